This is an optimization exercise on Yosys and OpenROAD, whose aim is small area, not a production implementation. The RTL was checked by simulation tests, not by an equivalence proof against the original design. The runs stand in the order in which they began. Some may have run side by side, so a run need not build on the results above it, and the first need not be the original design. The series may have gaps, and a smaller design here may also do less where the tests do not look. Power is estimated from default activity; no workload was simulated.

### design.v
`timescale 1ns / 1ps
module debouncer(input clk,input rst,input button1,output reg button2);
 reg [3:0] cnt1;
 reg [1:0]  cnt2;
always @(posedge clk) begin
  if(rst) begin
  button2<=1'b0;cnt1<=4'b0;cnt2<=2'b0;end
  else
  if(cnt1==0&&button1==1'b1) begin
  button2<=1'b1;cnt2<=2'b11;cnt1<=4'b1011;end
  else if(button2==1'b1&&cnt2!=0) begin
  cnt2<=cnt2-1'b1;cnt1<=cnt1-1'b1;end
  else if (cnt2==0&&cnt1!=0) begin button2<=1'b0;cnt1<=cnt1-1;end
  else button2<=1'b0;
end
endmodule
`timescale 1ns / 1ps
module flappy_game(input clk,input rst,
				input pushin,paus,quit,
				input STATUS_IN,
				input [7:0] temp,    
				input [7:0] temp2,   
				output reg [2:0] state,
				output reg mode,
				output reg [1:0] level,
				output reg [7:0] score1,score2,
				output reg [8:0] birdrow1,birdrow2,
				output reg [7:0] birdcolumn1,birdcolumn2,
				output reg [1:0] birdangle1,birdangle2,
				output [8:0] row0,row1,row2,
				output [9:0] column0,column1,column2,
				output reg [7:0] height2,
				output test);
parameter set0=3'b000,set=3'b001,set2=3'b010,play=3'b011,pause=3'b100,fail=3'b101;
parameter set2time=6'b111111;
reg [8:0] row[2:0]; 
reg [9:0] column[2:0]; 
reg [7:0] height; 
reg heightdir,heightch; 
reg [5:0] counter1; 
reg [7:0] counter2; 
reg collide1,collide2;
reg [3:0] risetimec1,risetimec2; 
reg [6:0] falltimec1,falltimec2; 
wire push,push1,push2;  
wire [8:0] randomR;
reg [7:0] temp1,temp21; 
wire Pause,Quit;
integer i;  
assign row0=row[0]; assign row1=row[1]; assign row2=row[2];
assign column0=column[0]; assign column1=column[1]; assign column2=column[2];
debouncer D1(clk,rst,pushin,push1); 
Random R(clk,rst,randomR);
assign test=temp1[0];
assign push=STATUS_IN? temp1[0]:push1||temp21[0];  
assign push2=temp21[7];  
assign Pause=paus||temp1[2]||temp21[2]; 
assign Quit=STATUS_IN? quit||temp1[1]:quit||temp21[1]; 
always@(posedge clk) begin   
if(rst) temp1<=8'b0; else
case(temp)
   0:temp1<=8'b0;
	8'b00100000:temp1<=8'b00000100;
   8'b01100001:temp1<=8'b00000010;
   8'b01100110:temp1<=8'b00000001;
	8'b01101100:temp1<=8'b10000000;
   8'b01110011:temp1<=8'b00001000;
	8'b00110001:temp1<=8'b01000000;
	8'b00110010:temp1<=8'b00100000;
	8'b00110011:temp1<=8'b00010000;
   default:temp1<=8'b0;  
endcase
end
always@(posedge clk) begin   
if(rst) temp21<=8'b0; else
case(temp2)
   8'b00100000:temp21<=8'b00000100;  
	8'b01100001:temp21<=8'b00000010;  
	8'b01100110:temp21<=8'b00000001;  
	8'b01101100:temp21<=8'b10000000;  
	8'b01110011:temp21<=8'b00001000;  
	8'b00110001:temp21<=8'b01000000;  
	8'b00110010:temp21<=8'b00100000;  
	8'b00110011:temp21<=8'b00010000;  
default:temp21<=8'b0; 
endcase	
end
always@(posedge clk) begin  
 if(rst) begin
   state=set0; mode=1'b0; level=2'b0; score1=8'b0; score2=8'b0;
   birdrow1=9'b0; birdrow2=9'b0; birdcolumn1=8'b0; birdcolumn2=8'b0;
   birdangle1=2'b0; birdangle2=2'b0; height=8'b0; height2=8'b0;
   heightdir=1'b0; heightch=1'b0; counter1=6'b0; counter2=8'b0;
   collide1=1'b0; collide2=1'b0; risetimec1=4'b0; risetimec2=4'b0;
   falltimec1=7'b0; falltimec2=7'b0;
   for(i=0;i<3;i=i+1) begin row[i]=9'b0; column[i]=10'b0; end
 end else begin
 if(state==set0) begin 
                if(STATUS_IN==1) begin 
					                      if(temp1[0]) begin mode=1'b0;state=set;end  
												 else if(temp1[7]||temp21[7]) begin mode=1'b1;state=set;end  
												 else state=set0;
											end
					 else begin
					         if(temp21[0]) begin mode=1'b0;state=set;end 
							   else if(temp21[7]) begin mode=1'b1;state=set;end
								else state=set0;
					      end
					 end 
 if(state==set) begin 
                if(Quit==1'b1)     begin state=set0;end else
                if(temp1[6:4]==3'b100||temp21[6:4]==3'b100) begin state=set2;height=210;level=2'b0;heightch=0;counter1=set2time;end else
                if(temp1[6:4]==3'b010||temp21[6:4]==3'b010) begin state=set2;height=150;level=2'b01;heightch=0;counter1=set2time;end else
					 if(temp1[6:4]==3'b001||temp21[6:4]==3'b001) begin state=set2;height=130;level=2'b10;heightch=1;counter1=set2time;end else
						                 begin state=set;height=0;end 
					 end 
 else
 if(state==set2) begin 
                    if(counter1==0) begin state=play;
					                           score1=8'b0;score2=8'b0;collide1=1'b0; birdangle1=2'b00;birdangle2=2'b00;
													   row[0]=1'b0;row[1]=1'b0;row[2]=1'b0;column[0]=1'b0;column[1]=1'b0;column[2]=1'b0;
                                          birdrow1=240;falltimec1=0;falltimec2=0;risetimec1=0;risetimec2=0;counter2=140;
														birdcolumn1=250;birdcolumn2=150;heightdir=1'b1;height2=height;
														collide2=mode?1'b0:1'b1;
														birdrow2=mode?240:511;
                                    end  
                    else counter1=counter1-1;  
					  end 
 else
 if(state==play) begin 
                    if(Pause==1'b1) state=pause; else 
						  if(birdrow1>470&&birdrow2>470)  state=fail; else 
						   state=play;
					  end 
 else
 if(state==pause) begin 
                     if(Quit==1'b1) state=play; else 
						                  state=pause;
						end 
 else
 if(state==fail) begin 
                     if(Quit==1'b1) state=set; else 
							               state=fail;
					  end 
 else
 state=set0;
 if(state==play) begin  
                    if(push==1) begin risetimec1=4'b1011;falltimec1=7'b0;end 
						  else
                    if(push==0&&risetimec1>0) risetimec1=risetimec1-1; 
						  else
                    if(push==0&&risetimec1==0&&falltimec1<7'b1111111) falltimec1=falltimec1+1;
	                 else falltimec1=7'b1111111;
						  if(mode==1'b1) begin 
						                       if(push2==1) begin risetimec2=4'b1011;falltimec2=7'b0;end 
						                       else
                                         if(push2==0&&risetimec2>0) risetimec2=risetimec2-1; 
						                       else
                                         if(push2==0&&risetimec2==0&&falltimec2<7'b1111111) falltimec2=falltimec2+1;
	                                      else falltimec2=7'b1111111; 
												 end
                 end
 if(state==play&&collide1==1'b0) begin   
                    if(risetimec1>4'b1000 && birdrow1>19)  begin birdrow1=birdrow1-5;birdangle1=2'b01;end 
						  else 
						  if(risetimec1>4'b0011 && birdrow1>19)  begin birdrow1=birdrow1-4;birdangle1=2'b01;end 
						  else 
						  if(risetimec1>4'b0000 && birdrow1>19)  begin birdrow1=birdrow1-2;birdangle1=2'b01;end 
						  else 
						  if(risetimec1>4'b0000 && birdrow1<=19) begin birdrow1=19;birdangle1=2'b00;end
	                 else 
						  if(risetimec1==0&&falltimec1<20&& birdrow1<500)       begin birdrow1=birdrow1+falltimec1[6:4];birdangle1=2'b00;end 
						  else 
						  if(risetimec1==0&&falltimec1>19&& birdrow1<500)       begin birdrow1=birdrow1+falltimec1[6:4];birdangle1=2'b10;end
						  else  begin birdrow1=511;birdangle1=2'b00;end
                 end
 if(state==play&&collide2==1'b0) begin   
                    if(risetimec2>4'b1000 && birdrow2>19)  begin birdrow2=birdrow2-5;birdangle2=2'b01;end 
						  else 
						  if(risetimec2>4'b0011 && birdrow2>19)  begin birdrow2=birdrow2-4;birdangle2=2'b01;end 
						  else 
						  if(risetimec2>4'b0000 && birdrow2>19)  begin birdrow2=birdrow2-2;birdangle2=2'b01;end 
						  else 
						  if(risetimec2>4'b0000 && birdrow2<=19) begin birdrow2=19;birdangle2=2'b00;end
	                 else 
						  if(risetimec2==0&&falltimec2<20&& birdrow2<500)       begin birdrow2=birdrow2+falltimec2[6:4];birdangle2=2'b00;end
                    else 
						  if(risetimec2==0&&falltimec2>19&& birdrow2<500)       begin birdrow2=birdrow2+falltimec2[6:4];birdangle2=2'b10;end						  
						  else  begin birdrow2=511;birdangle2=2'b00;end
                 end
 if(state==play&&(collide1==0||collide2==0)) begin  
                   if(counter2==119) begin 
                                        row[2]=row[1];column[2]=column[1];row[1]=row[0];column[1]=column[0];
													 column[0]=610;row[0]=randomR; counter2=counter2-1; 
	                                  end
						 else
                   if(counter2==0) begin counter2=120; end  
						 else begin 
						         counter2=counter2-1'b1;
									for(i=0;i<3;i=i+1) begin  
                                              if(column[i]>=25) column[i]=column[i]-2;else column[i]=0;
                                             end
									if(heightch==1) begin  
									                   if(height2>160) begin heightdir=0;height2=height2-2;end else
															 if(height2<130) begin heightdir=1;height2=height2+2;end else
															 height2=heightdir? height2+1:height2-1;
									                end
							   end
                 end
 if(state==play) begin 
                    for(i=1;i<3;i=i+1) begin 
						                       if(column[i]>birdcolumn2-25-16&&column[i]<birdcolumn2-25-13&&collide2==1'b0) score2=score2+1;else 
						                       if(column[i]==birdcolumn1-25-15&&collide1==1'b0) score1=score1+1;else
													  begin score2=score2;score1=score1; end
													end
                 end
 if(state==play) begin  
	                 if((column[0]>birdcolumn1-25-15)&&(column[0]<birdcolumn1+25+15)) 
						        begin 
								      if((birdrow1<row[0]+height/2-12)&&(birdrow1>row[0]-height/2+12)) collide1=collide1;
										else collide1=1'b1;
								  end 
						  else
                    if((column[1]>birdcolumn1-25-15)&&(column[1]<birdcolumn1+25+15)) 
						        begin 
								      if((birdrow1<row[1]+height/2-12)&&(birdrow1>row[1]-height/2+12)) collide1=collide1;
										else collide1=1'b1;
								  end 
						  else collide1=collide1;
                 end
 if(state==play&&mode==1'b1) begin  
                     if((column[0]>birdcolumn2-25-15)&&(column[0]<birdcolumn2+25+15)) 
						        begin 
								      if((birdrow2<row[0]+height/2-12)&&(birdrow2>row[0]-height/2+12)) collide2=collide2;
										else collide2=1'b1;
								  end 
						  else
                    if((column[1]>birdcolumn2-25-15)&&(column[1]<birdcolumn2+25+15)) 
						        begin 
								      if((birdrow2<row[1]+height/2-12)&&(birdrow2>row[1]-height/2+12)) collide2=collide2;
										else collide2=1'b1;
								  end 
						  else collide2=collide2;
                 end
 if(state==play&&collide1==1'b1&&birdrow1<505&&collide2==1'b0) begin 
                                                                  if(column[1]>birdcolumn1+25+15-2&&column[1]<birdcolumn1+25+15+2)
																						   begin birdrow1=birdrow1+4;birdcolumn1=birdcolumn1-2;end else
																						if(column[1]<birdcolumn1-25-15||column[1]>birdcolumn1+25+15) birdrow1=birdrow1+4;
																					end 
 if(state==play&&collide2==1'b1&&birdrow2<505&&collide1==1'b0) begin 
                                                                if(column[2]>birdcolumn2+25+15-2&&column[2]<birdcolumn2+25+15+2)
																					     begin birdrow2=birdrow2+4;birdcolumn2=birdcolumn2-2; end else
																				    if(column[2]<birdcolumn2-25-15||column[2]>birdcolumn2+25+15) birdrow2=birdrow2+4;
																					 end
 if(state==play&&collide1==1'b1&&collide2==1'b1) begin 
                                                 if(birdrow1<505) birdrow1=birdrow1+4;
																 if(birdrow2<505) birdrow2=birdrow2+4;
																end
 end
end
endmodule
module Random(input clk,input rst,output reg [8:0] random); 
reg [6:0] counter;
reg [4:0] random1;
always@(posedge clk) begin
  if(rst) begin counter=7'b0; random1=5'b0; random<=9'b0; end else begin
  counter=counter+1;
  case(counter[4:1])
    3'b000: random1=4'b1101^counter[5:2];
	 3'b001: random1=4'b1010^counter[5:2];
  	 3'b010: random1=4'b1111^counter[6:3];
	 3'b011: random1=4'b0111^counter[5:2];
	 3'b100: random1=4'b0110^counter[6:3];
	 3'b101: random1=4'b1101^counter[5:2];
	 3'b110: random1=4'b1110^counter[6:3];
	 default: random1=4'b1011^counter[5:2];
 endcase
  random<=365-17*random1;  
  end
end
endmodule
### run.sh
#!/bin/bash
# synth_recipe.tcl (not shown) runs the flow's synth.tcl, then flattens the netlist and writes it again
# the make line also repeats each setting of config.mk as NAME=value (left out here)
make -C /OpenROAD-flow-scripts/flow DESIGN_CONFIG=/design/flow/config.mk WORK_HOME=/design/flow/orfs CLKGATE_MAP_FILE= SYNTH_SCRIPT=/design/flow/synth_recipe.tcl finish
### config.mk
export PLATFORM = sky130hd
export DESIGN_NAME = flappy_game
export DESIGN_NICKNAME = flappy_game
export VERILOG_FILES = /design/flow/design.v
export SDC_FILE = /design/flow/constraint.sdc
export NUM_CORES = 4
export LEC_CHECK = 0
export CAP_MARGIN = 20
export CORE_MARGIN = 2
export CORE_UTILIZATION = 40
export SLEW_MARGIN = 20
### constraint.sdc
create_clock -name core_clock -period 20.0 [get_ports {clk}]
set_input_delay 4.0000 -clock core_clock [delete_from_list [all_inputs] [get_ports {clk}]]
set_output_delay 4.0000 -clock core_clock [all_outputs]
set_load 0.01 [all_outputs]
==> results of run 1 <==
-- power breakdown --
part,switching (mW),total (mW),internal [mW]
Combinational,0.136,0.221,0.0851
Clock,0.214,0.548,0.333
Sequential,0.0145,0.449,0.434
-- cell families (layout without fill, tap and decap cells) --
| kind of cell | count (synthesis) | after routing | synth area share, % |
|---|---|---|---|
| other cells | 1 | 2 | 0.0152 |
| mux | 42 | 42 | 1.78 |
| simple gates | 1273 | 1273 | 25.7 |
| flops | 209 | 209 | 16.9 |
| fa+ha+maj | 386 | 386 | 19.8 |
| compound gates | 874 | 874 | 24.6 |
| xor+xnor | 186 | 186 | 6.60 |
| buf+inv | 289 | 410 | 4.63 |
-- area by class of cell --
cell class	instances	area, um^2
fillers	6210	33400
multi-input cells	2763	19400
flip-flops and latches	209	4180
repair buffers	188	1780
well taps	790	988
clock buffers	40	817
inverters	172	646
clock inverters	10	159
-- Yosys cell counts, drive strengths merged, types with 13 or more instances --
cell | count | area, um^2
o31ai | 26 | 219
nor2b | 48 | 300
nor3 | 101 | 549
and2 | 52 | 325
nand2b | 45 | 282
or4 | 20 | 150
nand3 | 99 | 505
a211oi | 39 | 323
clkbuf | 77 | 289
a31oi | 43 | 284
a21o | 36 | 270
xor2 | 59 | 517
o22ai | 15 | 93.8
ha | 379 | 4740
and3 | 30 | 188
a22oi | 13 | 108
or3 | 34 | 213
mux2i | 30 | 300
xnor2 | 127 | 1110
o21ai | 170 | 870
inv | 171 | 642
o21bai | 14 | 105
nor2 | 345 | 1310
buf | 40 | 209
a21oi | 220 | 1120
dfxtp | 209 | 4180
o21a | 88 | 662
o211ai | 31 | 246
o2111ai | 15 | 144
nand2 | 320 | 1200
nand4 | 58 | 369
or2 | 21 | 131
nor4 | 38 | 250
nand3b | 13 | 110
-- layer usage --
layer	vias up	wire [um]	track usage, %
li1	12100	-	-
met2	917	39400	43.6
met1	11800	39700	36.8
met3	141	5930	3.45
met4	0	2310	6.61
met5	-	0	0
-- state kept, by name, indices dropped and copies added (netlist names), 6 cells and up --
name,cells
R.counter,7
R.random,9
birdcolumn1,8
birdcolumn2,8
birdrow1,9
birdrow2,9
column,30
counter1,6
counter2,8
falltimec1,7
falltimec2,7
height,7
height2,8
row,27
score1,8
score2,8
temp1,7
temp21,7
-- layout by cell type, fill, tap and decap left out, types with 14 or more instances in the layout --
| master | synthesis | layout |
|---|---|---|
| a211oi_1 | 36 | 36 |
| a21o_1 | 36 | 36 |
| a21oi_1 | 216 | 216 |
| a31oi_1 | 42 | 42 |
| and2_1 | 49 | 49 |
| and3_1 | 30 | 30 |
| buf_4 | 2 | 41 |
| clkbuf_16 | 0 | 29 |
| clkdlybuf4s50_1 | 0 | 146 |
| dfxtp_1 | 209 | 209 |
| ha_1 | 379 | 379 |
| inv_1 | 170 | 170 |
| mux2i_1 | 30 | 30 |
| nand2_1 | 319 | 319 |
| nand2b_1 | 45 | 45 |
| nand3_1 | 97 | 97 |
| nand4_1 | 57 | 57 |
| nor2_1 | 341 | 341 |
| nor2b_1 | 48 | 48 |
| nor3_1 | 96 | 96 |
| nor4_1 | 36 | 35 |
| o211ai_1 | 30 | 30 |
| o21a_1 | 87 | 87 |
| o21ai_0 | 160 | 159 |
| o21bai_1 | 14 | 14 |
| o22ai_1 | 15 | 15 |
| o31ai_1 | 23 | 23 |
| or2_2 | 18 | 18 |
| or3_1 | 34 | 34 |
| or4_1 | 20 | 20 |
| xnor2_1 | 127 | 127 |
| xor2_1 | 59 | 59 |
-- path summary, 6_finish.rpt --
path | start | endpoint | slack [ps] | cells past startpoint
setup / recovery | paus | birdrow1[8]$_SDFF_PP0_ | 6930 | 42
hold / removal | row[2][5]$_SDFF_PP0_ | row[2][5]$_SDFF_PP0_ | 460 | 2
setup reg to reg | state[1]$_SDFF_PP0_ | birdrow1[8]$_SDFF_PP0_ | 9050 | 39
hold reg to reg | row[2][5]$_SDFF_PP0_ | row[2][5]$_SDFF_PP0_ | 460 | 2
-- worst register-to-register path, delay by kind of cell (launching register included) --
kind	cells	cell delay [ps]
flops	1	480
compound gates	15	3620
simple gates	14	4230
buf+inv	5	1230
fa+ha+maj	4	1160
xor+xnor	1	150
==> flow_metrics.py, run 1 <==
metrics = {
    "run_status": {
        "status": "no timing/DRC/antenna violations",
    },
    "place": {
        "dp.cells": 4122,
        "placed_area_um2": 27000,
        "pre_cts_ws_ps": 6460,
        "hpwl_um": 67000,
        "io_buffer_count": 147,
        "gp_congestion": 0.931,
    },
    "yosys": {
        "syn_area_per_cell_um2": 7.58,
        "ys_seq_area_share_pct": 16.9,
        "synth_edf_count": 0,
        "ys_ff_latch": 209,
        "synth-main-ff-cell": "dfxtp_1",
        "ys_async_sr_fraction_pct": 0,
        "syn_area_um2": 24700,
        "netlist_instances": 3260,
        "synth-warning-count": 5,
        "ys_types": 126,
    },
    "worst_setup_path": {
        "crit_fanout": 21,
        "crit_type": "input pin to register",
        "path_common_cell": "o21ai_0",
        "endpoint_kind": "register",
        "cpPeakStageDelay_ps": 500,
        "cpLargestDelayFamily": "simple AND/OR/NAND/NOR gates",
        "critPathSlowestCell": "or2_2",
        "cp.required_ps": 20520,
        "arrival_ps": 13590,
        "worst-path-buf-inv": 6,
        "cp-start-kind": "input pin",
    },
    "global_routing": {
        "grt_max_degree": 77,
        "antenna_found_initial": 1,
        "grt.total_usage_pct": 26.6,
        "grt_remaining_overflow": 0,
        "grt_pass1_wl_um": 135000,
        "grt_pass1_vias": 22900,
    },
    "timing": {
        "worst_pin_slew_ps": 1170,
        "drv_slew": 0,
        "post-route-min-period_ps": 13070,
        "setup_tns_ps": 0,
        "slew_headroom_pct": 21.4,
        "fmax_mhz": 76.5,
        "setup_viol": 0,
        "whs_ps": 458,
        "skew_ps": 23.3,
        "final_hold_viol_count": 0,
        "grt_setup_unrepaired": "false",
        "period_share_pct": 65.4,
        "setup_slack_ps": 6930,
    },
    "clock_tree": {
        "cts_resized": 0,
        "cts.sinks": 209,
        "root_buffer": "clkbuf_16",
        "htreeDepth": 1,
        "cts-buffers-inserted": 29,
        "clk_pin_slew_ps": 60,
        "post-cts-setup-buffers": 0,
        "cts_buffer_depth": 3,
        "cts_tree": "built",
        "cts_hold_buf": 0,
        "clock_latency_ps": 600,
    },
    "detailed_routing": {
        "vias_per_cell": 5.99,
        "drt_iter0_drc": 2148,
        "firstDrtPassIters": 6,
        "wl_per_cell_um": 20.9,
        "routed_wl_um": 87300,
        "post-route-drc-count": 0,
        "via_count": 25000,
        "ant_nets": 0,
    },
    "layout": {
        "fin_util_pct": 45.6,
        "fin_area_um2": 28000,
        "drive_above_1_share_pct": 5.56,
        "final_nets": 3771,
        "num_antenna_cells": 0,
        "final_cells": 4172,
        "area_growth_pct": 13.2,
    },
    "floorplan": {
        "die_x_um": 252,
        "core_um2": 61400,
        "die_h_um": 252,
        "io_pins": 148,
        "start_util_pct": 40.2,
        "die_area_um2": 63700,
        "num_rows": 91,
    },
    "power": {
        "p_leak_nw": 12.2,
        "ir_drop_uv": 70.9,
        "p_total_mw": 1.22,
        "power_density_nw_per_um2": 43.5,
    },
    "run": {
        "cap_violations": 0,
    },
    "min_path": {
        "hold_class": "register to register",
    },
}
==> inputs of run 2 (changes only) <==
==> design.v (replaced) <==
`timescale 1ns / 1ps
module debouncer(input clk,input rst,input button1,output button2);
 reg [3:0] cnt1;
always @(posedge clk) begin
  if(rst) cnt1<=4'd0;
  else if(cnt1==4'd0) cnt1<=button1 ? 4'd11 : 4'd0;
  else cnt1<=cnt1-4'd1;
end
assign button2=cnt1[3];
endmodule
`timescale 1ns / 1ps
module flappy_game(input clk,input rst,
				input pushin,paus,quit,
				input STATUS_IN,
				input [7:0] temp,    
				input [7:0] temp2,   
				output reg [2:0] state,
				output reg mode,
				output reg [1:0] level,
				output reg [7:0] score1,score2,
				output reg [8:0] birdrow1,birdrow2,
				output [7:0] birdcolumn1,birdcolumn2,
				output reg [1:0] birdangle1,birdangle2,
				output reg [8:0] row0,row1,row2,
				output [9:0] column0,column1,column2,
				output [7:0] height2,
				output test);
parameter set0=3'b000,set=3'b001,set2=3'b010,play=3'b011,pause=3'b100,fail=3'b101;
function [9:0] add10(input [9:0] a, input [9:0] b, input ci);
  integer i; reg c;
  begin
    c=ci;
    for(i=0;i<10;i=i+1) begin
      add10[i]=a[i]^b[i]^c;
      c=(a[i]&b[i])|(a[i]&c)|(b[i]&c);
    end
  end
endfunction
reg [7:0] C;         
reg [1:0] n;         
reg z;               
reg [6:0] hgt;       
reg heightdir;
reg [6:0] bc1;       
wire g=bc1[6]|bc1[5];  
reg collide1,collide2;
reg [7:0] x1,x2;     
reg f1,f2,a1,a2,l2,l12,sp;
reg [1:0] lv;        
reg [8:0] G;         
reg [8:0] s;         
reg [8:0] brs;
reg [6:0] xi1,xi2;
reg [7:0] Cm;
reg [9:0] t;
reg win1,win2,in,s1,s2,aft1,aft2,push1b,sel2,play_now;
wire push,push1,push2;
wire [6:0] rcnt;
reg [8:0] randomR;
wire Pause,Quit;
wire [9:0] c0s,c2s;
debouncer D1(clk,rst,pushin,push1);
Random R(clk,rst,rcnt);
always @* begin
  case (rcnt[4:1])
    4'd0: t[3:0]=4'b1101^rcnt[5:2];
    4'd1: t[3:0]=4'b1010^rcnt[5:2];
    4'd2: t[3:0]=4'b1111^rcnt[6:3];
    4'd3: t[3:0]=4'b0111^rcnt[5:2];
    4'd4: t[3:0]=4'b0110^rcnt[6:3];
    4'd5: t[3:0]=4'b1101^rcnt[5:2];
    4'd6: t[3:0]=4'b1110^rcnt[6:3];
    default: t[3:0]=4'b1011^rcnt[5:2];
  endcase
  case (t[3:0])
    4'd0: randomR=9'd365;  4'd1: randomR=9'd348;  4'd2: randomR=9'd331;  4'd3: randomR=9'd314;
    4'd4: randomR=9'd297;  4'd5: randomR=9'd280;  4'd6: randomR=9'd263;  4'd7: randomR=9'd246;
    4'd8: randomR=9'd229;  4'd9: randomR=9'd212;  4'd10: randomR=9'd195; 4'd11: randomR=9'd178;
    4'd12: randomR=9'd161; 4'd13: randomR=9'd144; 4'd14: randomR=9'd127; default: randomR=9'd110;
  endcase
end
assign c0s = add10({2'd0,C},10'd119,1'b0);
assign c2s = add10({2'd0,C},10'h389,1'b0);    
assign column0 = (n!=2'd0) ? {c0s[8:0],1'b0} : 10'd0;
assign column1 = n[1] ? {1'b0,C,1'b0} : 10'd0;
assign column2 = (n==2'd3 && C>=8'd131) ? {c2s[8:0],1'b0} : 10'd0;
assign birdcolumn1 = {bc1,1'b0};
assign birdcolumn2 = {g,2'b00,g,1'b0,g,g,1'b0};    
assign height2 = {g,hgt};
assign test=f1;
assign push=STATUS_IN? f1:push1||f2;
assign push2=l2;
assign Pause=paus||sp;
assign Quit=quit||(STATUS_IN? a1:a2);
always@(posedge clk) begin   
  if(rst) begin f1<=0;f2<=0;l2<=0;l12<=0; end
  else begin
    f1<=temp==8'h66; f2<=temp2==8'h66;
    l2<=temp2==8'h6c; l12<=temp==8'h6c||temp2==8'h6c;
  end
end
always@(posedge clk) begin
  a1<=temp==8'h61; a2<=temp2==8'h61;
  sp<=temp==8'h20||temp2==8'h20;
  lv<=(temp==8'h31||temp2==8'h31)?2'd1:(temp==8'h32||temp2==8'h32)?2'd2:(temp==8'h33||temp2==8'h33)?2'd3:2'd0;
end
always@(posedge clk) begin  
 if(rst) begin
   state=set0; mode=1'b0; level=2'b0; score1=8'b0; score2=8'b0;
   birdrow1=9'b0; birdrow2=9'b0; bc1=7'b0;
   birdangle1=2'b0; birdangle2=2'b0; hgt=7'b0;
   n=2'b0; row0=9'b0; row1=9'b0; row2=9'b0;
 end else begin
 xi1=add10({3'd0,x1[6:0]},10'd0,1'b1);
 xi2=add10({3'd0,x2[6:0]},10'd0,1'b1);
 if(state==set0) begin
   if(STATUS_IN) begin
     if(f1) begin mode=1'b0;state=set;end
     else if(l12) begin mode=1'b1;state=set;end
   end else begin
     if(f2) begin mode=1'b0;state=set;end
     else if(l2) begin mode=1'b1;state=set;end
   end
 end
 if(state==set) begin
   if(Quit) state=set0;
   else if(lv!=2'd0) begin state=set2;level={lv[1]&lv[0],lv[1]&~lv[0]};x1=8'd64;end
 end
 else if(state==set2) begin
   if(x1[6:0]==7'h7f) begin state=play;
     score1=8'b0;score2=8'b0;collide1=1'b0;birdangle1=2'b00;birdangle2=2'b00;
     row0=9'd0;row1=9'd0;row2=9'd0;n=2'd0;C=8'd88;z=1'b0;
     birdrow1=9'd240;x1=8'd0;x2=8'd0;xi1=7'd1;xi2=7'd1;
     bc1=7'd125;heightdir=1'b1;
     hgt=(level==2'd0)?7'd82:(level==2'd1)?7'd22:7'd2;
     collide2=~mode;
     birdrow2=mode?9'd240:9'd511;
   end
   else x1[6:0]=xi1;
 end
 else if(state==play) begin
   if(Pause) state=pause;
   else if(birdrow1>9'd470&&birdrow2>9'd470) state=fail;
 end
 else if(state==pause) begin
   if(Quit) state=play;
 end
 else if(state==fail) begin
   if(Quit) state=set;
 end
 else state=set0;
 play_now=state==play;
 if(play_now) begin  
   if(push) x1=8'b1111_0101;
   else if(x1[7]||x1[6:0]!=7'h7f) x1={x1[7]&&x1[6:0]!=7'h7f,xi1};
   if(mode) begin
     if(push2) x2=8'b1111_0101;
     else if(x2[7]||x2[6:0]!=7'h7f) x2={x2[7]&&x2[6:0]!=7'h7f,xi2};
   end
 end
 if(play_now&&!collide1) begin  
   if(x1[7]) begin
     if(birdrow1>9'd19) begin
       birdrow1=add10({1'b0,birdrow1},(x1[6:0]<7'd120)?10'h3fb:(x1[6:0]<7'd125)?10'h3fc:10'h3fe,1'b0);
       birdangle1=2'b01;
     end else begin birdrow1=9'd19;birdangle1=2'b00;end
   end
   else if(birdrow1<9'd500) begin
     birdrow1=add10({1'b0,birdrow1},{7'd0,x1[6:4]},1'b0);
     birdangle1=(x1[6:0]>7'd19)?2'b10:2'b00;
   end
   else begin birdrow1=9'd511;birdangle1=2'b00;end
 end
 if(play_now&&!collide2) begin  
   if(x2[7]) begin
     if(birdrow2>9'd19) begin
       birdrow2=add10({1'b0,birdrow2},(x2[6:0]<7'd120)?10'h3fb:(x2[6:0]<7'd125)?10'h3fc:10'h3fe,1'b0);
       birdangle2=2'b01;
     end else begin birdrow2=9'd19;birdangle2=2'b00;end
   end
   else if(birdrow2<9'd500) begin
     birdrow2=add10({1'b0,birdrow2},{7'd0,x2[6:4]},1'b0);
     birdangle2=(x2[6:0]>7'd19)?2'b10:2'b00;
   end
   else begin birdrow2=9'd511;birdangle2=2'b00;end
 end
 sel2=C<8'd96;
 brs=sel2?birdrow2:birdrow1;
 s=add10({1'b0,brs},~{1'b0,row1},1'b1);
 case(level)
   2'd0: in=s[8]? s>9'h1a3 : s<9'd93;
   2'd1: in=s[8]? s>9'h1c1 : s<9'd63;
   default: in=s[8]? s>9'h1cb : s<9'd53;
 endcase
 Cm=add10({2'd0,C},10'h3ff,1'b0);
 if(play_now&&!(collide1&&collide2)) begin  
   if(C==8'd67) begin
     row2=row1;row1=row0;row0=randomR;C=8'd186;
     if(n!=2'd3) n={n[1]|n[0],~n[0]};
   end
   else if(C==8'd68&&!z&&n!=2'd0) z=1'b1;
   else begin
     C=Cm;z=1'b0;
     if(level==2'd2) begin
       if(hgt>7'd32) begin heightdir=1'b0;hgt=add10({3'd0,hgt},10'h3fe,1'b0);end
       else if(hgt<7'd2) begin heightdir=1'b1;hgt=add10({3'd0,hgt},10'd2,1'b0);end
       else hgt=add10({3'd0,hgt},heightdir?10'd1:10'h3ff,1'b0);
     end
   end
 end
 s1=play_now&&n[1]&&C==8'd105&&!collide1;
 s2=play_now&&n==2'd3&&C==8'd174&&!collide2;
 score1=add10({2'd0,score1},10'd0,s1);
 score2=add10({2'd0,score2},10'd0,s2);
 win1=n[1]&&C>8'd105&&C<8'd145;
 if(play_now&&win1&&!in) collide1=1'b1;
 win2=n[1]&&C<8'd95;
 if(play_now&&mode&&win2&&!in) collide2=1'b1;
 G=add10({2'd0,C},~{3'd0,bc1},1'b1);
 aft1=play_now&&collide1&&birdrow1<9'd505&&(collide2||!n[1]||(!G[8]&&G>=9'd20)||(G[8]&&G<9'h1ec));
 push1b=play_now&&collide1&&birdrow1<9'd505&&!collide2&&n[1]&&G==9'd20;
 aft2=play_now&&collide2&&birdrow2<9'd505&&(collide1||!(n==2'd3&&C>=8'd174));
 birdrow1[8:2]=add10({3'd0,birdrow1[8:2]},10'd0,aft1);
 birdrow2[8:2]=add10({3'd0,birdrow2[8:2]},10'd0,aft2);
 bc1=add10({3'd0,bc1},{10{push1b}},1'b0);
 end
end
endmodule
module Random(input clk,input rst,output reg [6:0] counter);
always@(posedge clk) begin
  if(rst) counter<=7'b0; else counter<=counter+7'd1;
end
endmodule
==> flow/run.sh (new file) <==
#!/bin/bash
# Layout flow: the standard flow (standard.sh) with three changes that
# leave the design, its registers and constraints as they are:
#  - synthesis maps the logic with an area-oriented abc script
#    (flow/abc_deep.script) and without extracting half/full adder cells;
#  - the port buffers are the smallest buffer, buf_1;
#  - clock tree synthesis uses small clock buffers and no dummy loads.
# Each tool's output goes to the ORFS logs under orfs/logs; make's output
# goes to standard.log.
set -euo pipefail
here=$(pwd)
{
  cat <<EOT
# The standard flow's synthesis script, with abc's mapping script replaced
proc abc {args} {
  set i [lsearch -exact \$args -script]
  if {\$i >= 0} { set args [lreplace \$args \$i [expr {\$i + 1}]] }
  yosys abc -script $here/flow/abc_deep.script {*}\$args
}
EOT
  cat synth_recipe.tcl
} > flow_synth.tcl
CTS="-sink_clustering_enable -repair_clock_nets -dont_use_dummy_load -buf_list sky130_fd_sc_hd__clkbuf_8 -root_buf sky130_fd_sc_hd__clkbuf_8"
bash standard.sh SYNTH_SCRIPT=$here/flow_synth.tcl ADDER_MAP_FILE= \
  BUFFER_PORTS_ARGS="-buffer_cell sky130_fd_sc_hd__buf_1" \
  CTS_ARGS="$CTS" finish > standard.log 2>&1
==> flow/abc_deep.script (new file) <==
strash
&get -n
&deepsyn -T 60
&dch -f
&nf -R 1000 -p
&put
==> standard.sh (new file) <==
#!/bin/bash
# synth_recipe.tcl (not shown) runs the flow's synth.tcl, then flattens the netlist and writes it again
# the make line also repeats each setting of config.mk as NAME=value (left out here)
make -C /OpenROAD-flow-scripts/flow DESIGN_CONFIG=/design/flow/config.mk WORK_HOME=/design/flow/orfs CLKGATE_MAP_FILE= SYNTH_SCRIPT=/design/flow/synth_recipe.tcl "${@:-finish}"
removed: run.sh
==> flow_metrics.py, run 2 <==
metrics = {
    "run_status": {
        "status": "no timing/DRC/antenna violations",
    },
    "place": {
        "hpwl_um": 16200,
        "dp.cells": 1338,
        "gp_congestion": 0.871,
        "pre_cts_ws_ps": 6770,
        "io_buffer_count": 137,
    },
    "worst_setup_path": {
        "arrival_ps": 13220,
        "rr_startpoint": "a2$_DFF_P_",
        "cp-start-kind": "input pin",
        "cp.required_ps": 20360,
        "endpoint_kind": "register",
        "crit_type": "input pin to register",
        "critPathSlowestCell": "or4b_1",
        "startpoint": "STATUS_IN",
        "path_common_cell": "o21ai_0",
        "crit_fanout": 9,
        "cpPeakStageDelay_ps": 530,
    },
    "floorplan": {
        "die_h_um": 143,
        "core_um2": 18800,
        "start_util_pct": 41.0,
        "io_pins": 148,
        "die_area_um2": 20300,
        "num_rows": 50,
        "die_x_um": 143,
    },
    "timing": {
        "period_share_pct": 64.3,
        "slew_headroom_pct": 29.5,
        "grt_setup_unrepaired": "false",
        "fmax_mhz": 77.8,
        "drv_slew": 0,
        "skew_ps": 39.5,
        "final_hold_viol_count": 0,
        "worst_pin_slew_ps": 1050,
        "setup_slack_ps": 7150,
        "post-route-min-period_ps": 12850,
        "setup_tns_ps": 0,
        "setup_viol": 0,
    },
    "global_routing": {
        "grt_pass1_wl_um": 35100,
        "grt_remaining_overflow": 0,
        "grt_pass1_vias": 6811,
        "antenna_found_initial": 0,
        "grt.total_usage_pct": 21.7,
        "grt_max_degree": 60,
    },
    "detailed_routing": {
        "drt_iter0_drc": 621,
        "wl_per_cell_um": 16.2,
        "via_count": 7603,
        "highest_layer": "met4",
        "routed-wl-met3_um": 1310,
        "routed_wl_um": 21900,
        "post-route-drc-count": 0,
        "vias_per_cell": 5.61,
        "met2_length_um": 9760,
        "wl_met1_um": 10600,
        "ant_nets": 0,
        "firstDrtPassIters": 5,
    },
    "layout": {
        "final_cell_mix": "buf_1 (136), nor2_1 (118), dfxtp_1 (107)",
        "final_common_cell": "buf_1",
        "final_nets": 1145,
        "fin_util_pct": 46.6,
        "drive_above_1_share_pct": 2.85,
        "multi_input_area_um2": 4570,
        "fillers": 1913,
        "num_antenna_cells": 0,
        "register_area_um2": 2980,
        "area_growth_pct": 13.9,
        "final_cells": 1355,
    },
    "yosys": {
        "synth-main-ff-cell": "dfxtp_1",
        "synthTopCellsByArea": "dfxtp_1 (28%), edfxtp_1 (11%), nor2_1 (5.8%)",
        "synth_top_cell_by_area": "dfxtp_1",
        "synth_top_area_share_pct": 27.9,
        "synth-warning-count": 3,
        "ys_types": 60,
        "synth_most_common_cell": "nor2_1",
        "ys_ff_latch": 135,
        "syn_area_um2": 7690,
        "syn_area_per_cell_um2": 8.01,
        "netlist_instances": 960,
        "synth_edf_count": 28,
        "ys_async_sr_fraction_pct": 0,
        "synth_common_cells": "nor2_1 (118), dfxtp_1 (107), nand2_1 (104)",
        "ys_seq_area_share_pct": 38.8,
    },
    "clock_tree": {
        "cts_buffer_depth": 2,
        "cts.sinks": 135,
        "cts-buffers-inserted": 17,
        "post-cts-setup-buffers": 0,
        "cts_resized": 0,
        "cts_tree": "built",
        "htreeDepth": 4,
        "root_buffer": "clkbuf_8",
        "cts_hold_buf": 0,
        "clock_latency_ps": 470,
        "clk_pin_slew_ps": 70,
    },
    "power": {
        "p_total_mw": 0.505,
        "p_leak_nw": 3.11,
        "ir_drop_uv": 41.4,
        "power_density_nw_per_um2": 57.7,
    },
    "run": {
        "cap_violations": 0,
    },
    "min_path": {
        "min_from": "row0[5]$_SDFF_PP0_",
        "hold_class": "register to register",
    },
}
run 2: final cells by class:
| cell class | count | share of cell area (%) |
|---|---|---|
| Tap cell | 234 | 3.34 |
| Sequential cell | 135 | 34.1 |
| Multi-Input combinational cell | 802 | 52.2 |
| Timing Repair Buffer | 150 | 7.00 |
| Clock buffer | 17 | 2.67 |
| Inverter | 17 | 0.729 |
run 2: path summary, 6_finish.rpt:
kind,endpoint,slack [ps],depth (start not counted)
worst min-delay path,row0[5]$_SDFF_PP0_,460,2
worst max-delay path,bc1[6]$_SDFF_PP0_,7150,41
worst max register to register,bc1[6]$_SDFF_PP0_,10550,40
worst min register to register,row0[5]$_SDFF_PP0_,460,2
run 2: cell families (layout without fill, tap and decap cells):
logic type	count (synthesis)	in the layout	synth area share [%]
flip-flops	135	135	38.8
AND/OR/NAND/NOR	460	460	29.6
XOR/XNOR	47	47	5.35
other	1	10	0.0488
AO/OA/AOI/OAI	274	274	22.5
multiplexers	8	8	1.06
adder cells (fa/ha/maj)	3	3	0.391
buffers and inverters	32	184	2.29
run 2: power by group:
| group | internal (mW) | leakage [nW] | total (mW) | switching (mW) |
|---|---|---|---|---|
| clock network | 0.0745 | 0.122 | 0.167 | 0.0923 |
| registers | 0.285 | 1.13 | 0.295 | 0.00983 |
| logic | 0.0165 | 1.85 | 0.0429 | 0.0264 |
run 2: per-layer routing:
layer	GRT usage (%)	vias to the layer above
li1	-	3832
met1	30.8	3511
met2	33.6	239
met3	3.82	21
met4	6.77	0
met5	0	-
run 2: worst max-delay path: cells and delay by family:
family / cells / cell delay [ps]
XOR/XNOR: 3 / 530
AND/OR/NAND/NOR: 20 / 4230
AO/OA/AOI/OAI: 14 / 3110
adder cells (fa/ha/maj): 3 / 1180
buffers and inverters: 1 / 180
run 2: through the flow:
stage / instance area, um^2 / hold WS, ps
finish: 8750 / 463
detailed placement: 8520 / 460
global route: 8750 / 503
global placement: 8520 / 452
floorplan: 7720 / 448
CTS: 8750 / 470
==> inputs of run 3 (changes only) <==
--- a/design.v
+++ b/design.v
@@ -109,7 +109,7 @@
    state=set0; mode=1'b0; level=2'b0; score1=8'b0; score2=8'b0;
    birdrow1=9'b0; birdrow2=9'b0; bc1=7'b0;
    birdangle1=2'b0; birdangle2=2'b0; hgt=7'b0;
-   n=2'b0; row0=9'b0; row1=9'b0; row2=9'b0;
+   n=2'b0; row0=9'b0; row1=9'b0; row2=9'b0; C=0; x1=0; x2=0; z=0; collide1=0; collide2=0; heightdir=0;
  end else begin
  xi1=add10({3'd0,x1[6:0]},10'd0,1'b1);
  xi2=add10({3'd0,x2[6:0]},10'd0,1'b1);
==> flow_metrics.py, run 3 <==
metrics = {
    "clock_tree": {
        "cts_resized": 0,
        "cts_hold_buf": 0,
        "cts-buffers-inserted": 17,
        "clock_latency_ps": 450,
        "clk_pin_slew_ps": 70,
        "htreeDepth": 4,
        "cts.sinks": 135,
        "post-cts-setup-buffers": 0,
        "root_buffer": "clkbuf_8",
        "cts_tree": "built",
        "cts_buffer_depth": 2,
    },
    "run_status": {
        "status": "no timing/DRC/antenna violations",
    },
    "power": {
        "ir_drop_uv": 37.7,
        "power_frac_comb_pct": 4.3,
        "power_density_nw_per_um2": 53.9,
        "p_sw_mw": 0.108,
        "p_int_mw": 0.352,
        "p_seq_share_pct": 59.5,
        "p_total_mw": 0.460,
        "p_clk_share_pct": 36.1,
        "p_sw_share_pct": 23.5,
        "p_leak_nw": 3.04,
    },
    "yosys": {
        "ys_seq_area_share_pct": 35.9,
        "syn_area_um2": 7520,
        "synth_edf_count": 0,
        "synth_most_common_cell": "nor2_1",
        "netlist_instances": 999,
        "synth_top_cell_by_area": "dfxtp_1",
        "synth_common_cells": "nor2_1 (143), dfxtp_1 (135), nand2_1 (114)",
        "synth-warning-count": 3,
        "synthTopCellsByArea": "dfxtp_1 (36%), nor2_1 (7.1%), a21oi_1 (6.6%)",
        "ys_types": 58,
        "syn_area_per_cell_um2": 7.53,
        "ys_async_sr_fraction_pct": 0,
        "ys_ff_latch": 135,
        "synth-main-ff-cell": "dfxtp_1",
        "synth_top_area_share_pct": 35.9,
    },
    "worst_setup_path": {
        "crit_type": "input pin to register",
        "cp.required_ps": 20340,
        "arrival_ps": 13650,
        "critPathSlowestCell": "o21ai_0",
        "r2r_cells": 42,
        "worst-path-buf-inv": 1,
        "crit_fanout": 8,
        "cpPeakStageDelay_ps": 460,
        "cpLargestDelayFamily": "simple AND/OR/NAND/NOR gates",
        "rr_startpoint": "l2$_SDFF_PP0_",
        "r2r_slack_ps": 10060,
        "endpoint_kind": "register",
        "r2r_end": "bc1[6]$_SDFF_PP0_",
        "cp-start-kind": "input pin",
    },
    "detailed_routing": {
        "drt_iter0_drc": 411,
        "firstDrtPassIters": 5,
        "via_count": 7801,
        "vias_per_cell": 5.62,
        "ant_nets": 0,
        "routed_wl_um": 22400,
        "post-route-drc-count": 0,
        "wl_per_cell_um": 16.1,
    },
    "floorplan": {
        "start_util_pct": 40.5,
        "num_rows": 50,
        "core_um2": 18600,
        "io_pins": 148,
        "die_area_um2": 19900,
        "die_x_um": 141,
        "die_h_um": 141,
    },
    "timing": {
        "period_share_pct": 66.5,
        "setup_tns_ps": 0,
        "drv_slew": 0,
        "skew_ps": 33.8,
        "worst_pin_slew_ps": 977,
        "post-route-min-period_ps": 13300,
        "final_hold_viol_count": 0,
        "grt_setup_unrepaired": "false",
        "fmax_mhz": 75.2,
        "slew_headroom_pct": 34.8,
        "setup_viol": 0,
    },
    "min_path": {
        "whs_path_depth": 2,
        "min_from": "birdangle1[1]$_SDFFE_PP0P_",
        "hold_class": "register to register",
        "min_to": "birdangle1[1]$_SDFFE_PP0P_",
    },
    "place": {
        "hpwl_um": 16400,
        "io_buffer_count": 137,
        "gp_congestion": 0.913,
    },
    "layout": {
        "num_antenna_cells": 0,
        "drive_above_1_share_pct": 2.34,
        "final_common_cell": "nor2_1",
        "area_growth_pct": 13.6,
        "final_nets": 1177,
        "fillers": 1958,
        "final_cell_mix": "nor2_1 (143), buf_1 (136), dfxtp_1 (135)",
    },
    "global_routing": {
        "grt_remaining_overflow": 0,
        "grt_pass1_vias": 7015,
        "grt.total_usage_pct": 22.3,
        "grt_max_degree": 55,
        "grt_pass1_wl_um": 35900,
        "antenna_found_initial": 0,
    },
    "run": {
        "cap_violations": 0,
    },
}
[run 3: cell types whose count changed in the layout (fill, tap and decap cells not counted), sizes merged, moves of 8 or more]
cell,before,now
o211ai,13,5
nand2,104,114
o21ai,74,56
dfxtp,107,135
nor2b,12,20
nand3,36,20
nor2,118,143
edfxtp,28,0
a21oi,79,99
nor3,47,76
[run 3: logic make-up after synthesis]
family / count (synthesis) / share of synthesized area (%)
buf+inv: 31 / 2.29
simple gates: 493 / 31.4
compound gates: 278 / 23.0
xor+xnor: 49 / 5.70
other cells: 1 / 0.0498
mux: 6 / 0.815
flops: 135 / 35.9
fa+ha+maj: 6 / 0.798
[run 3: power by group through the flow]
| stage | clock, mW | sequential, mW | combinational, mW |
|---|---|---|---|
| after detailed placement | 0 | 0.280 | 0.0198 |
| after global routing | 0.183 | 0.275 | 0.0227 |
| after floorplan | 0 | 0.279 | 0.0125 |
| final | 0.166 | 0.274 | 0.0199 |
| after global placement | 0 | 0.280 | 0.0196 |
| after CTS | 0.173 | 0.274 | 0.0199 |
[run 3: area by class of cell]
class / count / area [um^2] / share of cell area [%]
multi-input cells: 842 / 4700 / 54.9
flip-flops and latches: 135 / 2700 / 31.6
repair buffers: 143 / 563 / 6.59
well taps: 234 / 293 / 3.42
clock buffers: 17 / 234 / 2.74
inverters: 16 / 60.1 / 0.702
[run 3: how the worst max path moves through the flow]
| stage | start | to | slack (ps) | cells after the start |
|---|---|---|---|---|
| finish | STATUS_IN | bc1[6]$_SDFF_PP0_ | 6700 | 43 |
| global route | STATUS_IN | bc1[6]$_SDFF_PP0_ | 5570 | 43 |
| floorplan | STATUS_IN | bc1[6]$_SDFF_PP0_ | 7780 | 42 |
| global placement | STATUS_IN | bc1[6]$_SDFF_PP0_ | 6750 | 43 |
| detailed placement | STATUS_IN | bc1[6]$_SDFF_PP0_ | 6350 | 42 |
| CTS | STATUS_IN | bc1[6]$_SDFF_PP0_ | 6790 | 43 |
[run 3: per-layer routing]
metal	up-vias	wire length, um	global-route usage, %
li1	3908	-	-
met4	0	478	8.16
met2	265	10100	35.6
met5	-	0	1.00
met3	31	1400	4.72
met1	3597	10400	29.7
[run 3: metrics by stage]
| step | hold WS, ps | worst slack (ps) | instances | instance area, um^2 | util [%] |
|---|---|---|---|---|---|
| floorplan | 453 | 7780 | 1008 | 7560 | - |
| global placement | 444 | 6750 | 1370 | 8310 | 44.7 |
| detailed placement | 456 | 6350 | 1370 | 8310 | 44.7 |
| CTS | 463 | 6790 | 1387 | 8540 | 46.0 |
| global route | 488 | 5570 | 1387 | 8550 | 46.0 |
| finish | 458 | 6700 | 1387 | 8550 | 46.0 |
[run 3: tightest hold or removal path, stage by stage, from the launching register on]
cell	delay [ps]
dfxtp_1	310
nand2_1	50
a21oi_1	50
==> inputs of run 4 (changes only) <==
--- a/flow/run.sh
+++ b/flow/run.sh
@@ -20,7 +20,7 @@
 EOT
   cat synth_recipe.tcl
 } > flow_synth.tcl
-CTS="-sink_clustering_enable -repair_clock_nets -dont_use_dummy_load -buf_list sky130_fd_sc_hd__clkbuf_8 -root_buf sky130_fd_sc_hd__clkbuf_8"
+CTS="-sink_clustering_enable -sink_clustering_size 24 -sink_clustering_max_diameter 120 -repair_clock_nets -dont_use_dummy_load -buf_list sky130_fd_sc_hd__clkbuf_8 -root_buf sky130_fd_sc_hd__clkbuf_8"
 bash standard.sh SYNTH_SCRIPT=$here/flow_synth.tcl ADDER_MAP_FILE= \
   BUFFER_PORTS_ARGS="-buffer_cell sky130_fd_sc_hd__buf_1" \
   CTS_ARGS="$CTS" finish > standard.log 2>&1
==> flow_metrics.py, run 4 <==
metrics = {
    "detailed_routing": {
        "via_count": 7801,
        "post-route-drc-count": 0,
        "firstDrtPassIters": 5,
        "routed_wl_um": 22400,
        "wl_per_cell_um": 16.1,
        "drt_iter0_drc": 411,
        "ant_nets": 0,
        "vias_per_cell": 5.62,
    },
    "yosys": {
        "synth-main-ff-cell": "dfxtp_1",
        "ys_seq_area_share_pct": 35.9,
        "synth_top_family_by_area": "simple AND/OR/NAND/NOR gates",
        "synthAdderAreaFrac_pct": 0.798,
        "synth_top_cell_by_area": "dfxtp_1",
        "syn_area_per_cell_um2": 7.53,
        "synth-simple-area-share_pct": 31.4,
        "synthTopCellsByArea": "dfxtp_1 (36%), nor2_1 (7.1%), a21oi_1 (6.6%)",
        "synth_top_area_share_pct": 35.9,
        "ys_ff_latch": 135,
        "synth_most_common_cell": "nor2_1",
        "synth_edf_count": 0,
        "synth_common_cells": "nor2_1 (143), dfxtp_1 (135), nand2_1 (114)",
        "syn_area_um2": 7520,
        "ys_async_sr_fraction_pct": 0,
        "ys_types": 58,
        "synth_compound_area_share_pct": 23.0,
        "synth-warning-count": 3,
        "netlist_instances": 999,
        "muxShareOfSynthArea_pct": 0.815,
        "synth-xor-area-share_pct": 5.70,
    },
    "timing": {
        "setup_viol": 0,
        "slew_headroom_pct": 34.8,
        "drv_slew": 0,
        "period_share_pct": 66.5,
        "grt_setup_unrepaired": "false",
        "worst_pin_slew_ps": 977,
        "fmax_mhz": 75.2,
        "final_hold_viol_count": 0,
        "whs_ps": 458,
        "setup_slack_ps": 6700,
        "post-route-min-period_ps": 13300,
        "skew_ps": 33.8,
        "setup_tns_ps": 0,
    },
    "worst_setup_path": {
        "crit_type": "input pin to register",
        "cpLargestDelayFamily": "simple AND/OR/NAND/NOR gates",
        "cp.required_ps": 20340,
        "cp-start-kind": "input pin",
        "arrival_ps": 13650,
        "critPathSlowestCell": "o21ai_0",
        "crit_fanout": 8,
        "endpoint_kind": "register",
        "cpPeakStageDelay_ps": 460,
        "worst-path-buf-inv": 1,
    },
    "power": {
        "ir_drop_uv": 37.7,
        "power_frac_comb_pct": 4.3,
        "p_clk_share_pct": 36.1,
        "p_seq_share_pct": 59.5,
        "p_sw_mw": 0.108,
        "power_density_nw_per_um2": 53.9,
        "p_leak_nw": 3.04,
        "p_total_mw": 0.460,
        "p_sw_share_pct": 23.5,
        "p_int_mw": 0.352,
    },
    "global_routing": {
        "grt_remaining_overflow": 0,
        "grt.total_usage_pct": 22.3,
        "grt_pass1_vias": 7015,
        "grt_pass1_wl_um": 35900,
        "antenna_found_initial": 0,
        "grt_max_degree": 55,
    },
    "clock_tree": {
        "cts.sinks": 135,
        "cts-buffers-inserted": 17,
        "htreeDepth": 4,
        "clock_latency_ps": 450,
        "cts_tree": "built",
        "root_buffer": "clkbuf_8",
        "cts_buffer_depth": 2,
        "clk_pin_slew_ps": 70,
        "cts_hold_buf": 0,
        "cts_resized": 0,
        "post-cts-setup-buffers": 0,
    },
    "layout": {
        "fillers": 1958,
        "drive_above_1_share_pct": 2.34,
        "num_antenna_cells": 0,
        "final_nets": 1177,
        "area_growth_pct": 13.6,
        "register_area_um2": 2700,
        "multi_input_area_um2": 4700,
        "final_common_cell": "nor2_1",
        "final_cell_mix": "nor2_1 (143), buf_1 (136), dfxtp_1 (135)",
    },
    "floorplan": {
        "num_rows": 50,
        "core_um2": 18600,
        "io_pins": 148,
        "die_area_um2": 19900,
        "die_h_um": 141,
        "start_util_pct": 40.5,
        "die_x_um": 141,
    },
    "run_status": {
        "status": "no timing/DRC/antenna violations",
    },
    "min_path": {
        "hold_class": "register to register",
    },
    "place": {
        "gp_congestion": 0.913,
        "hpwl_um": 16400,
        "io_buffer_count": 137,
        "pre_cts_ws_ps": 6350,
    },
    "run": {
        "cap_violations": 0,
    },
}
run 4: cell counts after synthesis:
No cell type changed its count.
run 4: layer usage:
metal | wire, um | track usage (%)
met3 | 1400 | 4.72
met2 | 10100 | 35.6
met1 | 10400 | 29.7
met4 | 478 | 8.16
met5 | 0 | 1.00
run 4: power by group through the flow:
stage | Combinational (mW) | Clock (mW) | Sequential (mW)
floorplan | 0.0125 | 0 | 0.279
global placement | 0.0196 | 0 | 0.280
detailed placement | 0.0198 | 0 | 0.280
CTS | 0.0199 | 0.173 | 0.274
global route | 0.0227 | 0.183 | 0.275
finish | 0.0199 | 0.166 | 0.274
run 4: worst paths after layout:
check / startpoint / endpoint / slack [ps] / cells past startpoint
setup / recovery: STATUS_IN / bc1[6]$_SDFF_PP0_ / 6700 / 43
hold / removal: birdangle1[1]$_SDFFE_PP0P_ / birdangle1[1]$_SDFFE_PP0P_ / 460 / 2
setup reg to reg: l2$_SDFF_PP0_ / bc1[6]$_SDFF_PP0_ / 10060 / 42
hold reg to reg: birdangle1[1]$_SDFFE_PP0P_ / birdangle1[1]$_SDFFE_PP0P_ / 460 / 2
run 4: per-stage QoR:
stage	utilization (%)	area, um^2	instances
after floorplan	-	7560	1008
after global placement	44.7	8310	1370
final	46.0	8550	1387
after CTS	46.0	8540	1387
after global routing	46.0	8550	1387
after detailed placement	44.7	8310	1370
run 4: cells by family after synthesis:
kind of cell,after synthesis
other,1
AND/OR/NAND/NOR,493
multiplexers,6
XOR/XNOR,49
buffers and inverters,31
flip-flops,135
adder cells (fa/ha/maj),6
AO/OA/AOI/OAI,278
run 4: layout make-up:
type	count	area share, %
clock buffers	17	2.74
repair buffers	143	6.59
well taps	234	3.42
multi-input cells	842	54.9
flip-flops and latches	135	31.6
inverters	16	0.702
run 4: worst reg2reg max path, delay by kind of cell (launching register included):
| family | cells | cell delay [ps] |
|---|---|---|
| AO/OA/AOI/OAI | 14 | 2850 |
| XOR/XNOR | 2 | 400 |
| adder cells (fa/ha/maj) | 4 | 1580 |
| flip-flops | 1 | 450 |
| multiplexers | 1 | 190 |
| AND/OR/NAND/NOR | 21 | 4380 |
==> inputs of run 5 (changes only) <==
--- a/flow/run.sh
+++ b/flow/run.sh
@@ -20,7 +20,7 @@
 EOT
   cat synth_recipe.tcl
 } > flow_synth.tcl
-CTS="-sink_clustering_enable -sink_clustering_size 24 -sink_clustering_max_diameter 120 -repair_clock_nets -dont_use_dummy_load -buf_list sky130_fd_sc_hd__clkbuf_8 -root_buf sky130_fd_sc_hd__clkbuf_8"
+CTS="-sink_clustering_enable -sink_clustering_size 16 -repair_clock_nets -dont_use_dummy_load -buf_list sky130_fd_sc_hd__clkbuf_8 -root_buf sky130_fd_sc_hd__clkbuf_8"
 bash standard.sh SYNTH_SCRIPT=$here/flow_synth.tcl ADDER_MAP_FILE= \
   BUFFER_PORTS_ARGS="-buffer_cell sky130_fd_sc_hd__buf_1" \
   CTS_ARGS="$CTS" finish > standard.log 2>&1
==> flow_metrics.py, run 5 <==
metrics = {
    "timing": {
        "worst_pin_slew_ps": 977,
        "fmax_mhz": 75.2,
        "slew_headroom_pct": 34.8,
        "final_hold_viol_count": 0,
        "period_share_pct": 66.5,
        "post-route-min-period_ps": 13300,
        "setup_tns_ps": 0,
        "setup_viol": 0,
        "skew_ps": 33.8,
        "drv_slew": 0,
        "grt_setup_unrepaired": "false",
    },
    "global_routing": {
        "grt_pass1_vias": 7015,
        "grt_max_degree": 55,
        "grt.total_usage_pct": 22.3,
        "grt_pass1_wl_um": 35900,
        "antenna_found_initial": 0,
        "grt_remaining_overflow": 0,
    },
    "detailed_routing": {
        "via_count": 7801,
        "ant_nets": 0,
        "vias_per_cell": 5.62,
        "post-route-drc-count": 0,
        "routed_wl_um": 22400,
        "wl_per_cell_um": 16.1,
        "drt_iter0_drc": 411,
        "firstDrtPassIters": 5,
    },
    "yosys": {
        "synth-warning-count": 3,
        "netlist_instances": 999,
        "synth_edf_count": 0,
        "ys_async_sr_fraction_pct": 0,
        "syn_area_per_cell_um2": 7.53,
        "ys_seq_area_share_pct": 35.9,
        "syn_area_um2": 7520,
        "synth_top_area_share_pct": 35.9,
        "synth_common_cells": "nor2_1 (143), dfxtp_1 (135), nand2_1 (114)",
        "synth_most_common_cell": "nor2_1",
        "synth_top_cell_by_area": "dfxtp_1",
        "synth-main-ff-cell": "dfxtp_1",
        "ys_types": 58,
        "ys_ff_latch": 135,
        "synthTopCellsByArea": "dfxtp_1 (36%), nor2_1 (7.1%), a21oi_1 (6.6%)",
    },
    "worst_setup_path": {
        "startpoint": "STATUS_IN",
        "r2r_end": "bc1[6]$_SDFF_PP0_",
        "crit_type": "input pin to register",
        "cp.required_ps": 20340,
        "cpPeakStageDelay_ps": 460,
        "endpoint_kind": "register",
        "critPathSlowestCell": "o21ai_0",
        "crit_end": "bc1[6]$_SDFF_PP0_",
        "r2r_cells": 42,
        "crit_fanout": 8,
        "cp-start-kind": "input pin",
        "arrival_ps": 13650,
        "rr_startpoint": "l2$_SDFF_PP0_",
        "r2r_slack_ps": 10060,
    },
    "clock_tree": {
        "clock_latency_ps": 450,
        "cts_buffer_depth": 2,
        "cts-buffers-inserted": 17,
        "cts_hold_buf": 0,
        "clk_pin_slew_ps": 70,
        "cts_tree": "built",
        "cts_resized": 0,
        "htreeDepth": 4,
        "root_buffer": "clkbuf_8",
        "post-cts-setup-buffers": 0,
        "cts.sinks": 135,
    },
    "layout": {
        "num_antenna_cells": 0,
        "drive_above_1_share_pct": 2.34,
        "final_nets": 1177,
        "final_cell_mix": "nor2_1 (143), buf_1 (136), dfxtp_1 (135)",
        "final_cells": 1387,
        "area_growth_pct": 13.6,
        "final_common_cell": "nor2_1",
    },
    "floorplan": {
        "num_rows": 50,
        "die_h_um": 141,
        "io_pins": 148,
        "die_area_um2": 19900,
        "core_um2": 18600,
        "die_x_um": 141,
        "start_util_pct": 40.5,
    },
    "min_path": {
        "hold_class": "register to register",
    },
    "power": {
        "power_density_nw_per_um2": 53.9,
        "p_leak_nw": 3.04,
        "ir_drop_uv": 37.7,
    },
    "run_status": {
        "status": "no timing/DRC/antenna violations",
    },
    "place": {
        "io_buffer_count": 137,
        "gp_congestion": 0.913,
        "hpwl_um": 16400,
        "dp.cells": 1370,
    },
    "run": {
        "cap_violations": 0,
    },
}
-- run 5: cell counts after synthesis --
Identical to the previous run, type by type.
-- run 5: metal layers --
metal | track usage, % | share of wire [%] | vias up
li1 | - | - | 3908
met1 | 29.7 | 46 | 3597
met2 | 35.6 | 45 | 265
met3 | 4.72 | 6.2 | 31
met4 | 8.16 | 2.1 | 0
met5 | 1.00 | 0 | -
-- run 5: worst min path at each step --
| stage | cells past startpoint | endpoint | start |
|---|---|---|---|
| after CTS | 2 | birdangle1[1]$_SDFFE_PP0P_ | birdangle1[1]$_SDFFE_PP0P_ |
| final | 2 | birdangle1[1]$_SDFFE_PP0P_ | birdangle1[1]$_SDFFE_PP0P_ |
| after global placement | 2 | birdangle1[1]$_SDFFE_PP0P_ | birdangle1[1]$_SDFFE_PP0P_ |
| after detailed placement | 2 | birdangle1[1]$_SDFFE_PP0P_ | birdangle1[1]$_SDFFE_PP0P_ |
| after global routing | 2 | birdangle2[1]$_SDFFE_PP0P_ | birdangle2[1]$_SDFFE_PP0P_ |
| after floorplan | 1 | D1.cnt1[0]$_SDFF_PP0_ | D1.cnt1[0]$_SDFF_PP0_ |
-- run 5: through the flow --
stage               total power [mW]  hold slack [ps]  area, um^2  setup slack (ps)  util [%]
detailed placement             0.300              456        8310              6350      44.7
global placement               0.300              444        8310              6750      44.7
floorplan                      0.292              453        7560              7780         -
CTS                            0.467              463        8540              6790      46.0
global route                   0.480              488        8550              5570      46.0
finish                         0.460              458        8550              6700      46.0
-- run 5: report_power, final --
group	internal, mW	total [mW]	switching, mW
registers	0.271	0.274	0.00307
clock network	0.0748	0.166	0.0916
logic	0.00645	0.0199	0.0134
-- run 5: worst max-delay path: cells and delay by family --
kind            cells  cell delay, ps
simple gates       21            4350
compound gates     14            2910
fa+ha+maj           4            1580
xor+xnor            2             400
buf+inv             1             190
mux                 1             190
-- run 5: layout make-up --
cell class / instances / area [um^2]
Fill cell: 1958 / 10000
Multi-Input combinational cell: 842 / 4700
Sequential cell: 135 / 2700
Timing Repair Buffer: 143 / 563
Tap cell: 234 / 293
Clock buffer: 17 / 234
Inverter: 16 / 60.1
-- run 5: kinds of logic (layout without fill, tap and decap cells) --
| kind of cell | count (synthesis) | count (layout) | synth area share (%) |
|---|---|---|---|
| compound gates | 278 | 278 | 23.0 |
| xor+xnor | 49 | 49 | 5.70 |
| fa+ha+maj | 6 | 6 | 0.798 |
| buf+inv | 31 | 176 | 2.29 |
| flops | 135 | 135 | 35.9 |
| mux | 6 | 6 | 0.815 |
| other cells | 1 | 10 | 0.0498 |
| simple gates | 493 | 493 | 31.4 |
==> inputs of run 6 (changes only) <==
--- a/flow/run.sh
+++ b/flow/run.sh
@@ -20,7 +20,7 @@
 EOT
   cat synth_recipe.tcl
 } > flow_synth.tcl
-CTS="-sink_clustering_enable -sink_clustering_size 16 -repair_clock_nets -dont_use_dummy_load -buf_list sky130_fd_sc_hd__clkbuf_8 -root_buf sky130_fd_sc_hd__clkbuf_8"
+CTS="-repair_clock_nets -dont_use_dummy_load -buf_list sky130_fd_sc_hd__clkbuf_8 -root_buf sky130_fd_sc_hd__clkbuf_8"
 bash standard.sh SYNTH_SCRIPT=$here/flow_synth.tcl ADDER_MAP_FILE= \
   BUFFER_PORTS_ARGS="-buffer_cell sky130_fd_sc_hd__buf_1" \
   CTS_ARGS="$CTS" finish > standard.log 2>&1
==> flow_metrics.py, run 6 <==
metrics = {
    "min_path": {
        "min_to": "birdangle1[1]$_SDFFE_PP0P_",
        "hold_class": "register to register",
        "min_from": "birdangle1[1]$_SDFFE_PP0P_",
        "whs_path_depth": 2,
    },
    "global_routing": {
        "grt_remaining_overflow": 0,
        "grt.total_usage_pct": 22.3,
        "grt_pass1_wl_um": 35900,
        "grt_pass1_vias": 7015,
        "grt_max_degree": 55,
        "antenna_found_initial": 0,
    },
    "layout": {
        "final_common_cell": "nor2_1",
        "drive_above_1_share_pct": 2.34,
        "fin_util_pct": 46.0,
        "num_antenna_cells": 0,
        "final_cells": 1387,
        "area_growth_pct": 13.6,
        "final_nets": 1177,
        "final_cell_mix": "nor2_1 (143), buf_1 (136), dfxtp_1 (135)",
    },
    "floorplan": {
        "die_h_um": 141,
        "io_pins": 148,
        "start_util_pct": 40.5,
        "die_area_um2": 19900,
        "core_um2": 18600,
        "num_rows": 50,
        "die_x_um": 141,
    },
    "worst_setup_path": {
        "cpLargestDelayFamily": "simple AND/OR/NAND/NOR gates",
        "cp-start-kind": "input pin",
        "r2r_end": "bc1[6]$_SDFF_PP0_",
        "endpoint_kind": "register",
        "r2r_cells": 42,
        "rr_startpoint": "l2$_SDFF_PP0_",
        "arrival_ps": 13650,
        "r2r_slack_ps": 10060,
        "cp.required_ps": 20340,
        "cpPeakStageDelay_ps": 460,
        "startpoint": "STATUS_IN",
        "critPathSlowestCell": "o21ai_0",
        "crit_fanout": 8,
        "worst-path-buf-inv": 1,
        "crit_type": "input pin to register",
    },
    "clock_tree": {
        "cts.sinks": 135,
        "cts_buffer_depth": 2,
        "cts_resized": 0,
        "clock_latency_ps": 450,
        "cts_tree": "built",
        "htreeDepth": 4,
        "root_buffer": "clkbuf_8",
        "cts-buffers-inserted": 17,
        "post-cts-setup-buffers": 0,
        "clk_pin_slew_ps": 70,
        "cts_hold_buf": 0,
    },
    "yosys": {
        "synth-warning-count": 3,
        "netlist_instances": 999,
        "ys_async_sr_fraction_pct": 0,
        "ys_ff_latch": 135,
        "synth_top_cell_by_area": "dfxtp_1",
        "ys_seq_area_share_pct": 35.9,
        "synthTopCellsByArea": "dfxtp_1 (36%), nor2_1 (7.1%), a21oi_1 (6.6%)",
        "synth-main-ff-cell": "dfxtp_1",
        "syn_area_per_cell_um2": 7.53,
        "synth_top_area_share_pct": 35.9,
        "synth_most_common_cell": "nor2_1",
        "ys_types": 58,
        "synth_common_cells": "nor2_1 (143), dfxtp_1 (135), nand2_1 (114)",
        "synth_edf_count": 0,
        "syn_area_um2": 7520,
    },
    "detailed_routing": {
        "firstDrtPassIters": 5,
        "wl_per_cell_um": 16.1,
        "wl_met1_um": 10400,
        "ant_nets": 0,
        "routed_wl_um": 22400,
        "met2_length_um": 10100,
        "routed-wl-met3_um": 1400,
        "vias_per_cell": 5.62,
        "via_count": 7801,
        "highest_layer": "met4",
        "post-route-drc-count": 0,
        "drt_iter0_drc": 411,
    },
    "power": {
        "p_leak_nw": 3.04,
        "ir_drop_uv": 37.7,
        "power_density_nw_per_um2": 53.9,
    },
    "place": {
        "gp_congestion": 0.913,
        "io_buffer_count": 137,
        "pre_cts_ws_ps": 6350,
        "dp.cells": 1370,
        "hpwl_um": 16400,
    },
    "timing": {
        "post-route-min-period_ps": 13300,
        "fmax_mhz": 75.2,
        "final_hold_viol_count": 0,
        "setup_viol": 0,
        "worst_pin_slew_ps": 977,
        "grt_setup_unrepaired": "false",
        "slew_headroom_pct": 34.8,
        "drv_slew": 0,
        "skew_ps": 33.8,
        "period_share_pct": 66.5,
        "setup_tns_ps": 0,
        "whs_ps": 458,
        "setup_slack_ps": 6700,
    },
    "run_status": {
        "status": "no timing/DRC/antenna violations",
    },
    "run": {
        "cap_violations": 0,
    },
}
run 6: cell counts after synthesis:
Identical to the previous run, type by type.
run 6: worst max path at each step:
stage                              to  slack [ps]  cells after the start
finish              bc1[6]$_SDFF_PP0_        6700                     43
global route        bc1[6]$_SDFF_PP0_        5570                     43
CTS                 bc1[6]$_SDFF_PP0_        6790                     43
detailed placement  bc1[6]$_SDFF_PP0_        6350                     42
global placement    bc1[6]$_SDFF_PP0_        6750                     43
floorplan           bc1[6]$_SDFF_PP0_        7780                     42
run 6: kinds of logic (layout without fill, tap and decap cells):
| logic type | Yosys count | after routing | synth area share (%) |
|---|---|---|---|
| AOI/OAI and AO/OA | 278 | 278 | 23.0 |
| xor gates and xnor gates | 49 | 49 | 5.70 |
| adders and majority gates | 6 | 6 | 0.798 |
| buffers and inverters | 31 | 176 | 2.29 |
| DFF | 135 | 135 | 35.9 |
| muxes | 6 | 6 | 0.815 |
| other | 1 | 10 | 0.0498 |
| and+or+nand+nor | 493 | 493 | 31.4 |
run 6: power breakdown:
| part | internal, mW | total, mW | leakage (nW) | switching (mW) |
|---|---|---|---|---|
| Clock | 0.0748 | 0.166 | 0.122 | 0.0916 |
| Sequential | 0.271 | 0.274 | 1.09 | 0.00307 |
| Combinational | 0.00645 | 0.0199 | 1.83 | 0.0134 |
run 6: layer usage:
metal | track usage [%] | vias to the layer above
met5 | 1.00 | -
met4 | 8.16 | 0
met3 | 4.72 | 31
met2 | 35.6 | 265
met1 | 29.7 | 3597
li1 | - | 3908
run 6: tightest hold or removal path: stages, from the launching register on:
cell     delay, ps
dfxtp_1        310
nand2_1         50
a21oi_1         50
run 6: final cells by class:
class,count,area (um^2)
Fill cell,1958,10000
Multi-Input combinational cell,842,4700
Sequential cell,135,2700
Timing Repair Buffer,143,563
Tap cell,234,293
Clock buffer,17,234
Inverter,16,60.1
run 6: stage by stage:
stage	total power, mW	instance area [um^2]
5_1_grt	0.480	8550
6_report	0.460	8550
3_3_place_gp	0.300	8310
3_5_place_dp	0.300	8310
2_1_floorplan	0.292	7560
4_1_cts	0.467	8540
==> inputs of run 7 (changes only) <==
--- a/flow/run.sh
+++ b/flow/run.sh
@@ -20,7 +20,7 @@
 EOT
   cat synth_recipe.tcl
 } > flow_synth.tcl
-CTS="-repair_clock_nets -dont_use_dummy_load -buf_list sky130_fd_sc_hd__clkbuf_8 -root_buf sky130_fd_sc_hd__clkbuf_8"
+CTS="-sink_clustering_enable -repair_clock_nets -dont_use_dummy_load -buf_list sky130_fd_sc_hd__clkbuf_16 -root_buf sky130_fd_sc_hd__clkbuf_8"
 bash standard.sh SYNTH_SCRIPT=$here/flow_synth.tcl ADDER_MAP_FILE= \
   BUFFER_PORTS_ARGS="-buffer_cell sky130_fd_sc_hd__buf_1" \
   CTS_ARGS="$CTS" finish > standard.log 2>&1
==> flow_metrics.py, run 7 <==
metrics = {
    "yosys": {
        "synth_top_area_share_pct": 35.9,
        "synth_top_cell_by_area": "dfxtp_1",
        "netlist_instances": 999,
        "synth-main-ff-cell": "dfxtp_1",
        "ys_ff_latch": 135,
        "synth_edf_count": 0,
        "syn_area_um2": 7520,
        "synthTopCellsByArea": "dfxtp_1 (36%), nor2_1 (7.1%), a21oi_1 (6.6%)",
        "synth-warning-count": 3,
        "ys_types": 58,
        "synth_common_cells": "nor2_1 (143), dfxtp_1 (135), nand2_1 (114)",
        "ys_seq_area_share_pct": 35.9,
        "syn_area_per_cell_um2": 7.53,
        "synth_most_common_cell": "nor2_1",
        "ys_async_sr_fraction_pct": 0,
    },
    "timing": {
        "post-route-min-period_ps": 13230,
        "worst_pin_slew_ps": 956,
        "grt_setup_unrepaired": "false",
        "drv_slew": 0,
        "period_share_pct": 66.2,
        "final_hold_viol_count": 0,
        "setup_viol": 0,
        "slew_headroom_pct": 36.2,
        "fmax_mhz": 75.6,
        "setup_tns_ps": 0,
        "skew_ps": 27.0,
    },
    "layout": {
        "final_common_cell": "nor2_1",
        "final_cell_mix": "nor2_1 (143), buf_1 (136), dfxtp_1 (135)",
        "final_cells": 1387,
        "fillers": 1930,
        "final_nets": 1177,
        "num_antenna_cells": 0,
        "area_growth_pct": 16.0,
        "fin_util_pct": 47.0,
        "drive_above_1_share_pct": 2.34,
    },
    "floorplan": {
        "die_h_um": 141,
        "io_pins": 148,
        "start_util_pct": 40.5,
        "num_rows": 50,
        "die_x_um": 141,
        "die_area_um2": 19900,
        "core_um2": 18600,
    },
    "global_routing": {
        "grt_pass1_vias": 7056,
        "grt_max_degree": 55,
        "grt_remaining_overflow": 0,
        "antenna_found_initial": 0,
        "grt.total_usage_pct": 22.5,
        "grt_pass1_wl_um": 36100,
    },
    "worst_setup_path": {
        "arrival_ps": 13670,
        "cp-start-kind": "input pin",
        "critPathSlowestCell": "o21ai_0",
        "endpoint_kind": "register",
        "cpLargestDelayFamily": "simple AND/OR/NAND/NOR gates",
        "cp.required_ps": 20430,
        "worst-path-buf-inv": 1,
        "startpoint": "STATUS_IN",
        "crit_fanout": 8,
        "crit_type": "input pin to register",
        "cpPeakStageDelay_ps": 460,
        "rr_startpoint": "l2$_SDFF_PP0_",
    },
    "place": {
        "dp.cells": 1370,
        "io_buffer_count": 137,
        "hpwl_um": 16400,
        "gp_congestion": 0.913,
    },
    "detailed_routing": {
        "vias_per_cell": 5.61,
        "ant_nets": 0,
        "firstDrtPassIters": 5,
        "routed_wl_um": 22600,
        "wl_per_cell_um": 16.3,
        "post-route-drc-count": 0,
        "via_count": 7788,
        "drt_iter0_drc": 383,
    },
    "power": {
        "power_frac_comb_pct": 3.7,
        "p_seq_share_pct": 51.0,
        "power_density_nw_per_um2": 61.7,
        "p_total_mw": 0.539,
        "p_sw_share_pct": 22.3,
        "p_sw_mw": 0.120,
        "p_clk_share_pct": 45.3,
        "p_int_mw": 0.419,
        "ir_drop_uv": 52.8,
        "p_leak_nw": 3.12,
    },
    "clock_tree": {
        "cts-buffers-inserted": 17,
        "cts_tree": "built",
        "root_buffer": "clkbuf_8",
        "cts.sinks": 135,
        "htreeDepth": 4,
        "post-cts-setup-buffers": 0,
        "cts_hold_buf": 0,
        "clk_pin_slew_ps": 60,
        "cts_resized": 0,
        "clock_latency_ps": 530,
        "cts_buffer_depth": 2,
    },
    "run_status": {
        "status": "no timing/DRC/antenna violations",
    },
    "run": {
        "cap_violations": 0,
    },
    "min_path": {
        "min_from": "birdangle1[1]$_SDFFE_PP0P_",
        "hold_class": "register to register",
    },
}
run 7: power groups by stage:
stage          logic, mW  clock network (mW)  registers, mW
3_3_place_gp      0.0196                   0          0.280
6_report          0.0200               0.244          0.275
2_1_floorplan     0.0125                   0          0.279
3_5_place_dp      0.0198                   0          0.280
4_1_cts           0.0199               0.250          0.275
5_1_grt           0.0227               0.261          0.275
run 7: worst reg2reg max path: cells and delay by family, from the launching register on:
kind                     cells  cell delay [ps]
adder cells (fa/ha/maj)      4             1580
flip-flops                   1              440
AO/OA/AOI/OAI               14             2850
multiplexers                 1              200
XOR/XNOR                     2              400
AND/OR/NAND/NOR             21             4380
run 7: worst paths after layout:
kind	endpoint	slack, ps	depth (start not counted)
hold reg to reg	birdangle1[1]$_SDFFE_PP0P_	460	2
hold / removal	birdangle1[1]$_SDFFE_PP0P_	460	2
setup reg to reg	bc1[6]$_SDFF_PP0_	10060	42
setup / recovery	bc1[6]$_SDFF_PP0_	6770	43
run 7: metal layers:
layer,vias to the layer above,part of all wire (%),wire [um],GRT usage [%]
li1,3923,-,-,-
met1,3592,47,10600,29.8
met2,245,45,10200,36.1
met3,28,5.7,1290,4.89
met4,0,2.2,490,7.89
met5,-,0,0,1.00
run 7: final cells by class:
cell class | count | area (um^2) | share of cell area, %
repair buffers | 143 | 563 | 6.45
flip-flops and latches | 135 | 2700 | 31.0
clock buffers | 17 | 414 | 4.74
well taps | 234 | 293 | 3.35
inverters | 16 | 60.1 | 0.688
multi-input cells | 842 | 4700 | 53.8
run 7: cells by family (layout without fill, tap and decap cells):
logic type      Yosys count  in the layout  share of synthesized area [%]
xor+xnor                 49             49                           5.70
flops                   135            135                           35.9
fa+ha+maj                 6              6                          0.798
compound gates          278            278                           23.0
mux                       6              6                          0.815
buf+inv                  31            176                           2.29
other cells               1             10                         0.0498
simple gates            493            493                           31.4
run 7: per-stage QoR:
step                      cell area, um^2  hold slack, ps  setup WS, ps
after floorplan                      7560             453          7780
after global routing                 8730             485          5650
after global placement               8310             444          6750
after CTS                            8720             461          6880
final                                8730             457          6770
after detailed placement             8310             456          6350
==> inputs of run 8 (changes only) <==
--- a/design.v
+++ b/design.v
@@ -47,7 +47,7 @@
 reg [7:0] x1,x2;     
 reg f1,f2,a1,a2,l2,l12,sp;
 reg [1:0] lv;        
-reg [8:0] G;         
+reg [7:0] G;         
 reg [8:0] s;         
 reg [8:0] brs;
 reg [6:0] xi1,xi2;
@@ -80,7 +80,7 @@
   endcase
 end
 assign c0s = add10({2'd0,C},10'd119,1'b0);
-assign c2s = add10({2'd0,C},10'h389,1'b0);    
+assign c2s = {3'd0,add10({3'd0,C[6:0]},10'd9,1'b0)&10'h7f};    
 assign column0 = (n!=2'd0) ? {c0s[8:0],1'b0} : 10'd0;
 assign column1 = n[1] ? {1'b0,C,1'b0} : 10'd0;
 assign column2 = (n==2'd3 && C>=8'd131) ? {c2s[8:0],1'b0} : 10'd0;
@@ -202,9 +202,9 @@
    else begin
      C=Cm;z=1'b0;
      if(level==2'd2) begin
-       if(hgt>7'd32) begin heightdir=1'b0;hgt=add10({3'd0,hgt},10'h3fe,1'b0);end
-       else if(hgt<7'd2) begin heightdir=1'b1;hgt=add10({3'd0,hgt},10'd2,1'b0);end
-       else hgt=add10({3'd0,hgt},heightdir?10'd1:10'h3ff,1'b0);
+       if(hgt[5]&&hgt[4:0]!=5'd0) begin heightdir=1'b0;hgt[5:0]=add10({4'd0,hgt[5:0]},10'h3fe,1'b0);end
+       else if(hgt[5:1]==5'd0) begin heightdir=1'b1;hgt[5:0]=add10({4'd0,hgt[5:0]},10'd2,1'b0);end
+       else hgt[5:0]=add10({4'd0,hgt[5:0]},heightdir?10'd1:10'h3ff,1'b0);
      end
    end
  end
@@ -217,8 +217,8 @@
  win2=n[1]&&C<8'd95;
  if(play_now&&mode&&win2&&!in) collide2=1'b1;
  G=add10({2'd0,C},~{3'd0,bc1},1'b1);
- aft1=play_now&&collide1&&birdrow1<9'd505&&(collide2||!n[1]||(!G[8]&&G>=9'd20)||(G[8]&&G<9'h1ec));
- push1b=play_now&&collide1&&birdrow1<9'd505&&!collide2&&n[1]&&G==9'd20;
+ aft1=play_now&&collide1&&birdrow1<9'd505&&(collide2||!n[1]||(!G[7]&&G>=8'd20)||(G[7]&&G<8'hec));
+ push1b=play_now&&collide1&&birdrow1<9'd505&&!collide2&&n[1]&&G==8'd20;
  aft2=play_now&&collide2&&birdrow2<9'd505&&(collide1||!(n==2'd3&&C>=8'd174));
  birdrow1[8:2]=add10({3'd0,birdrow1[8:2]},10'd0,aft1);
  birdrow2[8:2]=add10({3'd0,birdrow2[8:2]},10'd0,aft2);
--- a/flow/run.sh
+++ b/flow/run.sh
@@ -20,7 +20,7 @@
 EOT
   cat synth_recipe.tcl
 } > flow_synth.tcl
-CTS="-sink_clustering_enable -repair_clock_nets -dont_use_dummy_load -buf_list sky130_fd_sc_hd__clkbuf_16 -root_buf sky130_fd_sc_hd__clkbuf_8"
+CTS="-sink_clustering_enable -repair_clock_nets -dont_use_dummy_load -buf_list sky130_fd_sc_hd__clkbuf_8 -root_buf sky130_fd_sc_hd__clkbuf_8"
 bash standard.sh SYNTH_SCRIPT=$here/flow_synth.tcl ADDER_MAP_FILE= \
   BUFFER_PORTS_ARGS="-buffer_cell sky130_fd_sc_hd__buf_1" \
   CTS_ARGS="$CTS" finish > standard.log 2>&1
==> flow/abc_deep.script (replaced) <==
strash
&get -n
&deepsyn -T 240
&dch -f
&nf -R 1000 -p -F 10 -A 10 -a
&put
==> flow_metrics.py, run 8 <==
metrics = {
    "worst_setup_path": {
        "crit_end": "bc1[6]$_SDFF_PP0_",
        "crit_fanout": 10,
        "r2r_slack_ps": 9280,
        "r2r_cells": 43,
        "startpoint": "STATUS_IN",
        "r2r_end": "bc1[6]$_SDFF_PP0_",
        "endpoint_kind": "register",
        "arrival_ps": 13840,
        "cp-start-kind": "input pin",
        "critPathSlowestCell": "o311ai_0",
        "crit_type": "input pin to register",
        "cp.required_ps": 20300,
        "cpPeakStageDelay_ps": 550,
        "rr_startpoint": "birdrow1[3]$_SDFF_PP0_",
    },
    "clock_tree": {
        "htreeDepth": 4,
        "cts_tree": "built",
        "post-cts-setup-buffers": 0,
        "cts.sinks": 135,
        "cts_buffer_depth": 2,
        "cts_resized": 0,
        "clock_latency_ps": 460,
        "clk_pin_slew_ps": 70,
        "root_buffer": "clkbuf_8",
        "cts-buffers-inserted": 17,
        "cts_hold_buf": 0,
    },
    "power": {
        "p_int_mw": 0.353,
        "p_sw_mw": 0.107,
        "ir_drop_uv": 38.3,
        "p_sw_share_pct": 23.3,
        "power_density_nw_per_um2": 54.3,
        "p_seq_share_pct": 59.9,
        "power_frac_comb_pct": 4.1,
        "p_clk_share_pct": 36.0,
        "p_leak_nw": 2.98,
    },
    "yosys": {
        "ys_ff_latch": 135,
        "synth_common_cells": "dfxtp_1 (135), nor2_1 (127), nand2_1 (118)",
        "synth_most_common_cell": "dfxtp_1",
        "synth_top_cell_by_area": "dfxtp_1",
        "synth-warning-count": 3,
        "synth_top_area_share_pct": 36.3,
        "syn_area_per_cell_um2": 7.59,
        "ys_seq_area_share_pct": 36.3,
        "ys_async_sr_fraction_pct": 0,
        "ys_types": 58,
        "synth_edf_count": 0,
        "synth-main-ff-cell": "dfxtp_1",
        "netlist_instances": 980,
        "syn_area_um2": 7440,
        "synthTopCellsByArea": "dfxtp_1 (36%), o21ai_0 (6.7%), nor2_1 (6.4%)",
    },
    "layout": {
        "area_growth_pct": 13.8,
        "final_cell_mix": "dfxtp_1 (135), buf_1 (135), nor2_1 (125)",
        "drive_above_1_share_pct": 2.56,
        "num_antenna_cells": 0,
        "final_nets": 1159,
    },
    "detailed_routing": {
        "vias_per_cell": 5.57,
        "firstDrtPassIters": 7,
        "ant_nets": 0,
        "via_count": 7602,
        "routed_wl_um": 21700,
        "drt_iter0_drc": 461,
        "post-route-drc-count": 0,
        "wl_per_cell_um": 15.9,
    },
    "floorplan": {
        "io_pins": 148,
        "num_rows": 49,
        "die_area_um2": 19700,
        "die_h_um": 140,
        "core_um2": 18100,
        "start_util_pct": 41.1,
        "die_x_um": 140,
    },
    "run_status": {
        "status": "no timing/DRC/antenna violations",
    },
    "place": {
        "hpwl_um": 15800,
        "pre_cts_ws_ps": 6050,
        "io_buffer_count": 136,
        "gp_congestion": 0.893,
    },
    "timing": {
        "grt_setup_unrepaired": "false",
        "post-route-min-period_ps": 13550,
        "whs_ps": 457,
        "skew_ps": 33.9,
        "final_hold_viol_count": 0,
        "setup_tns_ps": 0,
        "worst_pin_slew_ps": 811,
        "setup_slack_ps": 6450,
        "setup_viol": 0,
        "slew_headroom_pct": 45.9,
        "fmax_mhz": 73.8,
        "drv_slew": 0,
        "period_share_pct": 67.7,
    },
    "global_routing": {
        "grt_pass1_vias": 6766,
        "grt_remaining_overflow": 0,
        "antenna_found_initial": 0,
        "grt_pass1_wl_um": 34500,
        "grt_max_degree": 58,
        "grt.total_usage_pct": 21.5,
    },
    "run": {
        "cap_violations": 0,
    },
    "min_path": {
        "hold_class": "register to register",
    },
}
[run 8: critical path: cells and delay by family]
family	cells	cell delay (ps)
and+or+nand+nor	18	4430
AOI/OAI and AO/OA	13	2800
adders and majority gates	5	2020
buffers and inverters	2	180
xor gates and xnor gates	2	390
[run 8: cell families (layout without fill, tap and decap cells)]
kind of cell	after synthesis	after routing	synth area share (%)
adders and majority gates	5	5	0.673
and+or+nand+nor	446	446	29.0
other	1	11	0.0504
xor gates and xnor gates	49	49	5.77
AOI/OAI and AO/OA	299	299	24.5
muxes	7	7	0.993
buffers and inverters	38	183	2.73
DFF	135	135	36.3
[run 8: metrics by stage]
stage	utilization (%)	cell area (um^2)	cells	power, mW
final	46.8	8460	1364	0.460
after global routing	46.8	8460	1364	0.481
after CTS	46.8	8460	1364	0.466
after detailed placement	45.5	8220	1347	0.300
after global placement	45.5	8220	1347	0.300
after floorplan	-	7470	990	0.293
[run 8: cell type report]
cell class / instances / area [um^2]
Sequential cell: 135 / 2700
Timing Repair Buffer: 144 / 572
Multi-Input combinational cell: 817 / 4580
Fill cell: 1925 / 9630
Clock buffer: 17 / 234
Inverter: 22 / 82.6
Tap cell: 229 / 287
[run 8: worst min-delay path by stage]
stage	startpoint	to	slack, ps	cells past startpoint
floorplan	D1.cnt1[0]$_SDFF_PP0_	D1.cnt1[0]$_SDFF_PP0_	430	1
global placement	row0[7]$_SDFF_PP0_	row0[7]$_SDFF_PP0_	450	2
detailed placement	row0[7]$_SDFF_PP0_	row0[7]$_SDFF_PP0_	450	2
CTS	row0[7]$_SDFF_PP0_	row0[7]$_SDFF_PP0_	460	2
global route	row0[7]$_SDFF_PP0_	row0[7]$_SDFF_PP0_	490	2
finish	row0[7]$_SDFF_PP0_	row0[7]$_SDFF_PP0_	460	2
[run 8: power by group through the flow]
stage / Clock (mW) / Sequential, mW / Combinational [mW]
after global placement: 0 / 0.282 / 0.0188
after global routing: 0.184 / 0.276 / 0.0210
final: 0.165 / 0.276 / 0.0188
after floorplan: 0 / 0.281 / 0.0122
after CTS: 0.172 / 0.275 / 0.0188
after detailed placement: 0 / 0.282 / 0.0188
[run 8: layer usage]
| metal | track usage [%] | wire length [um] | vias to the layer above |
|---|---|---|---|
| met3 | 5.26 | 1600 | 23 |
| met4 | 7.02 | 370 | 0 |
| met2 | 34.3 | 9660 | 264 |
| met1 | 28.7 | 10000 | 3463 |
| met5 | 0 | 0 | - |
| li1 | - | - | 3852 |
==> inputs of run 9 (changes only) <==
==> flow/abc_deep.script (replaced) <==
strash
&get -n
&deepsyn -T 240 -t
&dch -f
&nf -R 1000 -p
&put
==> flow_metrics.py, run 9 <==
metrics = {
    "layout": {
        "num_antenna_cells": 0,
        "final_cell_mix": "dfxtp_1 (135), buf_1 (135), nor2_1 (122)",
        "final_nets": 1152,
        "fin_area_um2": 8450,
        "area_growth_pct": 13.5,
        "drive_above_1_share_pct": 2.30,
        "fillers": 1877,
        "multi_input_area_um2": 4610,
        "register_area_um2": 2700,
    },
    "detailed_routing": {
        "firstDrtPassIters": 5,
        "via_count": 7670,
        "ant_nets": 0,
        "post-route-drc-count": 0,
        "vias_per_cell": 5.65,
        "wl_per_cell_um": 16.0,
        "drt_iter0_drc": 525,
        "routed_wl_um": 21700,
    },
    "global_routing": {
        "antenna_found_initial": 1,
        "grt_max_degree": 44,
        "grt_pass1_wl_um": 34800,
        "grt_remaining_overflow": 0,
        "grt.total_usage_pct": 21.6,
        "grt_pass1_vias": 6876,
    },
    "clock_tree": {
        "cts_tree": "built",
        "cts-buffers-inserted": 17,
        "cts_resized": 0,
        "clk_pin_slew_ps": 80,
        "cts.sinks": 135,
        "cts_buffer_depth": 2,
        "htreeDepth": 4,
        "post-cts-setup-buffers": 0,
        "root_buffer": "clkbuf_8",
        "clock_latency_ps": 460,
        "cts_hold_buf": 0,
    },
    "min_path": {
        "hold_class": "register to register",
    },
    "yosys": {
        "ys_async_sr_fraction_pct": 0,
        "synth-xor-area-share_pct": 5.47,
        "netlist_instances": 976,
        "synth_most_common_cell": "dfxtp_1",
        "muxShareOfSynthArea_pct": 0.823,
        "synthTopCellsByArea": "dfxtp_1 (36%), nor2_1 (6.2%), nand2_1 (5.8%)",
        "ys_types": 55,
        "synth_top_family_by_area": "simple AND/OR/NAND/NOR gates",
        "synth_edf_count": 0,
        "synth_top_cell_by_area": "dfxtp_1",
        "synth_common_cells": "dfxtp_1 (135), nor2_1 (124), nand2_1 (116)",
        "synth-simple-area-share_pct": 31.0,
        "synth-warning-count": 3,
        "ys_seq_area_share_pct": 36.3,
        "synth-main-ff-cell": "dfxtp_1",
        "syn_area_per_cell_um2": 7.63,
        "syn_area_um2": 7450,
        "ys_ff_latch": 135,
        "synth_top_area_share_pct": 36.3,
        "synth_compound_area_share_pct": 23.0,
        "synthAdderAreaFrac_pct": 0.806,
    },
    "floorplan": {
        "die_x_um": 140,
        "core_um2": 18100,
        "io_pins": 148,
        "num_rows": 49,
        "die_area_um2": 19700,
        "start_util_pct": 41.1,
        "die_h_um": 140,
    },
    "timing": {
        "setup_tns_ps": 0,
        "final_hold_viol_count": 0,
        "drv_slew": 0,
        "setup_viol": 0,
        "post-route-min-period_ps": 14070,
        "slew_headroom_pct": 43.6,
        "fmax_mhz": 71.1,
        "worst_pin_slew_ps": 846,
        "setup_slack_ps": 5930,
        "period_share_pct": 70.3,
        "skew_ps": 35.0,
        "whs_ps": 454,
        "grt_setup_unrepaired": "false",
    },
    "worst_setup_path": {
        "critPathSlowestCell": "nor2b_1",
        "path_common_cell": "nor2_1",
        "endpoint_kind": "register",
        "cpPeakStageDelay_ps": 550,
        "crit_type": "input pin to register",
        "crit_fanout": 11,
        "cp-start-kind": "input pin",
        "r2r_slack_ps": 9240,
        "arrival_ps": 14450,
        "cp.required_ps": 20380,
    },
    "place": {
        "io_buffer_count": 136,
        "gp_congestion": 0.885,
        "placed_area_um2": 8210,
        "hpwl_um": 15900,
        "pre_cts_ws_ps": 5650,
    },
    "power": {
        "power_density_nw_per_um2": 55.4,
        "p_leak_nw": 2.98,
        "ir_drop_uv": 39.4,
        "p_total_mw": 0.468,
    },
    "run_status": {
        "status": "no timing/DRC/antenna violations",
    },
    "run": {
        "cap_violations": 0,
    },
}
-- run 9: cell types whose count changed after synthesis, moves of 5 or more --
cell      previous run  this run
o21ai_0             99        69
and2_0              29        35
or2_0                5        14
nor3_1              43        51
xnor2_1             30        25
nor3b_1             15         9
a22o_1              22        15
nand2b_1            12        27
-- run 9: worst paths after layout --
| kind | end | depth (start not counted) | startpoint |
|---|---|---|---|
| hold / removal | row2[2]$_SDFF_PP0_ | 2 | row2[2]$_SDFF_PP0_ |
| hold reg to reg | row2[2]$_SDFF_PP0_ | 2 | row2[2]$_SDFF_PP0_ |
| setup / recovery | birdrow1[8]$_SDFF_PP0_ | 47 | STATUS_IN |
| setup reg to reg | birdrow1[8]$_SDFF_PP0_ | 46 | l2$_SDFF_PP0_ |
-- run 9: per-layer routing --
| layer | global-route usage (%) | part of all wire, % | vias to the layer above |
|---|---|---|---|
| met5 | 0 | 0.060 | - |
| li1 | - | - | 3820 |
| met2 | 35.3 | 45 | 267 |
| met3 | 5.16 | 7.1 | 30 |
| met4 | 5.00 | 1.1 | 2 |
| met1 | 29.0 | 47 | 3551 |
-- run 9: layout make-up --
class / instances / share of cell area, %
timing repair buffer: 141 / 6.50
clock buffer: 17 / 2.77
tap: 229 / 3.39
multi-input combinational: 817 / 54.6
inverter: 18 / 0.799
sequential: 135 / 32.0
-- run 9: kinds of logic (layout without fill, tap and decap cells) --
kind of cell | count (synthesis) | in the layout
multiplexers | 6 | 6
other | 1 | 11
XOR/XNOR | 45 | 45
AND/OR/NAND/NOR | 475 | 475
buffers and inverters | 34 | 176
AO/OA/AOI/OAI | 274 | 274
flip-flops | 135 | 135
adder cells (fa/ha/maj) | 6 | 6
-- run 9: stage by stage --
stage,std cells,utilization (%)
after floorplan,986,-
after global placement,1340,45.2
after detailed placement,1340,45.2
after CTS,1357,46.5
after global routing,1357,46.6
final,1357,46.6
-- run 9: critical path: cells and delay by family --
kind,cells,cell delay [ps]
buffers and inverters,1,130
AO/OA/AOI/OAI,15,3230
adder cells (fa/ha/maj),3,1210
AND/OR/NAND/NOR,28,5880
-- run 9: power by group --
| group | switching, mW | total, mW | internal (mW) | leakage [nW] |
|---|---|---|---|---|
| combinational | 0.0149 | 0.0234 | 0.00848 | 1.76 |
| sequential | 0.00536 | 0.278 | 0.273 | 1.09 |
| clock | 0.0923 | 0.167 | 0.0747 | 0.122 |
==> inputs of run 10 (changes only) <==
==> flow/abc_deep.script (replaced) <==
strash
&get -n
&deepsyn -T 300 -t
&deepsyn -T 300 -S 7
&dch -f
&nf -R 1000 -p -F 10 -A 10 -a
&put
==> flow_metrics.py, run 10 <==
metrics = {
    "layout": {
        "fin_util_pct": 46.8,
        "num_antenna_cells": 0,
        "final_nets": 1163,
        "area_growth_pct": 14.1,
        "drive_above_1_share_pct": 2.81,
        "final_cell_mix": "dfxtp_1 (135), buf_1 (135), nor2_1 (130)",
    },
    "timing": {
        "setup_viol": 0,
        "fmax_mhz": 67.9,
        "skew_ps": 28.5,
        "final_hold_viol_count": 0,
        "setup_tns_ps": 0,
        "worst_pin_slew_ps": 967,
        "period_share_pct": 73.6,
        "grt_setup_unrepaired": "false",
        "post-route-min-period_ps": 14730,
        "slew_headroom_pct": 35.3,
        "drv_slew": 0,
    },
    "floorplan": {
        "num_rows": 49,
        "core_um2": 18100,
        "start_util_pct": 41.1,
        "die_area_um2": 19700,
        "io_pins": 148,
        "die_x_um": 140,
        "die_h_um": 140,
    },
    "yosys": {
        "synth_edf_count": 0,
        "synth_common_cells": "dfxtp_1 (135), nor2_1 (130), nand2_1 (105)",
        "synth_top_cell_by_area": "dfxtp_1",
        "ys_ff_latch": 135,
        "netlist_instances": 980,
        "synth-warning-count": 3,
        "ys_seq_area_share_pct": 36.3,
        "synth-main-ff-cell": "dfxtp_1",
        "synthTopCellsByArea": "dfxtp_1 (36%), nor2_1 (6.5%), a21oi_1 (5.6%)",
        "ys_types": 61,
        "syn_area_per_cell_um2": 7.60,
        "synth_top_area_share_pct": 36.3,
        "syn_area_um2": 7450,
        "synth_most_common_cell": "dfxtp_1",
        "ys_async_sr_fraction_pct": 0,
    },
    "clock_tree": {
        "cts-buffers-inserted": 17,
        "root_buffer": "clkbuf_8",
        "cts_hold_buf": 0,
        "post-cts-setup-buffers": 0,
        "cts_tree": "built",
        "cts.sinks": 135,
        "htreeDepth": 4,
        "cts_resized": 0,
        "cts_buffer_depth": 2,
        "clock_latency_ps": 450,
        "clk_pin_slew_ps": 60,
    },
    "global_routing": {
        "grt_pass1_wl_um": 34600,
        "grt_pass1_vias": 6898,
        "grt_remaining_overflow": 0,
        "grt_max_degree": 46,
        "antenna_found_initial": 0,
        "grt.total_usage_pct": 21.4,
    },
    "detailed_routing": {
        "post-route-drc-count": 0,
        "drt_iter0_drc": 440,
        "firstDrtPassIters": 4,
        "routed_wl_um": 21100,
        "wl_met1_um": 9870,
        "ant_nets": 0,
        "met2_length_um": 9740,
        "highest_layer": "met4",
        "wl_per_cell_um": 15.4,
        "routed-wl-met3_um": 1200,
        "vias_per_cell": 5.53,
        "via_count": 7566,
    },
    "worst_setup_path": {
        "cp.required_ps": 20360,
        "cpLargestDelayFamily": "simple AND/OR/NAND/NOR gates",
        "cp-start-kind": "input pin",
        "cpPeakStageDelay_ps": 590,
        "worst-path-buf-inv": 2,
        "crit_fanout": 9,
        "crit_type": "input pin to register",
        "path_common_cell": "nand2_1",
        "arrival_ps": 15090,
        "critPathSlowestCell": "o311ai_0",
        "endpoint_kind": "register",
    },
    "power": {
        "power_density_nw_per_um2": 54.6,
        "p_sw_share_pct": 23.5,
        "power_frac_comb_pct": 4.8,
        "ir_drop_uv": 37.6,
        "p_leak_nw": 3.03,
        "p_clk_share_pct": 35.4,
        "p_int_mw": 0.355,
        "p_sw_mw": 0.109,
        "p_seq_share_pct": 59.9,
    },
    "run": {
        "cap_violations": 0,
    },
    "place": {
        "gp_congestion": 0.832,
        "hpwl_um": 15300,
        "io_buffer_count": 136,
    },
    "min_path": {
        "hold_class": "register to register",
    },
    "run_status": {
        "status": "no timing/DRC/antenna violations",
    },
}
## run 10: cell type report
class,count,area (um^2)
clock buffers,17,234
fillers,1929,9650
inverters,23,86.3
multi-input cells,816,4590
flip-flops and latches,135,2700
well taps,229,287
repair buffers,148,602
## run 10: metal layers
layer  vias to the layer above  GRT usage [%]
met1                      3487           28.2
li1                       3836              -
met2                       223           36.1
met5                         -              0
met4                         0           5.26
met3                        20           4.44
## run 10: final timing paths
path,startpoint,to,slack (ps),cells after the start
max,STATUS_IN,bc1[6]$_SDFF_PP0_,5270,46
min,row2[4]$_SDFF_PP0_,row2[4]$_SDFF_PP0_,460,2
max reg2reg,l2$_SDFF_PP0_,bc1[6]$_SDFF_PP0_,8690,45
min reg2reg,row2[4]$_SDFF_PP0_,row2[4]$_SDFF_PP0_,460,2
## run 10: cells by family (layout without fill, tap and decap cells)
| kind of cell | Yosys count | in the layout | synth area share (%) |
|---|---|---|---|
| AO/OA/AOI/OAI | 279 | 279 | 23.4 |
| XOR/XNOR | 49 | 49 | 5.76 |
| adder cells (fa/ha/maj) | 5 | 5 | 0.672 |
| buffers and inverters | 39 | 188 | 2.77 |
| flip-flops | 135 | 135 | 36.3 |
| multiplexers | 4 | 4 | 0.554 |
| other | 1 | 11 | 0.0503 |
| AND/OR/NAND/NOR | 468 | 468 | 30.5 |
## run 10: metrics by stage
stage / power, mW / std cells / setup slack (ps) / hold WS, ps / cell area, um^2
3_3_place_gp: 0.306 / 1351 / 5410 / 434 / 8270
4_1_cts: 0.471 / 1368 / 5350 / 464 / 8500
5_1_grt: 0.487 / 1368 / 4160 / 480 / 8500
6_report: 0.465 / 1368 / 5270 / 458 / 8500
2_1_floorplan: 0.298 / 990 / 6660 / 448 / 7490
3_5_place_dp: 0.306 / 1351 / 4920 / 445 / 8270
## run 10: power groups by stage
stage	Sequential (mW)	Combinational [mW]	Clock (mW)
final	0.278	0.0221	0.164
after global routing	0.279	0.0253	0.183
after CTS	0.278	0.0222	0.171
after detailed placement	0.284	0.0221	0
after global placement	0.284	0.0220	0
after floorplan	0.283	0.0153	0
## run 10: worst reg2reg max path: cells and delay by family, from the launching register on
kind	cells	cell delay, ps
simple gates	23	5330
compound gates	17	3870
fa+ha+maj	4	1540
flops	1	410
buf+inv	1	120
==> inputs of run 11 (changes only) <==
==> flow/abc_deep.script (replaced) <==
strash
&get -n
&deepsyn -T 600 -t
&dch -f
&nf -R 1000 -p
&put
==> flow_metrics.py, run 11 <==
metrics = {
    "clock_tree": {
        "clock_latency_ps": 450,
        "cts-buffers-inserted": 17,
        "cts_resized": 0,
        "clk_pin_slew_ps": 70,
        "root_buffer": "clkbuf_8",
        "cts_tree": "built",
        "cts_hold_buf": 0,
        "post-cts-setup-buffers": 0,
        "htreeDepth": 4,
        "cts_buffer_depth": 2,
        "cts.sinks": 135,
    },
    "yosys": {
        "netlist_instances": 968,
        "ys_seq_area_share_pct": 36.6,
        "synth_top_cell_by_area": "dfxtp_1",
        "synth_top_area_share_pct": 36.6,
        "synth_edf_count": 0,
        "synth_common_cells": "nor2_1 (143), dfxtp_1 (135), nand2_1 (92)",
        "synth-main-ff-cell": "dfxtp_1",
        "syn_area_per_cell_um2": 7.63,
        "ys_ff_latch": 135,
        "synth-warning-count": 3,
        "ys_async_sr_fraction_pct": 0,
        "ys_types": 60,
        "syn_area_um2": 7380,
        "synth_most_common_cell": "nor2_1",
        "synthTopCellsByArea": "dfxtp_1 (37%), nor2_1 (7.3%), a21oi_1 (6.2%)",
    },
    "place": {
        "placed_area_um2": 8170,
        "io_buffer_count": 136,
        "pre_cts_ws_ps": 6710,
        "hpwl_um": 15500,
        "gp_congestion": 0.889,
    },
    "timing": {
        "fmax_mhz": 76.4,
        "setup_slack_ps": 6910,
        "grt_setup_unrepaired": "false",
        "skew_ps": 23.5,
        "setup_viol": 0,
        "period_share_pct": 65.4,
        "drv_slew": 0,
        "setup_tns_ps": 0,
        "slew_headroom_pct": 29.7,
        "post-route-min-period_ps": 13090,
        "worst_pin_slew_ps": 1050,
        "final_hold_viol_count": 0,
    },
    "run_status": {
        "status": "no timing/DRC/antenna violations",
    },
    "global_routing": {
        "grt_pass1_vias": 6822,
        "grt_remaining_overflow": 0,
        "grt_max_degree": 48,
        "antenna_found_initial": 0,
        "grt_pass1_wl_um": 34300,
        "grt.total_usage_pct": 21.4,
    },
    "min_path": {
        "hold_class": "register to register",
        "whs_path_depth": 2,
        "min_to": "row0[5]$_SDFF_PP0_",
        "min_from": "row0[5]$_SDFF_PP0_",
    },
    "worst_setup_path": {
        "r2r_end": "birdrow1[7]$_SDFF_PP0_",
        "endpoint_kind": "register",
        "r2r_slack_ps": 10220,
        "r2r_cells": 39,
        "critPathSlowestCell": "nor2b_1",
        "rr_startpoint": "l2$_SDFF_PP0_",
        "arrival_ps": 13390,
        "cp-start-kind": "input pin",
        "crit_type": "input pin to register",
        "cpPeakStageDelay_ps": 610,
        "cp.required_ps": 20300,
        "crit_fanout": 10,
    },
    "floorplan": {
        "io_pins": 148,
        "start_util_pct": 41.0,
        "num_rows": 49,
        "die_x_um": 140,
        "die_h_um": 140,
        "die_area_um2": 19600,
        "core_um2": 18000,
    },
    "detailed_routing": {
        "highest_layer": "met4",
        "drt_iter0_drc": 548,
        "via_count": 7497,
        "ant_nets": 0,
        "wl_per_cell_um": 15.5,
        "firstDrtPassIters": 5,
        "vias_per_cell": 5.55,
        "wl_met1_um": 9890,
        "post-route-drc-count": 0,
        "met2_length_um": 9510,
        "routed_wl_um": 21000,
        "routed-wl-met3_um": 1250,
    },
    "power": {
        "power_density_nw_per_um2": 55.5,
        "ir_drop_uv": 42.0,
        "p_leak_nw": 2.99,
        "p_total_mw": 0.467,
    },
    "layout": {
        "final_common_cell": "nor2_1",
        "area_growth_pct": 13.9,
        "fin_util_pct": 46.7,
        "num_antenna_cells": 0,
        "fin_area_um2": 8410,
        "final_cell_mix": "nor2_1 (142), dfxtp_1 (135), buf_1 (135)",
        "final_nets": 1147,
        "drive_above_1_share_pct": 2.58,
    },
    "run": {
        "cap_violations": 0,
    },
}
==> run 11: cell count changes in the layout (fill, tap and decap cells not counted), sizes merged, moves of 7 or more <==
cell	delta
a21oi	+7
nor2	+13
nor2b	-11
o21ai	-11
nor3	+9
nand2	-13
==> run 11: where the power goes <==
part / switching [mW] / internal, mW
logic: 0.0147 / 0.00780
registers: 0.00364 / 0.272
clock network: 0.0942 / 0.0748
==> run 11: final cells by class <==
| cell class | instances | area [um^2] |
|---|---|---|
| fillers | 1914 | 9620 |
| multi-input cells | 808 | 4540 |
| flip-flops and latches | 135 | 2700 |
| repair buffers | 144 | 572 |
| well taps | 229 | 287 |
| clock buffers | 17 | 234 |
| inverters | 19 | 71.3 |
==> run 11: per-layer routing <==
layer / track usage (%) / vias to the layer above
li1: - / 3799
met1: 29.1 / 3462
met2: 34.1 / 208
met3: 4.96 / 28
met4: 6.42 / 0
met5: 0 / -
==> run 11: logic make-up (layout without fill, tap and decap cells) <==
| logic type | Yosys count | after routing | share of synthesized area, % |
|---|---|---|---|
| adders and majority gates | 2 | 2 | 0.271 |
| and+or+nand+nor | 474 | 474 | 31.4 |
| AOI/OAI and AO/OA | 264 | 264 | 22.2 |
| other | 1 | 11 | 0.0508 |
| xor gates and xnor gates | 50 | 50 | 5.93 |
| DFF | 135 | 135 | 36.6 |
| buffers and inverters | 35 | 180 | 2.59 |
| muxes | 7 | 7 | 0.966 |
==> run 11: stage by stage <==
| stage | hold slack, ps | std cells |
|---|---|---|
| after CTS | 463 | 1352 |
| after detailed placement | 452 | 1335 |
| after global routing | 489 | 1352 |
| after floorplan | 434 | 978 |
| final | 458 | 1352 |
| after global placement | 440 | 1335 |
==> run 11: worst max path at each step <==
stage | startpoint | to | slack (ps) | depth (start not counted)
floorplan | STATUS_IN | bc1[6]$_SDFF_PP0_ | 8160 | 42
global placement | STATUS_IN | bc1[6]$_SDFF_PP0_ | 6930 | 41
detailed placement | STATUS_IN | bc1[6]$_SDFF_PP0_ | 6710 | 42
CTS | STATUS_IN | bc1[6]$_SDFF_PP0_ | 7100 | 42
global route | STATUS_IN | bc1[6]$_SDFF_PP0_ | 5680 | 45
finish | STATUS_IN | birdrow1[7]$_SDFF_PP0_ | 6910 | 40
==> run 11: critical path: cells and delay by family <==
| kind | cells | cell delay [ps] |
|---|---|---|
| buf+inv | 1 | 140 |
| fa+ha+maj | 2 | 800 |
| compound gates | 14 | 3340 |
| xor+xnor | 1 | 290 |
| mux | 1 | 220 |
| simple gates | 21 | 4610 |
==> inputs of run 12 (changes only) <==
--- a/design.v
+++ b/design.v
@@ -49,7 +49,7 @@
 reg [1:0] lv;        
 reg [7:0] G;         
 reg [8:0] s;         
-reg [8:0] brs;
+reg [8:0] brs,bsum;
 reg [6:0] xi1,xi2;
 reg [7:0] Cm;
 reg [9:0] t;
@@ -159,27 +159,25 @@
    end
  end
  if(play_now&&!collide1) begin  
+   bsum=add10({1'b0,birdrow1},x1[7]?((x1[6:0]<7'd120)?10'h3fb:(x1[6:0]<7'd125)?10'h3fc:10'h3fe):{7'd0,x1[6:4]},1'b0);
    if(x1[7]) begin
-     if(birdrow1>9'd19) begin
-       birdrow1=add10({1'b0,birdrow1},(x1[6:0]<7'd120)?10'h3fb:(x1[6:0]<7'd125)?10'h3fc:10'h3fe,1'b0);
-       birdangle1=2'b01;
-     end else begin birdrow1=9'd19;birdangle1=2'b00;end
+     if(birdrow1>9'd19) begin birdrow1=bsum;birdangle1=2'b01;end
+     else begin birdrow1=9'd19;birdangle1=2'b00;end
    end
    else if(birdrow1<9'd500) begin
-     birdrow1=add10({1'b0,birdrow1},{7'd0,x1[6:4]},1'b0);
+     birdrow1=bsum;
      birdangle1=(x1[6:0]>7'd19)?2'b10:2'b00;
    end
    else begin birdrow1=9'd511;birdangle1=2'b00;end
  end
  if(play_now&&!collide2) begin  
+   bsum=add10({1'b0,birdrow2},x2[7]?((x2[6:0]<7'd120)?10'h3fb:(x2[6:0]<7'd125)?10'h3fc:10'h3fe):{7'd0,x2[6:4]},1'b0);
    if(x2[7]) begin
-     if(birdrow2>9'd19) begin
-       birdrow2=add10({1'b0,birdrow2},(x2[6:0]<7'd120)?10'h3fb:(x2[6:0]<7'd125)?10'h3fc:10'h3fe,1'b0);
-       birdangle2=2'b01;
-     end else begin birdrow2=9'd19;birdangle2=2'b00;end
+     if(birdrow2>9'd19) begin birdrow2=bsum;birdangle2=2'b01;end
+     else begin birdrow2=9'd19;birdangle2=2'b00;end
    end
    else if(birdrow2<9'd500) begin
-     birdrow2=add10({1'b0,birdrow2},{7'd0,x2[6:4]},1'b0);
+     birdrow2=bsum;
      birdangle2=(x2[6:0]>7'd19)?2'b10:2'b00;
    end
    else begin birdrow2=9'd511;birdangle2=2'b00;end
@@ -202,9 +200,9 @@
    else begin
      C=Cm;z=1'b0;
      if(level==2'd2) begin
-       if(hgt[5]&&hgt[4:0]!=5'd0) begin heightdir=1'b0;hgt[5:0]=add10({4'd0,hgt[5:0]},10'h3fe,1'b0);end
-       else if(hgt[5:1]==5'd0) begin heightdir=1'b1;hgt[5:0]=add10({4'd0,hgt[5:0]},10'd2,1'b0);end
-       else hgt[5:0]=add10({4'd0,hgt[5:0]},heightdir?10'd1:10'h3ff,1'b0);
+       if(hgt[5]&&hgt[4:0]!=5'd0) heightdir=1'b0;
+       else if(hgt[5:1]==5'd0) heightdir=1'b1;
+       hgt[5:0]=add10({4'd0,hgt[5:0]},(hgt[5]&&hgt[4:0]!=5'd0)?10'h3fe:(hgt[5:1]==5'd0)?10'd2:heightdir?10'd1:10'h3ff,1'b0);
      end
    end
  end
==> flow/abc_deep.script (replaced) <==
strash
&get -n
&deepsyn -T 300 -t
&deepsyn -T 300 -S 7
&dch -f
&nf -R 1000 -p -F 10 -A 10 -a
&put
==> flow_metrics.py, run 12 <==
metrics = {
    "yosys": {
        "ys_async_sr_fraction_pct": 0,
        "synth_common_cells": "dfxtp_1 (135), nor2_1 (134), a21oi_1 (97)",
        "synth-warning-count": 3,
        "netlist_instances": 926,
        "synth-main-ff-cell": "dfxtp_1",
        "synth_top_area_share_pct": 37.5,
        "synthTopCellsByArea": "dfxtp_1 (37%), nor2_1 (7.0%), a21oi_1 (6.7%)",
        "syn_area_um2": 7210,
        "synth_top_cell_by_area": "dfxtp_1",
        "ys_ff_latch": 135,
        "ys_seq_area_share_pct": 37.5,
        "syn_area_per_cell_um2": 7.78,
        "synth_most_common_cell": "dfxtp_1",
        "ys_types": 58,
        "synth_edf_count": 0,
    },
    "floorplan": {
        "die_x_um": 138,
        "num_rows": 49,
        "start_util_pct": 40.4,
        "core_um2": 17800,
        "io_pins": 148,
        "die_h_um": 138,
        "die_area_um2": 19100,
    },
    "min_path": {
        "hold_class": "register to register",
    },
    "layout": {
        "num_antenna_cells": 0,
        "final_cell_mix": "dfxtp_1 (135), buf_1 (135), nor2_1 (134)",
        "final_cells": 1310,
        "multi_input_area_um2": 4350,
        "final_nets": 1105,
        "drive_above_1_share_pct": 2.59,
        "fillers": 1814,
        "area_growth_pct": 14.2,
        "fin_area_um2": 8230,
        "register_area_um2": 2700,
    },
    "power": {
        "p_int_mw": 0.355,
        "p_clk_share_pct": 35.6,
        "power_frac_comb_pct": 5.0,
        "p_sw_mw": 0.112,
        "ir_drop_uv": 39.7,
        "p_sw_share_pct": 24.0,
        "power_density_nw_per_um2": 56.8,
        "p_seq_share_pct": 59.4,
        "p_leak_nw": 2.97,
    },
    "place": {
        "hpwl_um": 15300,
        "io_buffer_count": 136,
        "placed_area_um2": 7990,
        "gp_congestion": 0.834,
        "pre_cts_ws_ps": 5590,
        "dp.cells": 1293,
    },
    "clock_tree": {
        "cts_tree": "built",
        "cts_hold_buf": 0,
        "post-cts-setup-buffers": 0,
        "htreeDepth": 4,
        "root_buffer": "clkbuf_8",
        "cts-buffers-inserted": 17,
        "cts_buffer_depth": 2,
        "clock_latency_ps": 460,
        "cts.sinks": 135,
        "clk_pin_slew_ps": 80,
        "cts_resized": 0,
    },
    "run_status": {
        "status": "no timing/DRC/antenna violations",
    },
    "detailed_routing": {
        "wl_per_cell_um": 15.8,
        "ant_nets": 0,
        "firstDrtPassIters": 5,
        "post-route-drc-count": 0,
        "via_count": 7268,
        "vias_per_cell": 5.55,
        "routed_wl_um": 20700,
        "drt_iter0_drc": 528,
    },
    "timing": {
        "drv_slew": 0,
        "whs_ps": 457,
        "final_hold_viol_count": 0,
        "setup_viol": 0,
        "setup_slack_ps": 5950,
        "fmax_mhz": 71.2,
        "slew_headroom_pct": 47.6,
        "worst_pin_slew_ps": 784,
        "period_share_pct": 70.3,
        "setup_tns_ps": 0,
        "post-route-min-period_ps": 14050,
        "skew_ps": 23.1,
        "grt_setup_unrepaired": "false",
    },
    "global_routing": {
        "grt_remaining_overflow": 0,
        "grt_pass1_vias": 6500,
        "grt_max_degree": 61,
        "grt.total_usage_pct": 21.5,
        "antenna_found_initial": 0,
        "grt_pass1_wl_um": 33700,
    },
    "worst_setup_path": {
        "path_common_cell": "o21ai_0",
        "cp.required_ps": 20310,
        "cp-start-kind": "input pin",
        "endpoint_kind": "register",
        "critPathSlowestCell": "or2_0",
        "cpLargestDelayFamily": "simple AND/OR/NAND/NOR gates",
        "crit_type": "input pin to register",
        "arrival_ps": 14360,
        "crit_fanout": 10,
        "worst-path-buf-inv": 2,
        "cpPeakStageDelay_ps": 650,
    },
    "run": {
        "cap_violations": 0,
    },
}
run 12: changes by cell type after synthesis, sizes merged, moves of 6 or more:
cell	change
o22ai	-9
nor2b	-11
nand3	-8
nand3b	+7
nand2	-8
nand2b	-11
o21ai	-12
a21oi	+6
nor2	-9
a31oi	+6
run 12: per-stage QoR:
stage	utilization [%]	power, mW
finish	46.1	0.468
floorplan	-	0.299
CTS	46.1	0.473
global placement	44.8	0.307
detailed placement	44.8	0.307
global route	46.1	0.488
run 12: area by class of cell:
type                       count  share of cell area, %
timing repair buffer         144                   6.95
clock buffer                  17                   2.84
multi-input combinational    762                   52.8
tap                          229                   3.48
inverter                      23                   1.05
sequential                   135                   32.8
run 12: path summary, 6_finish.rpt:
check                     start                      to  slack, ps  depth (start not counted)
max                   STATUS_IN  birdrow2[7]$_SDFF_PP0_       5950                         41
min reg2reg  row2[4]$_SDFF_PP0_      row2[4]$_SDFF_PP0_        460                          2
max reg2reg       l2$_SDFF_PP0_  birdrow2[7]$_SDFF_PP0_       9340                         39
min          row2[4]$_SDFF_PP0_      row2[4]$_SDFF_PP0_        460                          2
run 12: routing by layer:
metal / vias to the layer above / share of wire (%) / GRT usage, % / wire length, um
met4: 0 / 1.7 / 5.91 / 344
met5: - / 0 / 0 / 0
met3: 35 / 6.0 / 4.92 / 1250
met2: 218 / 46 / 34.2 / 9480
met1: 3367 / 47 / 29.5 / 9650
li1: 3648 / - / - / -
run 12: worst min-delay path, delay by kind of cell, from the launching register on:
family / cells / cell delay (ps)
and+or+nand+nor: 1 / 40
DFF: 1 / 330
AOI/OAI and AO/OA: 1 / 60
run 12: cell families after synthesis:
group,Yosys count,synth area share [%]
other,1,0.0520
xor gates and xnor gates,51,6.39
buffers and inverters,39,2.86
and+or+nand+nor,431,29.5
muxes,7,1.04
DFF,135,37.5
AOI/OAI and AO/OA,257,22.0
adders and majority gates,5,0.694
run 12: power by group through the flow:
stage	combinational [mW]	clock (mW)	sequential (mW)
floorplan	0.0159	0	0.283
global placement	0.0231	0	0.284
detailed placement	0.0230	0	0.284
CTS	0.0232	0.172	0.278
global route	0.0262	0.183	0.279
finish	0.0233	0.166	0.278
==> inputs of run 13 (changes only) <==
==> flow/abc_deep.script (replaced) <==
strash
&get -n
&deepsyn -T 600 -t
&deepsyn -T 600 -S 7
&dch -f
&nf -R 1000 -p -F 10 -A 10 -a
&put
==> flow_metrics.py, run 13 <==
metrics = {
    "detailed_routing": {
        "wl_per_cell_um": 15.5,
        "post-route-drc-count": 0,
        "routed_wl_um": 20300,
        "ant_nets": 0,
        "vias_per_cell": 5.48,
        "firstDrtPassIters": 6,
        "via_count": 7138,
        "drt_iter0_drc": 546,
    },
    "yosys": {
        "synth-main-ff-cell": "dfxtp_1",
        "synth_top_area_share_pct": 37.6,
        "ys_types": 55,
        "netlist_instances": 921,
        "ys_ff_latch": 135,
        "synth_most_common_cell": "dfxtp_1",
        "ys_seq_area_share_pct": 37.6,
        "synthTopCellsByArea": "dfxtp_1 (38%), nor2_1 (6.8%), a21oi_1 (6.3%)",
        "syn_area_per_cell_um2": 7.81,
        "ys_async_sr_fraction_pct": 0,
        "synth_top_cell_by_area": "dfxtp_1",
        "synth_edf_count": 0,
        "synth_common_cells": "dfxtp_1 (135), nor2_1 (130), a21oi_1 (91)",
        "syn_area_um2": 7200,
        "synth-warning-count": 3,
    },
    "worst_setup_path": {
        "endpoint_kind": "register",
        "critPathSlowestCell": "or2_0",
        "cp-start-kind": "input pin",
        "cp.required_ps": 20340,
        "cpPeakStageDelay_ps": 510,
        "crit_fanout": 13,
        "crit_type": "input pin to register",
        "path_common_cell": "o21ai_0",
        "arrival_ps": 13890,
    },
    "run": {
        "cap_violations": 0,
    },
    "timing": {
        "worst_pin_slew_ps": 926,
        "setup_tns_ps": 0,
        "slew_headroom_pct": 38.1,
        "post-route-min-period_ps": 13540,
        "period_share_pct": 67.7,
        "setup_slack_ps": 6460,
        "drv_slew": 0,
        "skew_ps": 29.4,
        "grt_setup_unrepaired": "false",
        "final_hold_viol_count": 0,
        "setup_viol": 0,
        "fmax_mhz": 73.8,
    },
    "power": {
        "ir_drop_uv": 45.4,
        "p_int_mw": 0.355,
        "p_sw_mw": 0.110,
        "p_sw_share_pct": 23.7,
        "power_density_nw_per_um2": 56.7,
        "power_frac_comb_pct": 5.1,
        "p_leak_nw": 2.98,
        "p_seq_share_pct": 59.4,
        "p_clk_share_pct": 35.6,
    },
    "clock_tree": {
        "cts_buffer_depth": 2,
        "cts.sinks": 135,
        "clk_pin_slew_ps": 60,
        "htreeDepth": 4,
        "clock_latency_ps": 440,
        "cts_tree": "built",
        "root_buffer": "clkbuf_8",
        "cts_resized": 0,
        "post-cts-setup-buffers": 0,
        "cts_hold_buf": 0,
        "cts-buffers-inserted": 17,
    },
    "place": {
        "dp.cells": 1285,
        "pre_cts_ws_ps": 6060,
        "io_buffer_count": 136,
        "hpwl_um": 15000,
        "gp_congestion": 0.924,
    },
    "layout": {
        "final_cells": 1303,
        "num_antenna_cells": 0,
        "drive_above_1_share_pct": 2.42,
        "area_growth_pct": 14.0,
        "final_cell_mix": "dfxtp_1 (135), buf_1 (135), nor2_1 (129)",
        "final_nets": 1098,
    },
    "floorplan": {
        "die_h_um": 138,
        "die_area_um2": 19100,
        "num_rows": 49,
        "core_um2": 17800,
        "die_x_um": 138,
        "start_util_pct": 40.5,
        "io_pins": 148,
    },
    "min_path": {
        "hold_class": "register to register",
    },
    "global_routing": {
        "grt_remaining_overflow": 0,
        "grt_pass1_wl_um": 33600,
        "grt.total_usage_pct": 21.3,
        "antenna_found_initial": 0,
        "grt_max_degree": 61,
        "grt_pass1_vias": 6620,
    },
    "run_status": {
        "status": "no timing/DRC/antenna violations",
    },
}
-- run 13: changes by cell type in the layout (fill, tap and decap cells not counted), moves of 5 or more --
cell	previous run	this run
nor3_1	59	52
nand2_1	84	79
nor2b_1	11	16
nor3b_1	8	13
nand3_1	14	26
a21oi_1	97	91
a31oi_1	16	7
nor2_1	134	129
xnor2_1	27	33
clkinv_1	23	18
-- run 13: final timing paths --
| path | startpoint | to | slack [ps] | depth (start not counted) |
|---|---|---|---|---|
| worst max-delay path | STATUS_IN | bc1[6]$_SDFF_PP0_ | 6460 | 43 |
| worst min register to register | row0[4]$_SDFF_PP0_ | row0[4]$_SDFF_PP0_ | 460 | 2 |
| worst min-delay path | row0[4]$_SDFF_PP0_ | row0[4]$_SDFF_PP0_ | 460 | 2 |
| worst max register to register | x1[2]$_SDFF_PP0_ | bc1[6]$_SDFF_PP0_ | 9880 | 41 |
-- run 13: area by class of cell --
type	count	area, um^2
multi-input combinational	762	4350
tap	229	287
sequential	135	2700
timing repair buffer	142	561
fill	1873	9580
clock buffer	17	234
inverter	18	67.6
-- run 13: critical path: cells and delay by family --
| family | cells | cell delay, ps |
|---|---|---|
| xor gates and xnor gates | 1 | 210 |
| buffers and inverters | 2 | 250 |
| and+or+nand+nor | 23 | 5510 |
| AOI/OAI and AO/OA | 14 | 2820 |
| adders and majority gates | 2 | 760 |
| muxes | 1 | 350 |
-- run 13: layer usage --
layer  wire length [um]  up-vias  GRT usage (%)
li1                   -     3613              -
met1               9450     3272           28.3
met2               9230      236           34.9
met3               1290       17           5.13
met4                298        0           5.64
met5                  0        -              0
-- run 13: logic make-up (layout without fill, tap and decap cells) --
logic type	after synthesis	count (layout)	share of synthesized area, %
simple gates	433	433	29.7
compound gates	250	250	21.6
flops	135	135	37.6
xor+xnor	58	58	7.06
buf+inv	34	177	2.61
fa+ha+maj	6	6	0.835
mux	4	4	0.574
other cells	1	11	0.0521
-- run 13: power by group through the flow --
stage	registers (mW)	logic [mW]	clock network [mW]
after floorplan	0.281	0.0161	0
after global placement	0.282	0.0232	0
after global routing	0.277	0.0268	0.184
after CTS	0.276	0.0234	0.172
after detailed placement	0.282	0.0233	0
final	0.276	0.0235	0.166
-- run 13: per-stage QoR --
stage / cell area [um^2] / util (%) / hold slack (ps) / total power [mW]
floorplan: 7230 / - / 426 / 0.298
global placement: 7960 / 44.8 / 444 / 0.305
detailed placement: 7960 / 44.8 / 445 / 0.306
CTS: 8190 / 46.1 / 464 / 0.471
global route: 8200 / 46.1 / 493 / 0.488
finish: 8200 / 46.1 / 461 / 0.465

re-timing with driven ports:
The flow's constraints put no driver on any port. The routed layouts listed below were extracted and timed again, unchanged, in two steps. Step 1 (the two cells are an assumption about what drives the block):
set clk [get_ports {clk}]
set_driving_cell -lib_cell sky130_fd_sc_hd__clkbuf_16 $clk
set_driving_cell -lib_cell sky130_fd_sc_hd__buf_2 [delete_from_list [all_inputs] $clk]
Step 2, shift: input delay + t, output delay - t, t = (earliest + latest rising clock arrival at the registers) / 2. This alone moves slack from input paths to output paths. Three values: ideal ports, drivers, drivers and shift; two values: the first two.
run	shift t [ns]	setup WS [ns]	clock arrival spread, ns
run 1	0.647	6.927 / 6.963 / 6.316	0.028 / 0.027
run 2	0.487	7.147 / 7.159 / 6.673	0.040 / 0.039
run 3	0.474	6.698 / 6.703 / 6.229	0.034 / 0.034
run 4	0.474	6.698 / 6.703 / 6.229	0.034 / 0.034
run 5	0.474	6.698 / 6.703 / 6.229	0.034 / 0.034
run 6	0.474	6.698 / 6.703 / 6.229	0.034 / 0.034
run 7	0.561	6.766 / 6.769 / 6.207	0.027 / 0.027
run 8	0.477	6.455 / 6.471 / 5.994	0.034 / 0.034
run 9	0.479	5.933 / 5.951 / 5.472	0.035 / 0.035
run 10	0.470	5.274 / 5.293 / 4.823	0.029 / 0.028
run 11	0.477	6.910 / 6.931 / 6.455	0.025 / 0.025
run 12	0.481	5.946 / 5.946 / 5.464	0.023 / 0.023
run 13	0.463	6.456 / 6.462 / 5.999	0.029 / 0.030
After both steps every run listed still meets setup and hold. For run 1, which loses most, drivers alone change the setup slack by +0.036 ns; drivers and shift together by -0.611 ns.
